What follows belongs to an exercise in optimizing a design on an open flow for small area; a production flow would make more cautious choices. Where RTL was checked, it was by simulation tests only, not by an equivalence proof against the original. Order is by start time. A run may have started before the one above it ended, and the first run may already hold edits. Some runs may be left out. An edit can pass the tests and still lose a function that they never use. The RTL of run 1 was laid out without a check of its function. No activity file was given, so power comes from the tool's default toggle rates.

File: design/flow/design.v
module tree#(parameter NUM = 128, LEN = 16, LEVEL = $clog2(NUM) )(
    input  clk,
    input  [NUM*LEN-1:0] in,
    output [LEN-1:0] sum
    );
    localparam G   = 16;              
    localparam NG  = NUM / G;         
    localparam LAT = LEVEL;           
    wire [NG*LEN-1:0] gres;
    genvar g;
    for (g = 0; g < NG; g = g + 1) begin : g_grp
        prio_sel #(.N(G), .LEN(LEN)) u_sel (.in(in[g*G*LEN +: G*LEN]), .out(gres[g*LEN +: LEN]));
    end
    reg [NG*LEN-1:0] r1;
    always @(posedge clk)
        r1 <= gres;
    localparam NH = NG / 2;
    wire [2*LEN-1:0] hres;
    prio_sel #(.N(NH), .LEN(LEN)) u_lo (.in(r1[0 +: NH*LEN]), .out(hres[0 +: LEN]));
    prio_sel #(.N(NH), .LEN(LEN)) u_hi (.in(r1[NH*LEN +: NH*LEN]), .out(hres[LEN +: LEN]));
    reg [2*LEN-1:0] r2;
    always @(posedge clk)
        r2 <= hres;
    wire [LEN-1:0] res = r2[0] ? r2[0 +: LEN] : r2[LEN +: LEN];
    reg [(LAT-2)*LEN-1:0] pipe;
    always @(posedge clk)
        pipe <= {pipe[(LAT-3)*LEN-1:0], res};
    assign sum = pipe[(LAT-2)*LEN-1 -: LEN];
endmodule
module prio_sel#(parameter N = 16, LEN = 16)(
    input  [N*LEN-1:0] in,
    output [LEN-1:0]   out
    );
    localparam NT = (N + 2) / 3;      
    wire [N-1:0] f;
    wire [N-1:0] p;                   
    genvar i, b;
    for (i = 0; i < N; i = i + 1) begin : g_flag
        assign f[i] = in[i*LEN];
    end
    onehot #(.N(N)) u_oh (.f(f), .p(p));
    or_tree #(.N(N)) u_any (.x(f), .y(out[0]));
    for (b = 1; b < LEN; b = b + 1) begin : g_bit
        wire [N-1:0] w;
        wire [NT-1:0] t;              
        for (i = 0; i < N; i = i + 1) begin : g_w
            assign w[i] = in[i*LEN+b];
        end
        for (i = 0; i < NT; i = i + 1) begin : g_t
            if (3*i+2 < N) begin : g_3
                aoi222 u_ao (.a0(p[3*i]), .b0(w[3*i]), .a1(p[3*i+1]), .b1(w[3*i+1]),
                             .a2(p[3*i+2]), .b2(w[3*i+2]), .y(t[i]));
            end else if (3*i+1 < N) begin : g_2
                aoi22 u_ao (.a0(p[3*i]), .b0(w[3*i]), .a1(p[3*i+1]), .b1(w[3*i+1]), .y(t[i]));
            end else begin : g_1
                nand2 u_ao (.a(p[3*i]), .b(w[3*i]), .y(t[i]));
            end
        end
        nand_tree #(.N(NT)) u_or (.x(t), .y(out[b]));
    end
endmodule
module onehot#(parameter N = 16)(
    input  [N-1:0] f,
    output [N-1:0] p
    );
    wire [N-1:0] e;                   
    genvar i;
    for (i = 1; i < N; i = i + 1) begin : g_e
        assign e[i] = ~|f[i-1:0];
    end
    assign p[0] = f[0];
    for (i = 1; i < N-1; i = i + 1) begin : g_p
        and2 u_p (.a(f[i]), .b(e[i]), .y(p[i]));
    end
    assign p[N-1] = e[N-1];
endmodule
module or_tree#(parameter N = 16)(
    input  [N-1:0] x,
    output         y
    );
    assign y = |x;
endmodule
module nand_tree#(parameter N = 6)(
    input  [N-1:0] x,
    output         y
    );
    assign y = ~&x;
endmodule
module aoi222(
    input a0, b0, a1, b1, a2, b2,
    output y
    );
    assign y = ~((a0 & b0) | (a1 & b1) | (a2 & b2));
endmodule
module aoi22(
    input a0, b0, a1, b1,
    output y
    );
    assign y = ~((a0 & b0) | (a1 & b1));
endmodule
module nand2(
    input a, b,
    output y
    );
    assign y = ~(a & b);
endmodule
module and2(
    input a, b,
    output y
    );
    assign y = a & b;
endmodule
File: design/flow/flow/run.sh
#!/bin/bash
# The standard layout, except that
# - the port buffers buffer_ports inserts during placement are the smallest
#   buffer (buf_1) instead of the one it picks itself,
# - the pin placer puts the data pins on the top and bottom edges only (met2),
#   one routing track apart, so that the 2065 ports fit along a smaller die,
# - and the clock pin sits alone on the left edge (flow/io.tcl).
set -euo pipefail
export BUFFER_PORTS_ARGS="-inputs -outputs -buffer_cell sky130_fd_sc_hd__buf_1"
export PLACE_PINS_ARGS="-min_distance 1 -min_distance_in_tracks -exclude left:* -exclude right:*"
export IO_CONSTRAINTS="$PWD/flow/io.tcl"
bash standard.sh finish > standard_flow.log 2>&1
File: design/flow/flow/io.tcl
# The clock pin alone on the left edge (met3), away from the densely packed
# data pins on the top and bottom edges.
place_pin -pin_name clk -layer met3 -location {0.4 160.14} -pin_size {0.8 0.3} -force_to_die_boundary
File: design/flow/standard.sh
#!/bin/bash
# synth_recipe.tcl (not shown) runs the flow's synth.tcl, then flattens the netlist and writes it again
# the make line also repeats each setting of config.mk as NAME=value (left out here)
make -C /OpenROAD-flow-scripts/flow DESIGN_CONFIG=/design/flow/config.mk WORK_HOME=/design/flow/orfs CLKGATE_MAP_FILE= SYNTH_SCRIPT=/design/flow/synth_recipe.tcl "${@:-finish}"
File: design/flow/config.mk
export PLATFORM = sky130hd
export DESIGN_NAME = tree
export DESIGN_NICKNAME = tree
export VERILOG_FILES = /design/flow/design.v
export SDC_FILE = /design/flow/constraint.sdc
export NUM_CORES = 4
export LEC_CHECK = 0
export CAP_MARGIN = 20
export CORE_AREA = 10 10 550 310
export DIE_AREA = 0 0 560 320
export SETUP_SLACK_MARGIN = 0.2
export SLEW_MARGIN = 20
export SYNTH_HIERARCHICAL = 1
File: design/flow/constraint.sdc
create_clock -name core_clock -period 2.0 [get_ports {clk}]
set_input_delay 0.4000 -clock core_clock [delete_from_list [all_inputs] [get_ports {clk}]]
set_output_delay 0.4000 -clock core_clock [all_outputs]
set_load 0.01 [all_outputs]
==> results.yml, run 1 <==
status:
  status: "stopped before the end"
  haltStage: "global routing"
  firstError: "[ERROR GRT-0116] Global routing finished with congestion. Check the congestion regions in the DRC Viewer."
floorplan:
  initial_core_util_pct: 10.2
  die_h_um: 320
  io_pins: 2064
  rows: 109
  fp.dieW_um: 560
clock_tree:
  htreeDepth: 1
  clock-sinks: 240
  clock_path_buffers: 3
  root_buffer: "clkbuf_16"
  cts_buffers: 30
grt:
  grt.total_usage_pct: 32.7
  grt_pass1_wl_um: 390000
  grt_start_max_net_pins: 19
  grt_pass1_vias: 38400
  grt_overflow: 4
logic_synthesis:
  yosys_warnings: 7
  synth_area_per_cell_um2: 9.71
  seq_area_frac_synth_pct: 29.5
  synth_nets: 3725
  ys_seq_elements: 240
  yosysUniqueCellTypes: 25
  syn_area_um2: 16300
  syn_inst: 1676
placement:
  dp_cells: 6385
  port_buffers: 2064
  place_congestion: 1.15
  dp_hpwl_um: 253000
Yosys cell counts (all sizes together):
cell | count | area, µm²
mux2 | 15 | 203
nor2 | 42 | 158
and2 | 116 | 726
and4 | 120 | 1050
buf | 38 | 302
or4 | 10 | 75.1
or2 | 1 | 6.26
nor3 | 42 | 390
nand4 | 8 | 50.1
nor4 | 56 | 500
nand2 | 188 | 726
clkinv | 8 | 40.0
or3 | 8 | 90.1
a222oi | 630 | 6310
nand3 | 128 | 741
inv | 26 | 97.6
dfxtp | 240 | 4800
per-module statistics from Yosys, one instance, submodules excluded, a selection:
module	cells	area, µm²	copies in the design
tree	274	5160	1
and2	1	6.26	116
nand2	1	3.75	150
aoi222	1	10.0	630
power by group through the flow:
stage               clock [µW]  combinational, µW  sequential [µW]
CTS                       6270               4150             5670
detailed placement           0               3720             5770
global placement             0               3740             5780
floorplan                    0                779             5450
timing repair:
item                       4_1_cts
gates resized for setup         75
hold buffers                   227
hold endpoints to repair        78
setup endpoints to repair       51
pin swaps                       45
buffers inserted                15
stage by stage:
stage | hold slack, ns | instance area (µm²) | setup WS (ns)
2_1_floorplan | 0.310 | 16300 | 0.209
3_3_place_gp | 0.312 | 31500 | -1.12
3_5_place_dp | 0.312 | 31500 | -1.13
4_1_cts | 0.000452 | 35100 | 0.0628
worst min path at each step:
stage | startpoint | end | slack, ns | depth (start not counted)
floorplan | pipe[0] | pipe[16] | 0.31 | 0
global placement | pipe[37] | pipe[53] | 0.31 | 0
detailed placement | pipe[20] | pipe[36] | 0.31 | 0
CTS | in[833] | r1[49] | 0.0005 | 3
layer usage:
metal	GRT usage (%)	overflow
met3	17.5	0
met4	33.3	1
met2	43.4	3
met1	35.6	0
met5	4.44	0
kinds of logic after synthesis:
kind of cell    synth area share [%]
simple gates                    27.7
compound gates                  38.8
mux                             1.25
buf+inv                         2.70
flops                           29.5
==> inputs of run 2 (changes only) <==
==> design/flow/design.v (replaced) <==
module tree#(parameter NUM = 128, LEN = 16, LEVEL = $clog2(NUM) )(
    input  clk,
    input  [NUM*LEN-1:0] in,
    output [LEN-1:0] sum
    );
    localparam G   = 16;              
    localparam NG  = NUM / G;         
    localparam LAT = LEVEL;           
    wire [NG*LEN-1:0] gres;
    genvar g;
    for (g = 0; g < NG; g = g + 1) begin : g_grp
        prio_sel #(.N(G), .LEN(LEN)) u_sel (.in(in[g*G*LEN +: G*LEN]), .out(gres[g*LEN +: LEN]));
    end
    reg [NG*LEN-1:0] r1;
    always @(posedge clk)
        r1 <= gres;
    localparam NH = NG / 2;
    wire [2*LEN-1:0] hres;
    prio_sel #(.N(NH), .LEN(LEN)) u_lo (.in(r1[0 +: NH*LEN]), .out(hres[0 +: LEN]));
    prio_sel #(.N(NH), .LEN(LEN)) u_hi (.in(r1[NH*LEN +: NH*LEN]), .out(hres[LEN +: LEN]));
    reg [2*LEN-1:0] r2;
    always @(posedge clk)
        r2 <= hres;
    wire [LEN-1:0] res = r2[0] ? r2[0 +: LEN] : r2[LEN +: LEN];
    reg [(LAT-2)*LEN-1:0] pipe;
    always @(posedge clk)
        pipe <= {pipe[(LAT-3)*LEN-1:0], res};
    assign sum = pipe[(LAT-2)*LEN-1 -: LEN];
endmodule
module prio_sel#(parameter N = 16, LEN = 16)(
    input  [N*LEN-1:0] in,
    output [LEN-1:0]   out
    );
    localparam NT = (N + 1) / 2;      
    wire [N-1:0] f;
    wire [N-1:0] np;                  
    genvar i, b;
    for (i = 0; i < N; i = i + 1) begin : g_flag
        assign f[i] = in[i*LEN];
    end
    onehot_n #(.N(N)) u_oh (.f(f), .np(np));
    or_tree #(.N(N)) u_any (.x(f), .y(out[0]));
    for (b = 1; b < LEN; b = b + 1) begin : g_bit
        wire [N-1:0] w;
        wire [NT-1:0] t;              
        for (i = 0; i < N; i = i + 1) begin : g_w
            assign w[i] = in[i*LEN+b];
        end
        for (i = 0; i < NT; i = i + 1) begin : g_t
            if (2*i+1 < N) begin : g_2
                oai22 u_oa (.a0(np[2*i]), .b0(w[2*i]), .a1(np[2*i+1]), .b1(w[2*i+1]), .y(t[i]));
            end else begin : g_1
                nor2 u_oa (.a(np[2*i]), .b(w[2*i]), .y(t[i]));
            end
        end
        nor_tree #(.N(NT)) u_and (.x(t), .y(out[b]));
    end
endmodule
module onehot_n#(parameter N = 16)(
    input  [N-1:0] f,
    output [N-1:0] np
    );
    wire [N-1:0] e;                   
    genvar i;
    for (i = 1; i < N; i = i + 1) begin : g_e
        assign e[i] = ~|f[i-1:0];
    end
    assign np[0] = ~f[0];
    for (i = 1; i < N-1; i = i + 1) begin : g_p
        nand2 u_p (.a(f[i]), .b(e[i]), .y(np[i]));
    end
    assign np[N-1] = ~e[N-1];
endmodule
module or_tree#(parameter N = 16)(
    input  [N-1:0] x,
    output         y
    );
    assign y = |x;
endmodule
module nor_tree#(parameter N = 8)(
    input  [N-1:0] x,
    output         y
    );
    localparam M = (N + 1) / 2;
    wire [M-1:0] z;
    genvar i;
    for (i = 0; i < N/2; i = i + 1) begin : g_pair
        nor2 u_nor (.a(x[2*i]), .b(x[2*i+1]), .y(z[i]));
    end
    if (N % 2) begin : g_odd
        assign z[M-1] = ~x[N-1];
    end
    and_tree #(.N(M)) u_and (.x(z), .y(y));
endmodule
module and_tree#(parameter N = 4)(
    input  [N-1:0] x,
    output         y
    );
    assign y = &x;
endmodule
module oai22(
    input a0, b0, a1, b1,
    output y
    );
    assign y = ~((a0 | b0) & (a1 | b1));
endmodule
module nor2(
    input a, b,
    output y
    );
    assign y = ~(a | b);
endmodule
module nand2(
    input a, b,
    output y
    );
    assign y = ~(a & b);
endmodule
--- a/design/flow/config.mk
+++ b/design/flow/config.mk
@@ -8,6 +8,5 @@
 export CAP_MARGIN = 20
 export CORE_AREA = 10 10 550 310
 export DIE_AREA = 0 0 560 320
-export SETUP_SLACK_MARGIN = 0.2
 export SLEW_MARGIN = 20
 export SYNTH_HIERARCHICAL = 1
==> run 2 against run 1 <==
Compared with the run above: now fails the layout checks on setup timing; synthesized cell count increased by 37%; area after synthesis up 2.0%.
==> results.yml, run 2 <==
logic_synthesis:
  synthFlopType: "dfxtp_1"
  yosysUniqueCellTypes: 22
  yosysMostFrequentCell: "o22ai_1"
  synthArstFlopShare_pct: 0
  synth_edf_count: 0
  syn_inst: 2296
  synth_nets: 4345
  synth_top_area_share_pct: 38.5
  synth_largest_area_cell: "o22ai_1"
  synth_area_per_cell_um2: 7.23
  synth_commonest_cells: "o22ai_1, nor2_1, dfxtp_1"
  syn_area_um2: 16600
  ys_seq_elements: 240
  synthTopCellsByArea: "o22ai_1, dfxtp_1, nor2_1"
  seq_area_frac_synth_pct: 29.0
  yosys_warnings: 7
grt:
  grt_pass1_vias: 34900
  grt_pass1_wl_um: 328000
  grt_start_max_net_pins: 17
  antenna_found_initial: 326
  grt_overflow: 0
  grt.total_usage_pct: 26.9
floorplan:
  fp.dieW_um: 560
  io_pins: 2064
  core_um2: 160000
  initial_core_util_pct: 10.4
  rows: 109
  die_h_um: 320
  die_area_um2: 179000
clock_tree:
  clock-sinks: 240
  htreeDepth: 1
  clk_latency_ns: 0.64
  post-cts-setup-buffer-count: 0
  clkSlewWorstSetupHoldPaths_ns: 0.07
  clock_path_buffers: 3
  root_buffer: "clkbuf_16"
  cts_tree: "yes"
  cts_buffers: 28
timing:
  clock.fmax_mhz: 484
  layout_setup_ws_ns: -0.0666
  worstMarginPinSlew_ns: 0.748
  fin_crit_sh_pct: 103
  layout_min_cycle_time_ns: 2.07
  maxSlewViolCount: 0
  finClkSkew_ns: 0.0282
  fin_tns_setup_ns: -0.123
  relSlewSlack_pct: 50.1
  setup_viol: 2
  rsz0062_at_grt: "yes"
  final-hold-violation-count: 0
worst_setup_path:
  arrival_ns: 2.58
  reg2reg_depth: 4
  reg2reg_to: "r2[3]"
  cp_max_fo: 6
  startpoint_type: "register"
  crit_type: "register to register"
  reg2reg_from: "r1[16]"
  regToRegSetupSlack_ns: -0.07
  required_ns: 2.51
  cp-end-kind: "register"
placement:
  place_congestion: 1.16
  port_buffers: 2064
  dp_slack_ns: -0.719
  dp_hpwl_um: 226000
  placed_cell_area_um2: 31000
layout:
  fill_cells: 18700
  final_common_cell: "buf_1"
  multi_input_area_um2: 11200
  final_cell_mix: "buf_1, o22ai_1, nor2_1, buf_4, dfxtp_1"
  final_net_count: 6851
  largest_register_ffs: 128
  regMostFlops: "r1"
  largestRegisters: "r1: 128 flops, pipe: 80 flops, r2: 32 flops"
  seqCellArea_um2: 4800
  final_layout_size_suffix_gt1_share_pct: 12.0
  area_growth_pct: 97.4
  fin_area_um2: 32700
drt:
  dr.pass1.iters: 7
  drtIter0Drc: 4510
  vias: 36200
  vias_per_cell: 4.97
  wl_um: 262000
  antenna_left: 0
  wire_per_inst_um: 35.9
  drc: 0
min_path:
  hp-class: "primary input to register"
  min_to: "r1[32]"
  hold_path_startpoint: "in[736]"
  hold_path_depth: 3
status:
  violations: "setup timing"
  status: "failed layout checks"
power:
  p_total_uw: 15000
  power_leakage_uw: 0.0103
  peakVddDrop_uv: 603
  powerDensity_nw_per_um2: 457
flow_run:
  maxCapViolCount: 0
-- run 2: cell types whose count changed after synthesis, sizes merged --
cell,before,now
and2,116,0
a222oi,630,0
nand3,128,8
nor2,42,552
nand2,188,124
or3,8,18
o22ai,0,1020
buf,38,58
nor3,42,32
-- run 2: cells by family after synthesis --
kind of cell | Yosys count | synth area share [%]
flops | 240 | 29.0
simple gates | 929 | 27.8
buf+inv | 92 | 3.55
compound gates | 1020 | 38.5
mux | 15 | 1.22
-- run 2: final cells by class --
cell class	instances	share of cell area, %
well taps	2164	8.27
diodes	296	2.26
flip-flops and latches	240	14.7
repair buffers	2534	37.1
multi-input cells	1964	34.3
clock buffers	31	2.17
inverters	34	0.420
clock inverters	21	0.799
-- run 2: what timing repair did --
action                     4_1_cts  5_1_grt
hold buffers                     2        0
gates resized for setup          2        5
setup endpoints to repair        2       12
hold endpoints to repair         2        0
pin swaps                        0        0
-- run 2: modules after synthesis, one instance, submodules excluded, a selection --
module,cells inside,flops+latches
nor2,1,0
nand2,1,0
oai22,1,0
tree,274,240
-- run 2: metrics by stage --
step / util [%] / instances / hold WS (ns)
3_5_place_dp: 19.4 / 6934 / 0.312
2_1_floorplan: - / 2296 / 0.310
6_report: 20.5 / 7284 / 0.110
4_1_cts: 20.0 / 6988 / 0.0447
3_3_place_gp: 19.4 / 6934 / 0.316
5_1_grt: 20.4 / 7244 / 0.0898
-- run 2: routing by layer --
layer	global-route usage [%]	share of wire [%]	up-vias
met1	26.3	32	16800
li1	-	-	14800
met3	10.2	9.3	1496
met5	0.691	0.13	-
met4	32.0	13	52
met2	40.7	46	3086
-- run 2: how the worst max path moves through the flow --
stage,slack [ns],endpoint,from,depth (start not counted)
4_1_cts,0.02,r1[123],in[1792],10
3_3_place_gp,-0.68,r1[104],in[1632],9
5_1_grt,-0.01,r2[3],r1[16],4
3_5_place_dp,-0.72,r1[104],in[1632],9
6_report,-0.07,r2[3],r1[16],4
2_1_floorplan,0.05,r1[100],in[1536],7
-- run 2: worst max-delay path: stages (launching register included) --
cell,delay (ns)
dfxtp_1,0.49
or3_1,0.64
o22ai_1,0.56
buf_4,0.23
nor2_1,0.04
-- run 2: power breakdown --
part | switching [µW] | leakage [µW] | internal (µW)
Clock | 2710 | 0.000457 | 2950
Combinational | 1940 | 0.00778 | 1760
Sequential | 355 | 0.00202 | 5270
==> inputs of run 3 (changes only) <==
--- a/design/flow/config.mk
+++ b/design/flow/config.mk
@@ -8,5 +8,6 @@
 export CAP_MARGIN = 20
 export CORE_AREA = 10 10 550 310
 export DIE_AREA = 0 0 560 320
+export SETUP_SLACK_MARGIN = 0.1
 export SLEW_MARGIN = 20
 export SYNTH_HIERARCHICAL = 1
==> run 3 against run 2 <==
Compared with the run above: now clean on timing, DRC and antenna; largest cell class unchanged; setup slack better by 0.20 ns; non-clock buffer count down 6; area after synthesis unchanged; die area unchanged; largest power group unchanged; clock skew up 0.015 ns.
==> results.yml, run 3 <==
floorplan:
  fp.dieW_um: 560
  die_h_um: 320
  rows: 109
  die_area_um2: 179000
  initial_core_util_pct: 10.4
  core_um2: 160000
  io_pins: 2064
logic_synthesis:
  yosysMostFrequentCell: "o22ai_1"
  ys_seq_elements: 240
  seq_area_frac_synth_pct: 29.0
  synth_nets: 4345
  synth_largest_area_cell: "o22ai_1"
  synth_edf_count: 0
  synth_commonest_cells: "o22ai_1, nor2_1, dfxtp_1"
  synthArstFlopShare_pct: 0
  yosysUniqueCellTypes: 22
  synth_area_per_cell_um2: 7.23
  synth_top_area_share_pct: 38.5
  syn_inst: 2296
  synthFlopType: "dfxtp_1"
  syn_area_um2: 16600
  synthTopCellsByArea: "o22ai_1, dfxtp_1, nor2_1"
  yosys_warnings: 7
grt:
  grt_overflow: 0
  antenna_found_initial: 354
  grt_start_max_net_pins: 17
  grt.total_usage_pct: 27.7
  grt_pass1_wl_um: 337000
  grt_pass1_vias: 35100
layout:
  final_net_count: 6847
  regMostFlops: "r1"
  fin_area_um2: 33000
  final_layout_size_suffix_gt1_share_pct: 12.2
  final_common_cell: "buf_1"
  fin_cells: 7308
  final_cell_mix: "buf_1, o22ai_1, nor2_1, buf_4, dfxtp_1"
  largestRegisters: "r1: 128 flops, pipe: 80 flops, r2: 32 flops"
  largest_register_ffs: 128
  area_growth_pct: 98.6
timing:
  layout_setup_ws_ns: 0.135
  fin_crit_sh_pct: 93.3
  setup_viol: 0
  maxSlewViolCount: 0
  fin_tns_setup_ns: 0
  relSlewSlack_pct: 53.4
  worstMarginPinSlew_ns: 0.693
  layout_min_cycle_time_ns: 1.87
  rsz0062_at_grt: "no"
  final-hold-violation-count: 0
  clock.fmax_mhz: 536
  finClkSkew_ns: 0.0437
drt:
  drc: 0
  vias_per_cell: 4.99
  antenna_left: 0
  drtIter0Drc: 5250
  wl_um: 267000
  wire_per_inst_um: 36.5
  dr.pass1.iters: 8
  vias: 36500
worst_setup_path:
  startpoint_type: "primary input"
  crit_type: "primary input to register"
  arrival_ns: 2.39
  cp_max_fo: 15
  required_ns: 2.53
  cp-end-kind: "register"
clock_tree:
  clkSlewWorstSetupHoldPaths_ns: 0.07
  htreeDepth: 1
  cts_buffers: 30
  clock-sinks: 240
  root_buffer: "clkbuf_16"
  clk_latency_ns: 0.67
  cts_tree: "yes"
  post-cts-setup-buffer-count: 0
  clock_path_buffers: 3
placement:
  dp_hpwl_um: 232000
  dp_cells: 6930
  port_buffers: 2064
  dp_slack_ns: -0.526
  place_congestion: 1.16
  placed_cell_area_um2: 31100
flow_run:
  maxCapViolCount: 0
power:
  power_leakage_uw: 0.0104
  p_total_uw: 15500
  peakVddDrop_uv: 675
  powerDensity_nw_per_um2: 469
status:
  status: "finished clean"
min_path:
  hp-class: "primary input to register"
run 3: cells by family after synthesis:
logic type             Yosys count  share of synthesized area (%)
buffers and inverters           92                           3.55
DFF                            240                           29.0
muxes                           15                           1.22
AOI/OAI and AO/OA             1020                           38.5
and+or+nand+nor                929                           27.8
run 3: final timing paths:
path	depth (start not counted)	start	slack, ns	endpoint
worst min register to register	0	pipe[38]	0.31	pipe[54]
worst max register to register	4	r1[64]	0.17	r2[29]
worst max-delay path	7	in[1952]	0.13	r1[118]
worst min-delay path	3	in[752]	0.07	r1[32]
run 3: repair_timing:
item	in CTS	in global routing
hold buffers	0	0
hold endpoints to repair	0	0
setup endpoints to repair	3	16
resized for setup	3	8
run 3: area by class of cell:
class / count / area, µm²
Fill cell: 18800 / 127000
Timing Repair Buffer: 2528 / 12200
Multi-Input combinational cell: 1964 / 11300
Sequential cell: 240 / 4810
Tap cell: 2164 / 2710
Antenna cell: 322 / 806
Clock buffer: 35 / 779
Clock inverter: 21 / 250
Inverter: 34 / 138
run 3: layer usage:
| layer | part of all wire [%] | GRT usage, % | up-vias |
|---|---|---|---|
| li1 | - | - | 14800 |
| met1 | 32 | 26.6 | 16800 |
| met2 | 47 | 43.2 | 3253 |
| met3 | 9.0 | 10.3 | 1591 |
| met4 | 13 | 32.1 | 26 |
| met5 | 0.073 | 1.09 | - |
run 3: stage by stage:
| step | hold slack [ns] | utilization, % |
|---|---|---|
| floorplan | 0.310 | - |
| global placement | 0.314 | 19.4 |
| detailed placement | 0.312 | 19.4 |
| CTS | 0.0158 | 20.1 |
| global route | 0.0441 | 20.5 |
| finish | 0.0743 | 20.6 |
run 3: Yosys stat by module, one instance, submodules excluded, a selection:
| module | cell area, µm² | cells inside | times used |
|---|---|---|---|
| oai22 | 6.26 | 1 | 1020 |
| nand2 | 3.75 | 1 | 116 |
| tree | 5160 | 274 | 1 |
| nor2 | 3.75 | 1 | 510 |
run 3: where the power goes:
group | total, µW | switching (µW) | internal, µW
sequential | 5650 | 380 | 5270
clock | 6090 | 2930 | 3160
combinational | 3720 | 1980 | 1740
run 3: critical path: stages:
cell     delay [ns]
buf_1          0.08
or4_1          0.57
buf_4          0.16
or3_4          0.47
o22ai_1        0.42
nor2_1         0.09
and4_1         0.19
==> inputs of run 4 (changes only) <==
--- a/design/flow/config.mk
+++ b/design/flow/config.mk
@@ -8,6 +8,7 @@
 export CAP_MARGIN = 20
 export CORE_AREA = 10 10 550 310
 export DIE_AREA = 0 0 560 320
+export GPL_TIMING_DRIVEN = 0
 export SETUP_SLACK_MARGIN = 0.1
 export SLEW_MARGIN = 20
 export SYNTH_HIERARCHICAL = 1
==> run 4 against run 3 <==
Compared with the run above: the layout now fails its checks (setup timing); combinational power decreased by 4%; area after synthesis unchanged; sequential cell count unchanged; critical path depth unchanged; largest cell class is now multi-input combinational cells.
==> results.yml, run 4 <==
grt:
  grt_start_max_net_pins: 17
  grt_overflow: 0
  grt_pass1_wl_um: 319000
  antenna_found_initial: 333
  grt.total_usage_pct: 26.3
  grt_pass1_vias: 33300
drt:
  vias_per_cell: 5.02
  drtIter0Drc: 4318
  dr.pass1.iters: 16
  antenna_left: 0
  vias: 34900
  wl_um: 255000
  wire_per_inst_um: 36.8
  drc: 0
status:
  violations: "setup timing"
  status: "failed layout checks"
layout:
  utilization_pct: 19.3
  fin_cells: 6948
  largestRegisters: "r1: 128 flops, pipe: 80 flops, r2: 32 flops"
  final_cell_mix: "buf_1, o22ai_1, nor2_1, dfxtp_1, and4_1"
  final_layout_size_suffix_gt1_share_pct: 9.51
  final_common_cell: "buf_1"
  area_growth_pct: 85.9
  regMostFlops: "r1"
  largest_register_ffs: 128
  fill_cells: 18900
  fin_area_um2: 30800
  final_net_count: 6503
worst_setup_path:
  cp_slowest_cell: "o22ai_2"
  cp_common_cell: "nor2_1"
  cp-end-kind: "register"
  crit_chain: "buf_1, or3_4, nor2_1, nand2_2, o22ai_2, nor2_1, and4_1"
  cp_max_fo: 15
  max_stage_delay_ns: 0.52
  crit_start: "in[0]"
  arrival_ns: 2.54
  cpLargestDelayFamily: "simple AND/OR/NAND/NOR gates"
  startpoint_type: "primary input"
  reg2reg_from: "r1[80]"
  cp.buffers_inverters: 1
  crit_type: "primary input to register"
  required_ns: 2.45
clock_tree:
  cts_buffers: 24
  root_buffer: "clkbuf_16"
  clk_latency_ns: 0.59
  clkSlewWorstSetupHoldPaths_ns: 0.06
  clock-sinks: 240
  htreeDepth: 1
  cts_tree: "yes"
  clock_path_buffers: 3
power:
  p_comb_share_pct: 25.8
  power_leakage_uw: 0.00877
  swShare_pct: 31.9
  p_sw_uw: 4430
  p_clk_share_pct: 34.2
  p_total_uw: 13900
  sequentialPowerShare_pct: 40.0
  peakVddDrop_uv: 535
  powerDensity_nw_per_um2: 450
  p_int_uw: 9450
floorplan:
  die_area_um2: 179000
  fp.dieW_um: 560
  io_pins: 2064
  core_um2: 160000
  rows: 109
  initial_core_util_pct: 10.4
  die_h_um: 320
logic_synthesis:
  synth_area_per_cell_um2: 7.23
  synth_edf_count: 0
  yosysMostFrequentCell: "o22ai_1"
  ys_seq_elements: 240
  synthArstFlopShare_pct: 0
  syn_area_um2: 16600
  seq_area_frac_synth_pct: 29.0
  yosysUniqueCellTypes: 22
  synth_commonest_cells: "o22ai_1, nor2_1, dfxtp_1"
  yosys_warnings: 7
  syn_inst: 2296
  synthFlopType: "dfxtp_1"
  synth_nets: 4345
  synth_top_area_share_pct: 38.5
  synth_largest_area_cell: "o22ai_1"
  synthTopCellsByArea: "o22ai_1, dfxtp_1, nor2_1"
flow_run:
  maxCapViolCount: 0
placement:
  dp_cells: 6524
  place_congestion: 1.11
  dp_hpwl_um: 215000
  port_buffers: 2064
  placed_cell_area_um2: 27100
timing:
  layout_min_cycle_time_ns: 2.09
  relSlewSlack_pct: 40.0
  maxSlewViolCount: 0
  rsz0062_at_grt: "yes"
  fin_crit_sh_pct: 104
  setup_viol: 7
  final-hold-violation-count: 0
  worstMarginPinSlew_ns: 0.898
  fin_tns_setup_ns: -0.309
  clock.fmax_mhz: 479
  finClkSkew_ns: 0.0159
  layout_setup_ws_ns: -0.0897
min_path:
  hold_path_startpoint: "in[1744]"
  hp-class: "primary input to register"
==> run 4: cell types whose count changed in the layout (fill, tap and decap cells not counted), sizes merged <==
cell | previous run | this run
dlygate4sd3 | 0 | 2
inv | 37 | 31
clkinvlp | 1 | 0
or3 | 18 | 19
buf | 2528 | 2181
clkinv | 15 | 11
clkbuf | 35 | 33
diode | 322 | 316
nand2 | 124 | 127
==> run 4: path summary, 6_finish.rpt <==
| kind | to | slack (ns) | depth (start not counted) |
|---|---|---|---|
| setup / recovery | r1[4] | -0.09 | 7 |
| hold / removal | r1[96] | 0.12 | 3 |
| setup reg to reg | r2[22] | 0.06 | 4 |
| hold reg to reg | pipe[38] | 0.33 | 0 |
==> run 4: timing repair <==
action / 4_1_cts / 5_1_grt
pin swaps: 25 / 29
cloned: 1 / 3
endpoints found under the hold margin: 2 / 0
hold buffers: 2 / 0
setup endpoints to repair: 118 / 112
gates resized for setup: 194 / 106
setup buffers: 23 / 39
==> run 4: power groups by stage <==
| stage | registers [µW] | logic [µW] | clock network [µW] |
|---|---|---|---|
| 6_report | 5560 | 3580 | 4750 |
| 5_1_grt | 5590 | 3800 | 5190 |
| 4_1_cts | 5550 | 3430 | 5000 |
| 3_5_place_dp | 5640 | 3310 | 0 |
| 3_3_place_gp | 5650 | 3310 | 0 |
| 2_1_floorplan | 5450 | 956 | 0 |
==> run 4: worst reg2reg max path, delay by kind of cell (launching register included) <==
| family | cells | cell delay [ns] |
|---|---|---|
| flip-flops | 1 | 0.34 |
| AND/OR/NAND/NOR | 2 | 0.88 |
| buffers and inverters | 1 | 0.15 |
| AO/OA/AOI/OAI | 1 | 0.48 |
==> run 4: cell families (layout without fill, tap and decap cells) <==
family | Yosys count | in the layout | synth area share, %
compound gates | 1020 | 1020 | 38.5
buf+inv | 92 | 2260 | 3.55
flops | 240 | 240 | 29.0
simple gates | 929 | 933 | 27.8
other cells | 0 | 316 | 0
mux | 15 | 15 | 1.22
==> run 4: Yosys stat by module, one instance, submodules excluded, a selection <==
module / area [µm²] / cells
tree: 5160 / 274
oai22: 6.26 / 1
nand2: 3.75 / 1
nor2: 3.75 / 1
==> run 4: layout make-up <==
| cell class | count | area [µm²] | share of cell area [%] |
|---|---|---|---|
| multi-input combinational | 1968 | 12600 | 40.9 |
| timing repair buffer | 2128 | 8550 | 27.7 |
| sequential | 240 | 4800 | 15.6 |
| tap | 2164 | 2710 | 8.78 |
| antenna | 316 | 791 | 2.56 |
| clock buffer | 30 | 653 | 2.12 |
| buffer | 58 | 452 | 1.46 |
| inverter | 34 | 139 | 0.450 |
| clock inverter | 10 | 131 | 0.426 |
==> run 4: per-layer routing <==
layer / global-route usage (%) / part of all wire (%) / vias to the layer above
li1: - / - / 14000
met2: 41.1 / 47 / 3106
met3: 10.3 / 8.8 / 1574
met1: 25.0 / 32 / 16100
met5: 1.06 / 0.14 / -
met4: 29.9 / 13 / 36
==> run 4: metrics by stage <==
| stage | setup WS, ns | hold WS, ns |
|---|---|---|
| 6_report | -0.0897 | 0.116 |
| 3_3_place_gp | -2.31 | 0.314 |
| 3_5_place_dp | -2.28 | 0.312 |
| 5_1_grt | -0.0119 | 0.0902 |
| 4_1_cts | 0.00310 | 0.0569 |
| 2_1_floorplan | 0.127 | 0.310 |
==> inputs of run 5 (changes only) <==
==> design/flow/config.mk (replaced) <==
export PLATFORM = sky130hd
export DESIGN_NAME = tree
export DESIGN_NICKNAME = tree
export VERILOG_FILES = /design/flow/design.v
export SDC_FILE = /design/flow/constraint.sdc
export NUM_CORES = 4
export LEC_CHECK = 0
export CAP_MARGIN = 5
export CORE_AREA = 10 10 550 310
export DIE_AREA = 0 0 560 320
export SETUP_SLACK_MARGIN = 0.1
export SLEW_MARGIN = 5
export SYNTH_HIERARCHICAL = 1
==> run 5 against run 4 <==
Compared with the run above: the run now finishes clean; die area stayed put; via count up 4.5%; total power grew 11%; utilization up 1.3 points; setup slack gained 0.22 ns; global-route usage is 1.4 points higher; clock-buffer cell count increased by 5; cell count increased by 5.2%; critical endpoint is now r1[118]; largest cell class is now buffers; largest power group is now clock.
==> results.yml, run 5 <==
timing:
  relSlewSlack_pct: 53.4
  clock.fmax_mhz: 536
  rsz0062_at_grt: "no"
  final-hold-violation-count: 0
  worstMarginPinSlew_ns: 0.693
  fin_crit_sh_pct: 93.3
  layout_min_cycle_time_ns: 1.87
  finClkSkew_ns: 0.0437
  setup_viol: 0
  maxSlewViolCount: 0
logic_synthesis:
  synth_edf_count: 0
  ys_seq_elements: 240
  seq_area_frac_synth_pct: 29.0
  synth_area_per_cell_um2: 7.23
  synth_top_area_share_pct: 38.5
  syn_area_um2: 16600
  synthArstFlopShare_pct: 0
  yosysUniqueCellTypes: 22
  synthTopCellsByArea: "o22ai_1, dfxtp_1, nor2_1"
  syn_inst: 2296
  yosysMostFrequentCell: "o22ai_1"
  synth_largest_area_cell: "o22ai_1"
  synth_commonest_cells: "o22ai_1, nor2_1, dfxtp_1"
  synthFlopType: "dfxtp_1"
  yosys_warnings: 7
  synth_nets: 4345
placement:
  place_congestion: 1.16
  port_buffers: 2064
  dp_hpwl_um: 232000
  placed_cell_area_um2: 31100
clock_tree:
  cts_tree: "yes"
  clk_latency_ns: 0.67
  htreeDepth: 1
  clock-sinks: 240
  clock_path_buffers: 3
  ctsHoldBuffers: 0
  post-cts-setup-buffer-count: 0
  root_buffer: "clkbuf_16"
  cts_buffers: 30
  clkSlewWorstSetupHoldPaths_ns: 0.07
grt:
  antenna_found_initial: 354
  grt_start_max_net_pins: 17
  grt.total_usage_pct: 27.7
  grt_overflow: 0
  grt_pass1_vias: 35100
  grt_pass1_wl_um: 337000
layout:
  fin_area_um2: 33000
  final_net_count: 6847
  final_cell_mix: "buf_1, o22ai_1, nor2_1, buf_4, dfxtp_1"
  regMostFlops: "r1"
  largest_register_ffs: 128
  final_layout_size_suffix_gt1_share_pct: 12.2
  largestRegisters: "r1: 128 flops, pipe: 80 flops, r2: 32 flops"
  area_growth_pct: 98.6
  final_common_cell: "buf_1"
  utilization_pct: 20.6
floorplan:
  fp.dieW_um: 560
  die_area_um2: 179000
  initial_core_util_pct: 10.4
  io_pins: 2064
  die_h_um: 320
  core_um2: 160000
  rows: 109
power:
  p_clk_share_pct: 39.4
  sequentialPowerShare_pct: 36.5
  power_leakage_uw: 0.0104
  peakVddDrop_uv: 675
  p_comb_share_pct: 24.1
  p_sw_uw: 5290
  swShare_pct: 34.2
  p_int_uw: 10200
  powerDensity_nw_per_um2: 469
drt:
  vias_per_cell: 4.99
  wl_um: 267000
  antenna_left: 0
  wire_per_inst_um: 36.5
  drc: 0
  dr.pass1.iters: 8
  drtIter0Drc: 5250
  vias: 36500
worst_setup_path:
  startpoint_type: "primary input"
  arrival_ns: 2.39
  reg2reg_to: "r2[29]"
  cp_max_fo: 15
  required_ns: 2.53
  cp-end-kind: "register"
  reg2reg_from: "r1[64]"
  regToRegSetupSlack_ns: 0.17
  crit_start: "in[1952]"
  endpoint: "r1[118]"
  reg2reg_depth: 4
  crit_type: "primary input to register"
flow_run:
  maxCapViolCount: 0
min_path:
  hp-class: "primary input to register"
status:
  status: "finished clean"
-- run 5: cell counts after synthesis --
No cell type changed its count.
-- run 5: area by class of cell --
cell class	instances	area, µm²
Antenna cell	322	806
Inverter	34	138
Sequential cell	240	4810
Timing Repair Buffer	2528	12200
Fill cell	18800	127000
Clock buffer	35	779
Clock inverter	21	250
Tap cell	2164	2710
Multi-Input combinational cell	1964	11300
-- run 5: Yosys stat by module (local to each module, per instance), a selection --
module / times used / flip-flops and latches / cells
nor2: 510 / 0 / 1
oai22: 1020 / 0 / 1
tree: 1 / 240 / 274
nand2: 116 / 0 / 1
-- run 5: routing by layer --
layer | share of wire, % | vias up | GRT usage (%) | wire length (µm)
met1 | 32 | 16800 | 26.6 | 84400
met4 | 13 | 26 | 32.1 | 34000
met5 | 0.073 | - | 1.09 | 195
met2 | 47 | 3253 | 43.2 | 124000
met3 | 9.0 | 1591 | 10.3 | 24100
li1 | - | 14800 | - | -
-- run 5: metrics by stage --
| step | total power (µW) | cells | hold slack, ns | TNS [ns] | setup slack (ns) |
|---|---|---|---|---|---|
| finish | 15500 | 7308 | 0.0743 | 0 | 0.135 |
| floorplan | 6410 | 2296 | 0.310 | 0 | 0.127 |
| global placement | 9410 | 6930 | 0.314 | -29.23 | -0.489 |
| global route | 16100 | 7247 | 0.0441 | 0 | 0.118 |
| CTS | 15600 | 6986 | 0.0158 | 0 | 0.0646 |
| detailed placement | 9370 | 6930 | 0.312 | -29.21 | -0.526 |
-- run 5: worst min-delay path by stage --
stage | start | endpoint | cells after the start
after global routing | in[224] | r1[0] | 3
after global placement | pipe[13] | pipe[29] | 0
final | in[752] | r1[32] | 3
after detailed placement | pipe[11] | pipe[27] | 0
after CTS | in[752] | r1[32] | 3
after floorplan | pipe[0] | pipe[16] | 0
-- run 5: worst max-delay path, cell delays in order --
cell and delay, ns:
buf_1 0.08, or4_1 0.57, buf_4 0.16, or3_4 0.47
o22ai_1 0.42, nor2_1 0.09, and4_1 0.19
-- run 5: kinds of logic (layout without fill, tap and decap cells) --
kind of cell / count (synthesis) / after routing / share of synthesized area (%)
and+or+nand+nor: 929 / 929 / 27.8
other: 0 / 322 / 0
AOI/OAI and AO/OA: 1020 / 1020 / 38.5
DFF: 240 / 240 / 29.0
buffers and inverters: 92 / 2618 / 3.55
muxes: 15 / 15 / 1.22
-- run 5: what timing repair did --
| action | CTS | global route |
|---|---|---|
| cloned | 0 | 0 |
| resized for setup | 3 | 8 |
| setup endpoints to repair | 3 | 16 |
-- run 5: power groups by stage --
stage | registers [µW] | logic (µW) | clock network (µW)
after global placement | 5750 | 3660 | 0
after detailed placement | 5740 | 3630 | 0
final | 5650 | 3720 | 6090
after floorplan | 5450 | 956 | 0
after CTS | 5640 | 3660 | 6290
after global routing | 5670 | 3950 | 6450
==> inputs of run 6 (changes only) <==
==> design/flow/config.mk (replaced) <==
export PLATFORM = sky130hd
export DESIGN_NAME = tree
export DESIGN_NICKNAME = tree
export VERILOG_FILES = /design/flow/design.v
export SDC_FILE = /design/flow/constraint.sdc
export NUM_CORES = 4
export LEC_CHECK = 0
export CAP_MARGIN = 20
export CORE_AREA = 10 10 550 310
export DIE_AREA = 0 0 560 320
export GPL_TIMING_DRIVEN = 0
export SETUP_SLACK_MARGIN = 0.3
export SLEW_MARGIN = 20
export SYNTH_HIERARCHICAL = 1
==> run 6 against run 5 <==
Compared with the run above: the run now fails in global routing; synthesized cell count did not move; area after synthesis is the same.
==> results.yml, run 6 <==
status:
  status: "stopped before the end"
  haltStage: "global routing"
  firstError: "[ERROR GRT-0116] Global routing finished with congestion. Check the congestion regions in the DRC Viewer."
logic_synthesis:
  ys_seq_elements: 240
  synth_nets: 4345
  synthArstFlopShare_pct: 0
  syn_area_um2: 16600
  synth_top_area_share_pct: 38.5
  yosys_warnings: 7
  yosysUniqueCellTypes: 22
  syn_inst: 2296
  synthFlopType: "dfxtp_1"
  yosysMostFrequentCell: "o22ai_1"
  synth_edf_count: 0
  synthTopCellsByArea: "o22ai_1, dfxtp_1, nor2_1"
  seq_area_frac_synth_pct: 29.0
  synth_area_per_cell_um2: 7.23
  synth_largest_area_cell: "o22ai_1"
  synth_commonest_cells: "o22ai_1, nor2_1, dfxtp_1"
grt:
  grt.total_usage_pct: 27.2
  grt_pass1_wl_um: 328000
  grt_overflow: 10
  grt_start_max_net_pins: 18
  grt_pass1_vias: 34900
clock_tree:
  cts_buffers: 24
  clock_path_buffers: 3
  root_buffer: "clkbuf_16"
  clock-sinks: 240
  htreeDepth: 1
placement:
  place_congestion: 1.10
  dp_cells: 6524
  port_buffers: 2064
  dp_hpwl_um: 212000
floorplan:
  initial_core_util_pct: 10.4
  rows: 109
  io_pins: 2064
  die_h_um: 320
  fp.dieW_um: 560
## run 6: cell families after synthesis
| family | after synthesis | synth area share (%) |
|---|---|---|
| and+or+nand+nor | 929 | 27.8 |
| DFF | 240 | 29.0 |
| AOI/OAI and AO/OA | 1020 | 38.5 |
| muxes | 15 | 1.22 |
| buffers and inverters | 92 | 3.55 |
## run 6: routing by layer
metal  track usage, %  GRT overflow
met3             7.62             0
met1             29.3             0
met5            0.239             0
met2             40.0             9
met4             31.9             1
## run 6: stage by stage
| step | cell area (µm²) | setup WS (ns) | TNS (ns) | power (µW) |
|---|---|---|---|---|
| 3_5_place_dp | 27300 | -1.17 | -74.26 | 9060 |
| 3_3_place_gp | 27300 | -1.24 | -73.94 | 9070 |
| 2_1_floorplan | 16800 | 0.164 | 0 | 6420 |
| 4_1_cts | 30100 | 0.195 | 0 | 14500 |
## run 6: worst max path at each step
stage	slack, ns	cells after the start	end	from
floorplan	0.16	7	r1[120]	in[1808]
global placement	-1.24	9	r1[124]	in[1808]
detailed placement	-1.17	9	r1[124]	in[1808]
CTS	0.20	8	r1[13]	in[0]
## run 6: per-module statistics from Yosys, one instance, submodules excluded, a selection
module	cell area, µm²	flops+latches	cells	copies in the design
nor2	3.75	0	1	510
oai22	6.26	0	1	1020
nand2	3.75	0	1	116
tree	5160	240	274	1
## run 6: power by group through the flow
stage	combinational, µW	clock [µW]	sequential, µW
after floorplan	964	0	5450
after CTS	3600	5340	5570
after global placement	3400	0	5660
after detailed placement	3400	0	5660
## run 6: what timing repair did
action	CTS
hold buffers	1
pin swaps	44
buffers inserted	57
setup endpoints to repair	142
resized for setup	294
cloned	6
endpoints found under the hold margin	1
==> inputs of run 7 (changes only) <==
--- a/design/flow/config.mk
+++ b/design/flow/config.mk
@@ -7,8 +7,8 @@
 export LEC_CHECK = 0
 export CAP_MARGIN = 20
 export CORE_AREA = 10 10 550 310
+export CTS_BUF_LIST = sky130_fd_sc_hd__clkbuf_4 sky130_fd_sc_hd__clkbuf_8
 export DIE_AREA = 0 0 560 320
-export GPL_TIMING_DRIVEN = 0
-export SETUP_SLACK_MARGIN = 0.3
+export SETUP_SLACK_MARGIN = 0.1
 export SLEW_MARGIN = 20
 export SYNTH_HIERARCHICAL = 1
==> run 7 against run 6 <==
Compared with the run above: the run now finishes clean; synthesized cell count did not move; area after synthesis stayed put.
==> results.yml, run 7 <==
floorplan:
  rows: 109
  initial_core_util_pct: 10.4
  die_area_um2: 179000
  io_pins: 2064
  die_h_um: 320
  fp.dieW_um: 560
  core_um2: 160000
logic_synthesis:
  synthTopCellsByArea: "o22ai_1, dfxtp_1, nor2_1"
  synthFlopType: "dfxtp_1"
  synth_top_family_by_area: "compound AO/OA/AOI/OAI gates"
  synthSimpleGateAreaFrac_pct: 27.8
  synth_top_area_share_pct: 38.5
  syn_inst: 2296
  synth-adder-area-share_pct: 0
  seq_area_frac_synth_pct: 29.0
  syn_area_um2: 16600
  synth_area_per_cell_um2: 7.23
  synthArstFlopShare_pct: 0
  synth_commonest_cells: "o22ai_1, nor2_1, dfxtp_1"
  yosysUniqueCellTypes: 22
  synth_largest_area_cell: "o22ai_1"
  synth_edf_count: 0
  synth_compound_area_share_pct: 38.5
  synth-xor-area-share_pct: 0
  yosysMostFrequentCell: "o22ai_1"
  ys_seq_elements: 240
  yosys_warnings: 7
  synthMuxAreaShare_pct: 1.22
  synth_nets: 4345
drt:
  antenna_left: 0
  vias: 36600
  dr.pass1.iters: 12
  wl_met1_um: 86000
  wl_met3_um: 23500
  top_layer: "met5"
  met2_length_um: 123000
  wire_per_inst_um: 36.4
  drc: 0
  vias_per_cell: 4.97
  wl_um: 268000
  drtIter0Drc: 4952
min_path:
  hold_path_startpoint: "in[1913]"
  hp-class: "primary input to register"
worst_setup_path:
  cp_max_fo: 15
  cp-end-kind: "register"
  max_stage_delay_ns: 0.70
  startpoint_type: "register"
  crit_chain: "or3_1, o22ai_1, nor2_1"
  required_ns: 2.51
  cp.depth: 3
  arrival_ns: 2.37
  cpLargestDelayFamily: "simple AND/OR/NAND/NOR gates"
  cp.buffers_inverters: 0
  reg2reg_from: "r1[64]"
  cp_slowest_cell: "or3_1"
  reg2reg_to: "r2[17]"
  regToRegSetupSlack_ns: 0.14
  reg2reg_depth: 3
  crit_start: "r1[64]"
  endpoint: "r2[17]"
  crit_type: "register to register"
power:
  p_total_uw: 15700
  powerDensity_nw_per_um2: 471
  power_leakage_uw: 0.0105
  peakVddDrop_uv: 375
grt:
  antenna_found_initial: 358
  grt_overflow: 0
  grt_pass1_wl_um: 338000
  grt_start_max_net_pins: 17
  grt.total_usage_pct: 27.8
  grt_pass1_vias: 35300
timing:
  fin_tns_setup_ns: 0
  layout_min_cycle_time_ns: 1.86
  worstMarginPinSlew_ns: 0.811
  fin_crit_sh_pct: 92.8
  clock.fmax_mhz: 539
  final-hold-violation-count: 0
  relSlewSlack_pct: 45.7
  maxSlewViolCount: 0
  finClkSkew_ns: 0.0769
  setup_viol: 0
  rsz0062_at_grt: "no"
layout:
  regMostFlops: "r1"
  seqCellArea_um2: 4810
  fill_cells: 18800
  final_layout_size_suffix_gt1_share_pct: 13.0
  largestRegisters: "r1: 128 flops, pipe: 80 flops, r2: 32 flops"
  final_net_count: 6874
  largest_register_ffs: 128
  fin_cells: 7357
  fin_area_um2: 33200
  final_cell_mix: "buf_1, o22ai_1, nor2_1, buf_4, dfxtp_1"
  final_common_cell: "buf_1"
  area_growth_pct: 100
  multi_input_area_um2: 11300
placement:
  dp_cells: 6930
  port_buffers: 2064
  placed_cell_area_um2: 31100
  dp_hpwl_um: 232000
  place_congestion: 1.16
clock_tree:
  cts_buffers: 46
  clk_latency_ns: 0.71
  clock-sinks: 240
  post-cts-setup-buffer-count: 0
  htreeDepth: 2
  cts_tree: "yes"
  root_buffer: "clkbuf_8"
  clock_path_buffers: 3
  clkSlewWorstSetupHoldPaths_ns: 0.09
flow_run:
  maxCapViolCount: 0
status:
  status: "finished clean"
## run 7: power breakdown
part,internal [µW],switching (µW),leakage (µW),total (µW)
logic,1760,2000,0.00793,3750
clock network,3350,2910,0.000576,6250
registers,5270,378,0.00202,5650
## run 7: how the worst min path moves through the flow
| stage | end | slack [ns] | cells past startpoint |
|---|---|---|---|
| 2_1_floorplan | pipe[16] | 0.31 | 0 |
| 3_3_place_gp | pipe[29] | 0.31 | 0 |
| 3_5_place_dp | pipe[27] | 0.31 | 0 |
| 4_1_cts | r1[121] | 0.008 | 4 |
| 5_1_grt | r1[121] | 0.04 | 4 |
| 6_report | r1[121] | 0.09 | 4 |
## run 7: worst min-delay path: cells and delay by family
| kind | cells | cell delay, ns |
|---|---|---|
| compound gates | 1 | 0.11 |
| buf+inv | 1 | 0.07 |
| simple gates | 2 | 0.19 |
## run 7: stage by stage
step                hold WS, ns  util (%)  worst slack, ns
global placement          0.314      19.4           -0.489
finish                   0.0909      20.8            0.144
global route             0.0360      20.7            0.131
CTS                     0.00761      20.2            0.126
detailed placement        0.312      19.4           -0.526
floorplan                 0.310         -            0.127
## run 7: timing repair
| item | CTS | global route |
|---|---|---|
| pin swaps | 0 | 5 |
| resized for setup | 5 | 21 |
| setup endpoints to repair | 8 | 23 |
| gates cloned | 0 | 2 |
| endpoints found under the hold margin | 4 | 0 |
| hold buffers | 9 | 0 |
## run 7: cells by family after synthesis
group	Yosys count
flops	240
simple gates	929
mux	15
buf+inv	92
compound gates	1020
## run 7: per-module statistics from Yosys (local to each module, per instance), a selection
module,cells,flip-flops and latches,copies in the design,area [µm²]
nand2,1,0,116,3.75
nor2,1,0,510,3.75
oai22,1,0,1020,6.26
tree,274,240,1,5160
## run 7: final cells by class
cell class | instances | share of cell area [%]
antenna | 331 | 2.49
clock buffer | 57 | 2.27
clock inverter | 28 | 1.02
inverter | 34 | 0.414
multi-input combinational | 1965 | 34.1
sequential | 240 | 14.5
tap | 2164 | 8.15
timing repair buffer | 2538 | 37.0
## run 7: layer usage
layer	vias up	GRT usage (%)
li1	14900	-
met1	16900	26.7
met2	3192	43.1
met3	1594	10.5
met4	34	32.5
met5	-	0.851
==> inputs of run 8 (changes only) <==
==> design/flow/flow/run.sh (replaced) <==
#!/bin/bash
# The standard layout, except that
# - the port buffers buffer_ports inserts during placement are the smallest
#   buffer (buf_1) instead of the one it picks itself,
# - the pin placer may put pins one routing track apart (instead of two), so
#   that the 2065 ports fit along a smaller die,
# - and flow/io.tcl gives each group of data pins its own stretch of the top or
#   bottom edge, the result pins the right edge and the clock pin the left.
set -euo pipefail
export BUFFER_PORTS_ARGS="-inputs -outputs -buffer_cell sky130_fd_sc_hd__buf_1"
export PLACE_PINS_ARGS="-min_distance 1 -min_distance_in_tracks"
export IO_CONSTRAINTS="$PWD/flow/io.tcl"
bash standard.sh finish > standard_flow.log 2>&1
==> design/flow/flow/io.tcl (replaced) <==
# The clock pin alone on the left edge (met3).
place_pin -pin_name clk -layer met3 -location {0.4 160.14} -pin_size {0.8 0.3} -force_to_die_boundary
# Each stage-1 group of 16 words (256 pins) gets its own 130 um stretch of the
# bottom (groups 0-3) or top (groups 4-7) edge, so that its logic stays close
# together; the result pins go on the right edge.
for {set g 0} {$g < 8} {incr g} {
  set names {}
  for {set i [expr {$g * 256}]} {$i < [expr {($g + 1) * 256}]} {incr i} {
    lappend names "in\[$i\]"
  }
  set x0 [expr {20 + 130 * ($g % 4)}]
  set edge [expr {$g < 4 ? "bottom" : "top"}]
  set_io_pin_constraint -pin_names $names -region $edge:$x0-[expr {$x0 + 130}]
}
set names {}
for {set i 0} {$i < 16} {incr i} { lappend names "sum\[$i\]" }
set_io_pin_constraint -pin_names $names -region right:100-220
--- a/design/flow/config.mk
+++ b/design/flow/config.mk
@@ -7,7 +7,6 @@
 export LEC_CHECK = 0
 export CAP_MARGIN = 20
 export CORE_AREA = 10 10 550 310
-export CTS_BUF_LIST = sky130_fd_sc_hd__clkbuf_4 sky130_fd_sc_hd__clkbuf_8
 export DIE_AREA = 0 0 560 320
 export SETUP_SLACK_MARGIN = 0.1
 export SLEW_MARGIN = 20
==> run 8 against run 7 <==
Compared with the run above: critical path depth is 7 higher; area after synthesis stayed put; synthesized cell count stayed put; utilization is 1.1 points lower; sequential cell count stayed put; critical path type is now primary input to register; critical endpoint is now r1[15].
==> results.yml, run 8 <==
status:
  status: "finished clean"
clock_tree:
  root_buffer: "clkbuf_16"
  clock_path_buffers: 3
  clkSlewWorstSetupHoldPaths_ns: 0.07
  cts_buffers: 27
  post-cts-setup-buffer-count: 0
  clk_latency_ns: 0.65
  cts_tree: "yes"
  htreeDepth: 1
  clock-sinks: 240
layout:
  fill_cells: 18800
  area_growth_pct: 90.0
  regMostFlops: "r1"
  final_layout_size_suffix_gt1_share_pct: 9.69
  final_common_cell: "buf_1"
  largestRegisters: "r1: 128 flops, pipe: 80 flops, r2: 32 flops"
  largest_register_ffs: 128
  fin_area_um2: 31500
  final_cell_mix: "buf_1, o22ai_1, nor2_1, buf_4, dfxtp_1"
  final_net_count: 6726
  utilization_pct: 19.7
  fin_cells: 7107
logic_synthesis:
  synthArstFlopShare_pct: 0
  syn_inst: 2296
  synthFlopType: "dfxtp_1"
  synthMuxAreaShare_pct: 1.22
  yosysUniqueCellTypes: 22
  synth_edf_count: 0
  synth_commonest_cells: "o22ai_1, nor2_1, dfxtp_1"
  syn_area_um2: 16600
  synth_top_family_by_area: "compound AO/OA/AOI/OAI gates"
  synth-adder-area-share_pct: 0
  ys_seq_elements: 240
  synth_largest_area_cell: "o22ai_1"
  synthTopCellsByArea: "o22ai_1, dfxtp_1, nor2_1"
  synth_compound_area_share_pct: 38.5
  seq_area_frac_synth_pct: 29.0
  synth_top_area_share_pct: 38.5
  yosysMostFrequentCell: "o22ai_1"
  synth_nets: 4345
  synth_area_per_cell_um2: 7.23
  synthSimpleGateAreaFrac_pct: 27.8
  synth-xor-area-share_pct: 0
  yosys_warnings: 7
min_path:
  hp-class: "primary input to register"
power:
  swShare_pct: 33.2
  p_sw_uw: 4920
  p_int_uw: 9900
  p_comb_share_pct: 24.3
  power_leakage_uw: 0.00958
  peakVddDrop_uv: 691
  sequentialPowerShare_pct: 38.1
  powerDensity_nw_per_um2: 470
  p_clk_share_pct: 37.6
floorplan:
  io_pins: 2064
  initial_core_util_pct: 10.4
  fp.dieW_um: 560
  rows: 109
  die_h_um: 320
  core_um2: 160000
  die_area_um2: 179000
worst_setup_path:
  arrival_ns: 2.32
  cp-end-kind: "register"
  required_ns: 2.53
  cp_max_fo: 15
  startpoint_type: "primary input"
  crit_type: "primary input to register"
placement:
  port_buffers: 2064
  placed_cell_area_um2: 29900
  dp_cells: 6807
  place_congestion: 1.13
  dp_hpwl_um: 177000
timing:
  worstMarginPinSlew_ns: 0.638
  finClkSkew_ns: 0.0432
  relSlewSlack_pct: 57.1
  maxSlewViolCount: 0
  fin_crit_sh_pct: 89.6
  layout_min_cycle_time_ns: 1.79
  rsz0062_at_grt: "no"
  setup_viol: 0
  final-hold-violation-count: 0
  clock.fmax_mhz: 558
drt:
  wire_per_inst_um: 28.7
  drtIter0Drc: 4335
  vias_per_cell: 4.84
  vias: 34400
  antenna_left: 0
  wl_um: 204000
  drc: 0
  dr.pass1.iters: 8
grt:
  grt.total_usage_pct: 20.6
  grt_start_max_net_pins: 17
  antenna_found_initial: 241
  grt_overflow: 0
  grt_pass1_vias: 33600
  grt_pass1_wl_um: 265000
flow_run:
  maxCapViolCount: 0
-- run 8: through the flow --
stage | power (µW) | TNS (ns) | setup WS, ns | hold slack [ns]
after detailed placement | 9180 | -19.91 | -0.343 | 0.312
final | 14800 | 0 | 0.208 | 0.0966
after global routing | 15500 | 0 | 0.197 | 0.0572
after CTS | 14900 | 0 | 0.154 | 0.0200
after floorplan | 6410 | 0 | 0.127 | 0.310
after global placement | 9240 | -20.51 | -0.367 | 0.312
-- run 8: per-layer routing --
metal	global-route usage [%]	wire length, µm
met1	22.5	71500
met2	29.4	88900
met3	7.16	19000
met4	23.3	24400
met5	0.0797	150
-- run 8: final timing paths --
path / cells after the start / slack, ns / to / start
worst min-delay path: 3 / 0.1 / r1[32] / in[720]
worst max-delay path: 10 / 0.21 / r1[15] / in[0]
worst min register to register: 0 / 0.32 / pipe[17] / pipe[1]
worst max register to register: 3 / 0.28 / r2[25] / r1[64]
-- run 8: modules after synthesis, one instance, submodules excluded, excerpt --
module  flip-flops and latches  cell area, µm²  cells  times used
nand2                        0            3.75      1         116
nor2                         0            3.75      1         510
oai22                        0            6.26      1        1020
tree                       240            5160    274           1
-- run 8: final cells by class --
cell class              count  area, µm²  share of cell area, %
multi-input cells        1964      11300                   35.7
repair buffers           2410      11100                   35.2
flip-flops and latches    240       4810                   15.2
well taps                2164       2710                   8.59
clock buffers              32        724                   2.30
diodes                    247        618                   1.96
clock inverters            16        190                  0.603
inverters                  34        138                  0.437
-- run 8: power by group through the flow --
stage / Clock (µW) / Sequential (µW) / Combinational (µW)
finish: 5580 / 5650 / 3600
global route: 5960 / 5680 / 3820
CTS: 5800 / 5630 / 3490
detailed placement: 0 / 5730 / 3460
global placement: 0 / 5750 / 3490
floorplan: 0 / 5450 / 956
-- run 8: worst max-delay path, cell delays in order --
cell	delay, ns
buf_1	0.13
or3_4	0.43
clkinv_2	0.09
nand2_1	0.15
nor4_1	0.20
nand2_1	0.08
buf_4	0.20
o22ai_1	0.24
nor2_1	0.16
and4_1	0.23
-- run 8: kinds of logic after synthesis --
group | Yosys count
muxes | 15
DFF | 240
and+or+nand+nor | 929
AOI/OAI and AO/OA | 1020
buffers and inverters | 92
-- run 8: timing repair --
action	CTS	global route
setup endpoints to repair	2	4
hold buffers	5	0
resized for setup	2	3
endpoints found under the hold margin	3	0
==> inputs of run 9 (changes only) <==
--- a/design/flow/design.v
+++ b/design/flow/design.v
@@ -14,18 +14,12 @@
     reg [NG*LEN-1:0] r1;
     always @(posedge clk)
         r1 <= gres;
-    localparam NH = NG / 2;
-    wire [2*LEN-1:0] hres;
-    prio_sel #(.N(NH), .LEN(LEN)) u_lo (.in(r1[0 +: NH*LEN]), .out(hres[0 +: LEN]));
-    prio_sel #(.N(NH), .LEN(LEN)) u_hi (.in(r1[NH*LEN +: NH*LEN]), .out(hres[LEN +: LEN]));
-    reg [2*LEN-1:0] r2;
+    wire [LEN-1:0] res;
+    prio_sel #(.N(NG), .LEN(LEN)) u_top (.in(r1), .out(res));
+    reg [(LAT-1)*LEN-1:0] pipe;
     always @(posedge clk)
-        r2 <= hres;
-    wire [LEN-1:0] res = r2[0] ? r2[0 +: LEN] : r2[LEN +: LEN];
-    reg [(LAT-2)*LEN-1:0] pipe;
-    always @(posedge clk)
-        pipe <= {pipe[(LAT-3)*LEN-1:0], res};
-    assign sum = pipe[(LAT-2)*LEN-1 -: LEN];
+        pipe <= {pipe[(LAT-2)*LEN-1:0], res};
+    assign sum = pipe[(LAT-1)*LEN-1 -: LEN];
 endmodule
 module prio_sel#(parameter N = 16, LEN = 16)(
     input  [N*LEN-1:0] in,
==> run 9 against run 8 <==
Compared with the run above: critical path depth decreased by 3; setup slack worse by 0.089 ns; sequential power down 5.5%; non-clock buffer count rose by 72; critical path type is now register to register; largest cell class is now buffers; highest routed layer unchanged.
==> results.yml, run 9 <==
worst_setup_path:
  required_ns: 2.52
  cp_common_cell: "buf_4"
  crit_type: "register to register"
  arrival_ns: 2.40
  cp-end-kind: "register"
  max_stage_delay_ns: 0.45
  cp_max_fo: 15
  cp_slowest_cell: "o22ai_1"
  startpoint_type: "register"
  reg2reg_depth: 7
  regToRegSetupSlack_ns: 0.12
  crit_chain: "buf_4, inv_1, nand2_1, buf_4, o22ai_1, nor2_1, and2_1"
floorplan:
  io_pins: 2064
  core_um2: 160000
  die_area_um2: 179000
  rows: 109
  initial_core_util_pct: 9.96
  die_h_um: 320
  fp.dieW_um: 560
clock_tree:
  cts_tree: "yes"
  root_buffer: "clkbuf_16"
  post-cts-setup-buffer-count: 0
  clock_path_buffers: 3
  cts_buffers: 29
  clock-sinks: 224
  clkSlewWorstSetupHoldPaths_ns: 0.07
  htreeDepth: 1
  ctsHoldBuffers: 0
  clk_latency_ns: 0.66
flow_run:
  maxCapViolCount: 0
min_path:
  hp-class: "primary input to register"
  hold_path_depth: 3
timing:
  relSlewSlack_pct: 54.8
  layout_setup_ws_ns: 0.118
  rsz0062_at_grt: "yes"
  clock.fmax_mhz: 531
  final-hold-violation-count: 0
  finClkSkew_ns: 0.0345
  fin_tns_setup_ns: 0
  worstMarginPinSlew_ns: 0.672
  maxSlewViolCount: 0
  setup_viol: 0
  layout_min_cycle_time_ns: 1.88
  fin_crit_sh_pct: 94.1
logic_synthesis:
  synth_edf_count: 0
  synthFlopType: "dfxtp_1"
  synth_top_area_share_pct: 40.0
  yosys_warnings: 7
  synthTopCellsByArea: "o22ai_1, dfxtp_1, nor2_1"
  synthArstFlopShare_pct: 0
  yosysMostFrequentCell: "o22ai_1"
  yosysUniqueCellTypes: 20
  synth_area_per_cell_um2: 7.08
  syn_inst: 2252
  ys_seq_elements: 224
  synth_nets: 4301
  seq_area_frac_synth_pct: 28.1
  synth_commonest_cells: "o22ai_1, nor2_1, dfxtp_1"
  syn_area_um2: 15900
  synth_largest_area_cell: "o22ai_1"
placement:
  dp_slack_ns: -0.455
  place_congestion: 1.08
  dp_hpwl_um: 212000
  port_buffers: 2064
  dp_cells: 6872
layout:
  largestRegisters: "r1: 128 flops, pipe: 96 flops"
  final_common_cell: "buf_1"
  utilization_pct: 20.2
  final_cell_mix: "buf_1, o22ai_1, nor2_1, buf_4, dfxtp_1"
  largest_register_ffs: 128
  final_layout_size_suffix_gt1_share_pct: 11.4
  area_growth_pct: 102
  regMostFlops: "r1"
  fin_cells: 7271
  final_net_count: 6789
drt:
  antenna_left: 0
  drtIter0Drc: 3555
  wire_per_inst_um: 33.3
  drc: 0
  wl_um: 242000
  vias: 34500
  vias_per_cell: 4.74
  dr.pass1.iters: 6
power:
  peakVddDrop_uv: 771
  power_leakage_uw: 0.00984
  powerDensity_nw_per_um2: 455
grt:
  grt_pass1_wl_um: 305000
  grt_start_max_net_pins: 16
  antenna_found_initial: 347
  grt_pass1_vias: 33900
  grt.total_usage_pct: 24.6
  grt_overflow: 0
status:
  status: "finished clean"
==> run 9: cell count changes in the layout (fill, tap and decap cells not counted), moves of 5 or more <==
cell / before / now
diode_2: 247 / 346
buf_4: 283 / 347
dfxtp_1: 239 / 222
and2_1: 0 / 12
o22ai_1: 1017 / 1006
buf_12: 58 / 68
mux2_4: 9 / 0
o22ai_2: 3 / 12
mux2_2: 6 / 0
dlygate4sd3_1: 5 / 0
==> run 9: timing repair <==
item,4_1_cts,5_1_grt
setup endpoints to repair,15,14
gates resized for setup,11,18
gates cloned,0,1
pin swaps,1,1
==> run 9: worst paths after layout <==
path         startpoint  endpoint
max               r1[0]  pipe[11]
min            in[1520]    r1[80]
max reg2reg       r1[0]  pipe[11]
min reg2reg    pipe[13]  pipe[29]
==> run 9: layout make-up <==
type / instances / area, µm²
Fill cell: 18900 / 128000
Timing Repair Buffer: 2482 / 11800
Multi-Input combinational cell: 1969 / 11300
Sequential cell: 224 / 4490
Tap cell: 2164 / 2710
Antenna cell: 346 / 866
Clock buffer: 31 / 743
Clock inverter: 21 / 256
Inverter: 34 / 138
==> run 9: per-layer routing <==
metal / vias to the layer above / global-route usage [%] / part of all wire [%]
met5: - / 0.213 / 0.091
li1: 14600 / - / -
met3: 1349 / 6.87 / 6.7
met2: 2549 / 37.9 / 46
met1: 15900 / 25.0 / 34
met4: 34 / 29.6 / 13
==> run 9: metrics by stage <==
stage	hold slack [ns]	total power, µW	area, µm²
floorplan	0.310	5910	16000
global placement	0.312	8800	30200
detailed placement	0.312	8710	30200
CTS	0.0105	14900	31300
global route	0.0297	15400	32200
finish	0.0952	14700	32300
==> run 9: kinds of logic (layout without fill, tap and decap cells) <==
logic type | count (synthesis) | after routing | share of synthesized area, %
other cells | 0 | 346 | 0
flops | 224 | 224 | 28.1
compound gates | 1020 | 1020 | 40.0
buf+inv | 59 | 2568 | 2.04
simple gates | 949 | 949 | 29.8
==> run 9: where the power goes <==
group | switching (µW) | leakage [µW] | internal (µW) | total, µW
Clock | 2790 | 0.000472 | 3160 | 5940
Combinational | 1720 | 0.00748 | 1670 | 3390
Sequential | 420 | 0.00188 | 4920 | 5340
Total | 4930 | 0.00984 | 9750 | 14700
==> run 9: critical path, delay by kind of cell (launching register included) <==
kind            cells  cell delay (ns)
simple gates        3             0.49
buf+inv             3             0.47
compound gates      1             0.45
flops               1             0.35
==> run 9: modules after synthesis (local to each module, per instance), excerpt <==
| module | cell area (µm²) | copies in the design | flops+latches | cells |
|---|---|---|---|---|
| tree | 4600 | 1 | 224 | 240 |
| nand2 | 3.75 | 118 | 0 | 1 |
| nor2 | 3.75 | 510 | 0 | 1 |
| oai22 | 6.26 | 1020 | 0 | 1 |
==> inputs of run 10 (changes only) <==
--- a/design/flow/design.v
+++ b/design/flow/design.v
@@ -14,12 +14,18 @@
     reg [NG*LEN-1:0] r1;
     always @(posedge clk)
         r1 <= gres;
-    wire [LEN-1:0] res;
-    prio_sel #(.N(NG), .LEN(LEN)) u_top (.in(r1), .out(res));
-    reg [(LAT-1)*LEN-1:0] pipe;
+    localparam NH = NG / 2;
+    wire [2*LEN-1:0] hres;
+    prio_sel #(.N(NH), .LEN(LEN)) u_lo (.in(r1[0 +: NH*LEN]), .out(hres[0 +: LEN]));
+    prio_sel #(.N(NH), .LEN(LEN)) u_hi (.in(r1[NH*LEN +: NH*LEN]), .out(hres[LEN +: LEN]));
+    reg [2*LEN-1:0] r2;
     always @(posedge clk)
-        pipe <= {pipe[(LAT-2)*LEN-1:0], res};
-    assign sum = pipe[(LAT-1)*LEN-1 -: LEN];
+        r2 <= hres;
+    wire [LEN-1:0] res = r2[0] ? r2[0 +: LEN] : r2[LEN +: LEN];
+    reg [(LAT-2)*LEN-1:0] pipe;
+    always @(posedge clk)
+        pipe <= {pipe[(LAT-3)*LEN-1:0], res};
+    assign sum = pipe[(LAT-2)*LEN-1 -: LEN];
 endmodule
 module prio_sel#(parameter N = 16, LEN = 16)(
     input  [N*LEN-1:0] in,
--- a/design/flow/config.mk
+++ b/design/flow/config.mk
@@ -8,6 +8,7 @@
 export CAP_MARGIN = 20
 export CORE_AREA = 10 10 550 310
 export DIE_AREA = 0 0 560 320
-export SETUP_SLACK_MARGIN = 0.1
+export GPL_TIMING_DRIVEN = 0
+export SETUP_SLACK_MARGIN = 0.2
 export SLEW_MARGIN = 20
 export SYNTH_HIERARCHICAL = 1
==> run 10 against run 9 <==
Compared with the run above: clock skew is essentially flat; cell area shrank 6.8%; fmax grew 0.81%; critical path depth grew 1; register-to-register slack gained 0.06 ns; via count shrank 3.7%; total power shrank 7.4%; routed wire length shrank 11%.
==> results.yml, run 10 <==
layout:
  regMostFlops: "r1"
  final_cell_mix: "buf_1, o22ai_1, nor2_1, dfxtp_1, and4_1"
  fin_cells: 6872
  final_common_cell: "buf_1"
  final_layout_size_suffix_gt1_share_pct: 9.31
  area_growth_pct: 81.3
  fill_cells: 18900
  final_net_count: 6471
  largest_register_ffs: 128
  largestRegisters: "r1: 128 flops, pipe: 80 flops, r2: 32 flops"
logic_synthesis:
  syn_inst: 2296
  synthTopCellsByArea: "o22ai_1, dfxtp_1, nor2_1"
  yosysMostFrequentCell: "o22ai_1"
  seq_area_frac_synth_pct: 29.0
  synth_largest_area_cell: "o22ai_1"
  synth_area_per_cell_um2: 7.23
  syn_area_um2: 16600
  synthArstFlopShare_pct: 0
  synth-xor-area-share_pct: 0
  synth_top_family_by_area: "compound AO/OA/AOI/OAI gates"
  yosys_warnings: 7
  synthFlopType: "dfxtp_1"
  synth_compound_area_share_pct: 38.5
  synth_nets: 4345
  synthSimpleGateAreaFrac_pct: 27.8
  synth_top_area_share_pct: 38.5
  synth-adder-area-share_pct: 0
  ys_seq_elements: 240
  synth_commonest_cells: "o22ai_1, nor2_1, dfxtp_1"
  synth_edf_count: 0
  synthMuxAreaShare_pct: 1.22
  yosysUniqueCellTypes: 22
drt:
  wire_per_inst_um: 31.3
  vias_per_cell: 4.83
  drc: 0
  wl_um: 215000
  antenna_left: 0
  dr.pass1.iters: 6
  vias: 33200
  drtIter0Drc: 3378
clock_tree:
  clock-sinks: 240
  cts_buffers: 23
  cts_tree: "yes"
  root_buffer: "clkbuf_16"
  clock_path_buffers: 3
  clk_latency_ns: 0.59
  clkSlewWorstSetupHoldPaths_ns: 0.06
  htreeDepth: 1
timing:
  fin_crit_sh_pct: 93.3
  final-hold-violation-count: 0
  maxSlewViolCount: 0
  worstMarginPinSlew_ns: 0.814
  layout_setup_ws_ns: 0.134
  rsz0062_at_grt: "yes"
  hold-worst-slack_ns: 0.0747
  relSlewSlack_pct: 45.6
  finClkSkew_ns: 0.0340
  clock.fmax_mhz: 536
  setup_viol: 0
  layout_min_cycle_time_ns: 1.87
power:
  p_comb_share_pct: 25.8
  p_clk_share_pct: 33.5
  sequentialPowerShare_pct: 40.7
  powerDensity_nw_per_um2: 451
  swShare_pct: 31.4
  peakVddDrop_uv: 696
  power_leakage_uw: 0.00855
  p_int_uw: 9320
  p_sw_uw: 4260
worst_setup_path:
  required_ns: 2.47
  regToRegSetupSlack_ns: 0.18
  startpoint_type: "primary input"
  crit_type: "primary input to register"
  reg2reg_to: "r2[27]"
  cp_max_fo: 15
  arrival_ns: 2.33
  cp_slowest_cell: "nor2_1"
  reg2reg_depth: 4
  reg2reg_from: "r1[80]"
  max_stage_delay_ns: 0.44
  cp-end-kind: "register"
  crit_chain: "buf_1, nor4_4, nand3_4, nor2_1, nand2_4, o22ai_1, nor2_1, and4_1"
  cp_common_cell: "nor2_1"
floorplan:
  fp.dieW_um: 560
  die_h_um: 320
  initial_core_util_pct: 10.4
  io_pins: 2064
  die_area_um2: 179000
  core_um2: 160000
  rows: 109
grt:
  grt_pass1_vias: 32400
  grt_pass1_wl_um: 272000
  grt_start_max_net_pins: 16
  antenna_found_initial: 276
  grt_overflow: 0
  grt.total_usage_pct: 21.4
min_path:
  hold_path_depth: 3
  min_to: "r1[32]"
  hp-class: "primary input to register"
  hold_path_startpoint: "in[752]"
flow_run:
  maxCapViolCount: 0
placement:
  dp_cells: 6524
  dp_hpwl_um: 183000
  dp_slack_ns: -0.859
  place_congestion: 1.05
  port_buffers: 2064
status:
  status: "finished clean"
-- run 10: layer usage --
layer / vias up / global-route usage [%] / wire, µm
li1: 14000 / - / -
met1: 15400 / 22.3 / 76000
met2: 2523 / 32.5 / 98400
met3: 1362 / 6.47 / 15100
met4: 24 / 24.4 / 25500
met5: - / 0.638 / 151
-- run 10: cells by family (layout without fill, tap and decap cells) --
logic type / Yosys count / after routing
compound gates: 1020 / 1020
buf+inv: 92 / 2216
flops: 240 / 240
mux: 15 / 15
other cells: 0 / 271
simple gates: 929 / 946
-- run 10: metrics by stage --
step                      TNS, ns  util [%]  instance area [µm²]  total power (µW)
final                           0      18.8                30100             13600
after global routing            0      18.8                30000             14200
after CTS                       0      17.9                28600             13600
after detailed placement   -62.71      17.1                27300              8890
after global placement     -63.07      17.1                27300              8920
after floorplan                 0         -                16800              6420
-- run 10: power by group through the flow --
stage | Clock, µW | Combinational, µW | Sequential [µW]
2_1_floorplan | 0 | 964 | 5450
3_3_place_gp | 0 | 3300 | 5610
3_5_place_dp | 0 | 3270 | 5620
4_1_cts | 4740 | 3350 | 5520
5_1_grt | 4920 | 3760 | 5560
6_report | 4550 | 3510 | 5520
-- run 10: cell type report --
class	instances	area, µm²	area share, %
antenna	271	678	2.25
buffer	58	452	1.50
clock buffer	30	652	2.17
clock inverter	10	110	0.366
inverter	34	168	0.557
multi-input combinational	1981	12500	41.7
sequential	240	4810	16.0
tap	2164	2710	9.00
timing repair buffer	2084	7970	26.5
-- run 10: timing repair --
item	CTS	global route
gates cloned	3	14
resized for setup	96	149
buffers inserted	13	7
hold buffers	0	0
endpoints found under the setup margin	88	129
pin swaps	6	21
endpoints found under the hold margin	0	0
-- run 10: worst max-delay path by stage --
stage | slack, ns | start | depth (start not counted) | endpoint
floorplan | 0.16 | in[1808] | 7 | r1[120]
global placement | -0.90 | in[1056] | 9 | r1[71]
detailed placement | -0.86 | in[1056] | 9 | r1[71]
CTS | 0.16 | in[0] | 9 | r1[6]
global route | 0.13 | in[288] | 9 | r1[24]
finish | 0.13 | in[864] | 8 | r1[53]
-- run 10: Yosys stat by module, one instance, submodules excluded, excerpt --
module | cell area, µm² | times used | cells inside | flops+latches
oai22 | 6.26 | 1020 | 1 | 0
nand2 | 3.75 | 116 | 1 | 0
tree | 5160 | 1 | 274 | 240
nor2 | 3.75 | 510 | 1 | 0
-- run 10: critical path: cells and delay by family --
kind            cells  cell delay (ns)
simple gates        6             1.36
buf+inv             1             0.43
compound gates      1             0.12
==> inputs of run 11 (changes only) <==
--- a/design/flow/config.mk
+++ b/design/flow/config.mk
@@ -9,6 +9,7 @@
 export CORE_AREA = 10 10 550 310
 export DIE_AREA = 0 0 560 320
 export GPL_TIMING_DRIVEN = 0
+export PLACE_DENSITY = 0.4
 export SETUP_SLACK_MARGIN = 0.2
 export SLEW_MARGIN = 20
 export SYNTH_HIERARCHICAL = 1
==> run 11 against run 10 <==
Compared with the run above: still clean on timing, DRC and antenna; die area did not move; clock skew is 0.0088 ns lower; setup slack got worse by 0.042 ns; fmax shrank 2.2%; sequential share of layout area up 0.052 points; critical path type unchanged; largest cell class unchanged; largest power group unchanged.
==> results.yml, run 11 <==
drt:
  wire_per_inst_um: 31.0
  antenna_left: 0
  vias_per_cell: 4.75
  drtIter0Drc: 3391
  drc: 0
  dr.pass1.iters: 7
  wl_um: 213000
  vias: 32700
timing:
  setup_viol: 0
  final-hold-violation-count: 0
  maxSlewViolCount: 0
  fin_crit_sh_pct: 95.4
  relSlewSlack_pct: 45.7
  finClkSkew_ns: 0.0252
  clock.fmax_mhz: 524
  rsz0062_at_grt: "yes"
  worstMarginPinSlew_ns: 0.808
  layout_min_cycle_time_ns: 1.91
  hold-worst-slack_ns: 0.0531
grt:
  grt_pass1_wl_um: 268000
  grt.total_usage_pct: 21.3
  grt_overflow: 0
  grt_pass1_vias: 31800
  grt_start_max_net_pins: 16
  antenna_found_initial: 267
layout:
  final_net_count: 6484
  largestRegisters: "r1: 128 flops, pipe: 80 flops, r2: 32 flops"
  largest_register_ffs: 128
  final_layout_size_suffix_gt1_share_pct: 8.67
  final_common_cell: "buf_1"
  utilization_pct: 18.7
  area_growth_pct: 80.7
  final_cell_mix: "buf_1, o22ai_1, nor2_1, dfxtp_1, and4_1"
  regMostFlops: "r1"
clock_tree:
  cts_tree: "yes"
  root_buffer: "clkbuf_16"
  htreeDepth: 1
  clkSlewWorstSetupHoldPaths_ns: 0.07
  clock_path_buffers: 3
  clock-sinks: 240
  clk_latency_ns: 0.59
  ctsHoldBuffers: 0
  cts_buffers: 24
logic_synthesis:
  ys_seq_elements: 240
  synth_top_area_share_pct: 38.5
  yosysMostFrequentCell: "o22ai_1"
  synth_nets: 4345
  synthFlopType: "dfxtp_1"
  syn_inst: 2296
  yosys_warnings: 7
  yosysUniqueCellTypes: 22
  synth_commonest_cells: "o22ai_1, nor2_1, dfxtp_1"
  seq_area_frac_synth_pct: 29.0
  synth_edf_count: 0
  synth_area_per_cell_um2: 7.23
  synthArstFlopShare_pct: 0
  synthTopCellsByArea: "o22ai_1, dfxtp_1, nor2_1"
  syn_area_um2: 16600
  synth_largest_area_cell: "o22ai_1"
flow_run:
  maxCapViolCount: 0
worst_setup_path:
  cp-end-kind: "register"
  startpoint_type: "primary input"
  arrival_ns: 2.33
  required_ns: 2.42
  crit_type: "primary input to register"
  cp_max_fo: 15
placement:
  dp_hpwl_um: 181000
  place_congestion: 1.06
  port_buffers: 2064
power:
  p_total_uw: 13500
  power_leakage_uw: 0.00850
  peakVddDrop_uv: 571
  powerDensity_nw_per_um2: 452
floorplan:
  io_pins: 2064
  die_area_um2: 179000
  die_h_um: 320
  core_um2: 160000
  fp.dieW_um: 560
  rows: 109
  initial_core_util_pct: 10.4
status:
  status: "finished clean"
min_path:
  hp-class: "primary input to register"
-- run 11: cell count changes in the layout (fill, tap and decap cells not counted), moves of 5 or more --
cell / before / now
o22ai_2: 63 / 48
o22ai_1: 952 / 968
clkbuf_2: 11 / 3
buf_4: 71 / 84
nand2_1: 40 / 48
nand2_2: 69 / 64
buf_1: 2053 / 2059
nand2_4: 30 / 24
-- run 11: area by class of cell --
cell class	count	area, µm²
repair buffers	2098	8050
inverters	34	168
diodes	273	683
multi-input cells	1979	12400
flip-flops and latches	240	4800
fillers	18900	130000
well taps	2164	2710
clock inverters	12	103
clock buffers	29	659
plain buffers	58	452
-- run 11: what timing repair did --
item / in CTS / in global routing
setup buffers: 12 / 22
pin swaps: 8 / 28
setup endpoints to repair: 70 / 124
gates resized for setup: 61 / 145
gates cloned: 3 / 12
-- run 11: power breakdown --
group / switching, µW / total (µW) / internal (µW)
registers: 292 / 5560 / 5270
logic: 1810 / 3390 / 1580
clock network: 2210 / 4600 / 2380
-- run 11: logic make-up (layout without fill, tap and decap cells) --
family                 count (synthesis)  count (layout)  share of synthesized area, %
AOI/OAI and AO/OA                   1020            1020                          38.5
muxes                                 15              15                          1.22
other                                  0             273                             0
DFF                                  240             240                          29.0
buffers and inverters                 92            2231                          3.55
and+or+nand+nor                      929             944                          27.8
-- run 11: final timing paths --
| path | start | to | slack (ns) | depth (start not counted) |
|---|---|---|---|---|
| worst max-delay path | in[1024] | r1[72] | 0.09 | 9 |
| worst min-delay path | in[752] | r1[32] | 0.05 | 3 |
| worst max register to register | r1[80] | r2[22] | 0.11 | 4 |
| worst min register to register | pipe[62] | pipe[78] | 0.33 | 0 |
-- run 11: per-stage QoR --
stage                     cells  setup TNS, ns  worst slack, ns  area (µm²)
after floorplan            2296              0            0.164       16800
after global placement     6524         -57.49            -1.07       27300
after detailed placement   6524         -54.29           -0.981       27300
after CTS                  6580              0           0.0989       28400
after global routing       6854              0           0.0800       29900
final                      6887              0           0.0918       30000
-- run 11: modules after synthesis (local to each module, per instance), excerpt --
module,flip-flops and latches,times used,cells inside,area [µm²]
oai22,0,1020,1,6.26
nand2,0,116,1,3.75
nor2,0,510,1,3.75
tree,240,1,274,5160
-- run 11: worst max-delay path, cell delays in order --
cell and delay (ns):
buf_1 0.12, or3_4 0.43, clkinv_4 0.07, nand2_1 0.16, nor3_2 0.22, nand2_4 0.20
o22ai_4 0.32, nor2_1 0.07, and4_1 0.31
-- run 11: metal layers --
layer	vias up	GRT usage (%)	part of all wire (%)	wire, µm
met2	2414	33.8	47	101000
met5	-	0.425	0.12	266
met3	1335	5.37	5.9	12700
met1	15000	21.6	34	73500
li1	14000	-	-	-
met4	24	24.3	12	25900
==> inputs of run 12 (changes only) <==
--- a/design/flow/design.v
+++ b/design/flow/design.v
@@ -14,18 +14,12 @@
     reg [NG*LEN-1:0] r1;
     always @(posedge clk)
         r1 <= gres;
-    localparam NH = NG / 2;
-    wire [2*LEN-1:0] hres;
-    prio_sel #(.N(NH), .LEN(LEN)) u_lo (.in(r1[0 +: NH*LEN]), .out(hres[0 +: LEN]));
-    prio_sel #(.N(NH), .LEN(LEN)) u_hi (.in(r1[NH*LEN +: NH*LEN]), .out(hres[LEN +: LEN]));
-    reg [2*LEN-1:0] r2;
+    wire [LEN-1:0] res;
+    prio_sel #(.N(NG), .LEN(LEN)) u_top (.in(r1), .out(res));
+    reg [(LAT-1)*LEN-1:0] pipe;
     always @(posedge clk)
-        r2 <= hres;
-    wire [LEN-1:0] res = r2[0] ? r2[0 +: LEN] : r2[LEN +: LEN];
-    reg [(LAT-2)*LEN-1:0] pipe;
-    always @(posedge clk)
-        pipe <= {pipe[(LAT-3)*LEN-1:0], res};
-    assign sum = pipe[(LAT-2)*LEN-1 -: LEN];
+        pipe <= {pipe[(LAT-2)*LEN-1:0], res};
+    assign sum = pipe[(LAT-1)*LEN-1 -: LEN];
 endmodule
 module prio_sel#(parameter N = 16, LEN = 16)(
     input  [N*LEN-1:0] in,
==> run 12 against run 11 <==
Compared with the run above: the layout now fails its checks (setup timing); sequential share of layout area is 0.79 points lower; utilization decreased by 0.31 points; global-route usage down 0.71 points; highest routed layer unchanged; critical endpoint is now pipe[12]; first-iteration DRC count increased by 6.3%; worst hold slack gained 0.041 ns.
==> results.yml, run 12 <==
grt:
  grtUsageMet3_pct: 5.79
  grt_pass1_vias: 31300
  grt_start_max_net_pins: 19
  grt_overflow: 0
  grt_busiest_layer: "met2"
  use_met1_pct: 22.2
  grt_pass1_wl_um: 261000
  met2_usage_pct: 30.5
  grt.total_usage_pct: 20.6
  antenna_found_initial: 223
logic_synthesis:
  ys_seq_elements: 224
  synth_top_family_by_area: "compound AO/OA/AOI/OAI gates"
  syn_area_um2: 15900
  synth-xor-area-share_pct: 0
  yosys_warnings: 7
  synthArstFlopShare_pct: 0
  synthSimpleGateAreaFrac_pct: 29.8
  syn_inst: 2252
  synth_area_per_cell_um2: 7.08
  yosysMostFrequentCell: "o22ai_1"
  synth_largest_area_cell: "o22ai_1"
  synthFlopType: "dfxtp_1"
  synth-adder-area-share_pct: 0
  synth_edf_count: 0
  yosysUniqueCellTypes: 20
  synth_top_area_share_pct: 40.0
  synth_nets: 4301
  synthMuxAreaShare_pct: 0
  synthTopCellsByArea: "o22ai_1, dfxtp_1, nor2_1"
  synth_compound_area_share_pct: 40.0
  seq_area_frac_synth_pct: 28.1
  synth_commonest_cells: "o22ai_1, nor2_1, dfxtp_1"
timing:
  layout_setup_ws_ns: -0.106
  finClkSkew_ns: 0.0277
  clock.fmax_mhz: 475
  hold-worst-slack_ns: 0.0937
  layout_min_cycle_time_ns: 2.11
  fin_crit_sh_pct: 105
  rsz0062_at_grt: "yes"
  worstMarginPinSlew_ns: 0.909
  final-hold-violation-count: 0
  setup_viol: 6
  relSlewSlack_pct: 38.9
  maxSlewViolCount: 0
layout:
  seqCellArea_um2: 4490
  largestRegisters: "r1: 128 flops, pipe: 96 flops"
  utilization_pct: 18.4
  regMostFlops: "r1"
  final_layout_size_suffix_gt1_share_pct: 7.78
  final_net_count: 6431
  fill_cells: 18900
  final_common_cell: "buf_1"
  final_cell_mix: "buf_1, o22ai_1, nor2_1, dfxtp_1, and4_1"
  area_growth_pct: 85.0
  multi_input_area_um2: 12400
  largest_register_ffs: 128
  fin_cells: 6813
floorplan:
  fp.dieW_um: 560
  die_area_um2: 179000
  core_um2: 160000
  initial_core_util_pct: 9.96
  rows: 109
  die_h_um: 320
  io_pins: 2064
worst_setup_path:
  max_stage_delay_ns: 0.43
  crit_type: "register to register"
  reg2reg_depth: 7
  arrival_ns: 2.58
  cp_max_fo: 8
  reg2reg_from: "r1[0]"
  startpoint_type: "register"
  reg2reg_to: "pipe[12]"
  required_ns: 2.47
  cp-end-kind: "register"
  regToRegSetupSlack_ns: -0.11
  cp_slowest_cell: "or3_4"
  crit_chain: "or3_4, nor3_4, nand2_4, buf_12, o22ai_4, nor2_4, and2_4"
drt:
  drc: 0
  vias: 32700
  antenna_left: 0
  wl_um: 206000
  dr.pass1.iters: 8
  wire_per_inst_um: 30.3
  vias_per_cell: 4.79
  drtIter0Drc: 3604
clock_tree:
  htreeDepth: 1
  cts_tree: "yes"
  clock_path_buffers: 3
  clkSlewWorstSetupHoldPaths_ns: 0.07
  clk_latency_ns: 0.58
  root_buffer: "clkbuf_16"
  cts_buffers: 22
  clock-sinks: 224
status:
  violations: "setup timing"
  status: "failed layout checks"
power:
  powerDensity_nw_per_um2: 452
  swShare_pct: 31.5
  power_leakage_uw: 0.00809
  p_int_uw: 9130
  p_total_uw: 13300
  p_sw_uw: 4210
  p_clk_share_pct: 36.7
  sequentialPowerShare_pct: 39.5
  p_comb_share_pct: 23.8
  peakVddDrop_uv: 527
min_path:
  min_to: "r1[80]"
  hp-class: "primary input to register"
  hold_path_depth: 3
  hold_path_startpoint: "in[1520]"
placement:
  dp_slack_ns: -0.783
  place_congestion: 1.09
  port_buffers: 2064
  dp_cells: 6480
  dp_hpwl_um: 175000
flow_run:
  maxCapViolCount: 0
## run 12: kinds of logic after synthesis
family | count (synthesis)
flops | 224
compound gates | 1020
buf+inv | 59
simple gates | 949
## run 12: power groups by stage
stage                     combinational, µW  clock [µW]  sequential, µW
after global routing                   3420        5400            5300
after global placement                 3030           0            5310
after CTS                              3060        5210            5240
final                                  3180        4890            5270
after floorplan                         832           0            5090
after detailed placement               3010           0            5300
## run 12: layout make-up
class,count,area share (%)
antenna,252,2.14
buffer,25,0.636
clock buffer,24,1.93
clock inverter,15,0.823
inverter,34,0.569
multi-input combinational,1981,42.2
sequential,224,15.2
tap,2164,9.18
timing repair buffer,2094,27.3
## run 12: worst max-delay path, delay by kind of cell, from the launching register on
kind / cells / cell delay [ns]
AO/OA/AOI/OAI: 1 / 0.23
AND/OR/NAND/NOR: 5 / 1.16
flip-flops: 1 / 0.39
buffers and inverters: 1 / 0.20
## run 12: Yosys stat by module (local to each module, per instance), excerpt
| module | area (µm²) | copies in the design | flip-flops and latches | cells inside |
|---|---|---|---|---|
| nand2 | 3.75 | 118 | 0 | 1 |
| tree | 4600 | 1 | 224 | 240 |
| oai22 | 6.26 | 1020 | 0 | 1 |
| nor2 | 3.75 | 510 | 0 | 1 |
## run 12: metrics by stage
step,TNS [ns],instance area (µm²)
after floorplan,0,16200
after global placement,-66.24,26600
after detailed placement,-63.32,26600
after CTS,-0.449,28000
after global routing,-0.811,29400
final,-0.354,29500
## run 12: worst max path at each step
| stage | start | endpoint | slack, ns | cells past startpoint |
|---|---|---|---|---|
| after floorplan | in[1808] | r1[120] | 0.16 | 7 |
| after global placement | r1[0] | pipe[11] | -0.77 | 6 |
| after detailed placement | r1[0] | pipe[11] | -0.78 | 6 |
| after CTS | r1[0] | pipe[11] | -0.08 | 6 |
| after global routing | r1[0] | pipe[11] | -0.11 | 6 |
| final | r1[0] | pipe[12] | -0.11 | 7 |
## run 12: layer usage
layer  share of wire [%]  routed length, µm
met5               0.014                 28
met4                  12              24800
met3                 7.4              15300
met2                  45              93100
met1                  35              73100
## run 12: timing repair
action | CTS | global route
setup endpoints to repair | 86 | 110
hold endpoints to repair | 1 | 0
buffers inserted | 4 | 25
cloned | 3 | 9
hold buffers | 1 | 0
resized for setup | 121 | 103
pin swaps | 19 | 28
==> inputs of run 13 (changes only) <==
--- a/design/flow/design.v
+++ b/design/flow/design.v
@@ -14,12 +14,18 @@
     reg [NG*LEN-1:0] r1;
     always @(posedge clk)
         r1 <= gres;
-    wire [LEN-1:0] res;
-    prio_sel #(.N(NG), .LEN(LEN)) u_top (.in(r1), .out(res));
-    reg [(LAT-1)*LEN-1:0] pipe;
+    localparam NH = NG / 2;
+    wire [2*LEN-1:0] hres;
+    prio_sel #(.N(NH), .LEN(LEN)) u_lo (.in(r1[0 +: NH*LEN]), .out(hres[0 +: LEN]));
+    prio_sel #(.N(NH), .LEN(LEN)) u_hi (.in(r1[NH*LEN +: NH*LEN]), .out(hres[LEN +: LEN]));
+    reg [2*LEN-1:0] r2;
     always @(posedge clk)
-        pipe <= {pipe[(LAT-2)*LEN-1:0], res};
-    assign sum = pipe[(LAT-1)*LEN-1 -: LEN];
+        r2 <= hres;
+    wire [LEN-1:0] res = r2[0] ? r2[0 +: LEN] : r2[LEN +: LEN];
+    reg [(LAT-2)*LEN-1:0] pipe;
+    always @(posedge clk)
+        pipe <= {pipe[(LAT-3)*LEN-1:0], res};
+    assign sum = pipe[(LAT-2)*LEN-1 -: LEN];
 endmodule
 module prio_sel#(parameter N = 16, LEN = 16)(
     input  [N*LEN-1:0] in,
--- a/design/flow/flow/io.tcl
+++ b/design/flow/flow/io.tcl
@@ -1,5 +1,5 @@
 # The clock pin alone on the left edge (met3).
-place_pin -pin_name clk -layer met3 -location {0.4 160.14} -pin_size {0.8 0.3} -force_to_die_boundary
+place_pin -pin_name clk -layer met3 -location {0.4 120.02} -pin_size {0.8 0.3} -force_to_die_boundary
 # Each stage-1 group of 16 words (256 pins) gets its own 130 um stretch of the
 # bottom (groups 0-3) or top (groups 4-7) edge, so that its logic stays close
 # together; the result pins go on the right edge.
@@ -14,4 +14,4 @@
 }
 set names {}
 for {set i 0} {$i < 16} {incr i} { lappend names "sum\[$i\]" }
-set_io_pin_constraint -pin_names $names -region right:100-220
+set_io_pin_constraint -pin_names $names -region right:60-180
--- a/design/flow/config.mk
+++ b/design/flow/config.mk
@@ -6,8 +6,8 @@
 export NUM_CORES = 4
 export LEC_CHECK = 0
 export CAP_MARGIN = 20
-export CORE_AREA = 10 10 550 310
-export DIE_AREA = 0 0 560 320
+export CORE_AREA = 10 10 550 230
+export DIE_AREA = 0 0 560 240
 export GPL_TIMING_DRIVEN = 0
 export PLACE_DENSITY = 0.4
 export SETUP_SLACK_MARGIN = 0.2
==> run 13 against run 12 <==
Compared with the run above: critical endpoint is now r2[1]; cell count shrank 7.3%; routed wire length shrank 3.0%; synthesized cell count up 2.0%; now clean on timing, DRC and antenna; clock power shrank 8.6%.
==> results.yml, run 13 <==
layout:
  area_growth_pct: 78.7
  largest_register_ffs: 128
  fill_cells: 13700
  largestRegisters: "r1: 128 flops, pipe: 80 flops, r2: 32 flops"
  final_layout_size_suffix_gt1_share_pct: 9.93
  regMostFlops: "r1"
  final_cell_mix: "buf_1, o22ai_1, nor2_1, dfxtp_1, and4_1"
  final_common_cell: "buf_1"
  final_net_count: 6488
  multi_input_area_um2: 12700
  fin_cells: 6317
  fin_area_um2: 29600
  seqCellArea_um2: 4800
floorplan:
  core_um2: 117000
  die_h_um: 240
  rows: 80
  io_pins: 2064
  fp.dieW_um: 560
  initial_core_util_pct: 14.1
  die_area_um2: 134000
power:
  powerDensity_nw_per_um2: 455
  p_total_uw: 13500
  peakVddDrop_uv: 348
  power_leakage_uw: 0.00874
drt:
  wl_um: 200000
  antenna_left: 0
  drtIter0Drc: 3140
  drc: 0
  dr.pass1.iters: 8
  vias_per_cell: 5.23
  wire_per_inst_um: 31.7
  vias: 33000
min_path:
  hp-class: "primary input to register"
  hold_path_startpoint: "in[1520]"
clock_tree:
  htreeDepth: 1
  clk_latency_ns: 0.54
  ctsHoldBuffers: 0
  clock_path_buffers: 3
  root_buffer: "clkbuf_16"
  clock-sinks: 240
  clkSlewWorstSetupHoldPaths_ns: 0.07
  cts_buffers: 20
  cts_tree: "yes"
placement:
  place_congestion: 1.12
  dp_hpwl_um: 169000
  dp_cells: 5959
  port_buffers: 2064
  placed_cell_area_um2: 26600
timing:
  maxSlewViolCount: 0
  rsz0062_at_grt: "yes"
  clock.fmax_mhz: 526
  layout_min_cycle_time_ns: 1.90
  fin_tns_setup_ns: 0
  worstMarginPinSlew_ns: 0.960
  finClkSkew_ns: 0.0171
  setup_viol: 0
  relSlewSlack_pct: 35.4
  final-hold-violation-count: 0
  fin_crit_sh_pct: 95.0
logic_synthesis:
  synthArstFlopShare_pct: 0
  synth_nets: 4345
  ys_seq_elements: 240
  synth_edf_count: 0
  syn_area_um2: 16600
  syn_inst: 2296
  synthTopCellsByArea: "o22ai_1, dfxtp_1, nor2_1"
  yosys_warnings: 7
  synth_largest_area_cell: "o22ai_1"
  synth_area_per_cell_um2: 7.23
  yosysUniqueCellTypes: 22
  synth_commonest_cells: "o22ai_1, nor2_1, dfxtp_1"
  seq_area_frac_synth_pct: 29.0
  yosysMostFrequentCell: "o22ai_1"
  synthFlopType: "dfxtp_1"
  synth_top_area_share_pct: 38.5
grt:
  antenna_found_initial: 225
  grt_overflow: 0
  grt_start_max_net_pins: 19
  grt.total_usage_pct: 26.0
  grt_pass1_wl_um: 249000
  grt_pass1_vias: 31800
status:
  status: "finished clean"
worst_setup_path:
  cp_max_fo: 15
  arrival_ns: 2.33
  required_ns: 2.43
  cp-end-kind: "register"
  crit_type: "register to register"
  reg2reg_from: "r1[16]"
  startpoint_type: "register"
  crit_start: "r1[16]"
flow_run:
  maxCapViolCount: 0
-- run 13: changes by cell type in the layout (fill, tap and decap cells not counted), moves of 17 or more --
cell / change
dfxtp_1: +20
buf_4: +37
o22ai_2: +36
o22ai_4: -17
and4_1: -18
and4_4: +17
o22ai_1: -19
-- run 13: what timing repair did --
action	CTS	global route
setup endpoints to repair	58	131
cloned	3	16
setup buffers	16	22
pin swaps	8	38
endpoints found under the hold margin	0	0
gates resized for setup	66	213
-- run 13: modules after synthesis (local to each module, per instance), excerpt --
module | times used | cell area (µm²)
tree | 1 | 5160
oai22 | 1020 | 6.26
nand2 | 116 | 3.75
nor2 | 510 | 3.75
-- run 13: stage by stage --
| stage | setup WS, ns | utilization, % | hold WS [ns] |
|---|---|---|---|
| 2_1_floorplan | 0.164 | - | 0.310 |
| 3_3_place_gp | -0.763 | 22.6 | 0.314 |
| 3_5_place_dp | -0.727 | 22.6 | 0.312 |
| 4_1_cts | 0.115 | 23.6 | 0.0471 |
| 5_1_grt | 0.0567 | 25.1 | 0.0537 |
| 6_report | 0.0995 | 25.2 | 0.106 |
-- run 13: kinds of logic (layout without fill, tap and decap cells) --
group / count (synthesis) / count (layout) / synth area share [%]
AO/OA/AOI/OAI: 1020 / 1020 / 38.5
AND/OR/NAND/NOR: 929 / 947 / 27.8
flip-flops: 240 / 240 / 29.0
buffers and inverters: 92 / 2231 / 3.55
multiplexers: 15 / 15 / 1.22
other: 0 / 265 / 0
-- run 13: layout make-up --
cell class | count | share of cell area, %
Antenna cell | 265 | 2.24
Buffer | 58 | 1.52
Clock buffer | 25 | 1.85
Clock inverter | 11 | 0.574
Inverter | 34 | 0.566
Multi-Input combinational cell | 1982 | 42.7
Sequential cell | 240 | 16.2
Tap cell | 1599 | 6.75
Timing Repair Buffer | 2103 | 27.5
-- run 13: report_power, final --
part | switching, µW | total [µW] | internal [µW]
clock network | 1980 | 4470 | 2490
registers | 267 | 5530 | 5270
logic | 1890 | 3490 | 1600
total | 4140 | 13500 | 9350
-- run 13: routing by layer --
| layer | up-vias | share of wire, % | routed length [µm] | track usage (%) |
|---|---|---|---|---|
| met5 | - | 0.085 | 171 | 0 |
| met4 | 22 | 12 | 24600 | 31.2 |
| met3 | 1249 | 6.0 | 12000 | 6.89 |
| met2 | 2239 | 45 | 91000 | 39.2 |
| met1 | 15600 | 36 | 72300 | 27.6 |
| li1 | 14000 | - | - | - |
-- run 13: worst max-delay path: stages, from the launching register on --
cell and delay, ns:
dfxtp_1 0.42, nand2_1 0.37, o22ai_1 0.75, nor2_1 0.09
buf_4 0.16
-- run 13: worst paths after layout --
| kind | end | slack [ns] | depth (start not counted) |
|---|---|---|---|
| setup reg to reg | r2[1] | 0.1 | 4 |
| hold reg to reg | pipe[27] | 0.32 | 0 |
| setup / recovery | r2[1] | 0.1 | 4 |
| hold / removal | r1[80] | 0.11 | 3 |

-- port drivers added, routing unchanged --
How much do the figures lean on ideal ports? The routed layouts below were timed once more, with nothing changed but the port constraints.
Step 1: set_driving_cell puts a clkbuf_16 on clk and a buf_2 on each other input, an assumption about the parent block.
Step 2, shift: input delay + t, output delay - t, t = (earliest + latest rising clock arrival at the registers) / 2. This alone moves slack from input paths to output paths.
Three values: no drivers, after step 1, after step 2; two values: the first two.
run | t (ns) | setup slack, ns | pins driven straight from the clock port
run 2 | 0.689 | -0.067 / -0.067 / -0.744 | 1
run 3 | 0.706 | 0.135 / 0.123 / -0.582 | 1
run 4 | 0.640 | -0.090 / -0.107 / -0.747 | 1
run 5 | 0.706 | 0.135 / 0.123 / -0.582 | 1
run 7 | 0.728 | 0.144 / 0.122 / -0.606 | 1
run 8 | 0.692 | 0.208 / 0.222 / -0.470 | 1
run 9 | 0.700 | 0.118 / 0.118 / -0.578 | 1
run 10 | 0.635 | 0.134 / 0.104 / -0.531 | 1
run 11 | 0.633 | 0.092 / 0.037 / -0.595 | 1
run 12 | 0.629 | -0.106 / -0.106 / -0.491 | 1
run 13 | 0.597 | 0.099 / 0.099 / -0.493 | 1
Met with ideal ports but missed after step 2: setup timing in 8 of these runs. The setup slack of run 7, which loses most, moves by -0.022 ns with the drivers and by -0.750 ns with both steps.
